What follows belongs to an exercise in optimizing a design on an open flow for small area, a short achievable clock period and few clock cycles; a production flow would make more cautious choices. Only simulation tests tie the RTL to the original design; equivalence was not proved. Runs are listed by start time; runs that overlapped did not see each other's results, and the first one shown may already differ from the original design. Some runs may be left out. An edit can pass the tests and still lose a function that they never use.

==> design.v <==
module fa(input a, input b, input c, output s, output co);
  assign s = a ^ b ^ c;
  assign co = (a & b) | (a & c) | (b & c);
endmodule
module ha(input a, input b, output s, output co);
  assign s = a ^ b;
  assign co = a & b;
endmodule
module hn(input a, input b, output s, output co);
  xn2 ux(a, b, s);
  or2 uo(a, b, co);
endmodule
module xn2(input a, input b, output y);
  assign y = ~(a ^ b);
endmodule
module or2(input a, input b, output y);
  assign y = a | b;
endmodule
module mj(input a, input b, input c, output co);
  assign co = (a & b) | (a & c) | (b & c);
endmodule
module satadd(input [15:0] a, input [15:0] b, output [15:0] z);
  wire [16:0] s = {a[15], a} + {b[15], b};
  assign z = (s[16] ^ s[15]) ? {s[16], {15{~s[16]}}} : s[15:0];
endmodule
module bsel(input a1, input a0, input one, input two, input neg, output x);
  assign x = ((one & a1) | (two & a0)) ^ neg;
endmodule
module satmul(input [15:0] a, input [15:0] b, output [15:0] z);
  wire one1 = b[0];
  wire two2 = b[1] & ~b[0];
  wire q3 = ((one1 & a[0]) ^ b[1]);
  wire n4;
  bsel un4(a[1], a[0], one1, two2, b[1], n4);
  wire n5;
  bsel un5(a[2], a[1], one1, two2, b[1], n5);
  wire n6;
  bsel un6(a[3], a[2], one1, two2, b[1], n6);
  wire n7;
  bsel un7(a[4], a[3], one1, two2, b[1], n7);
  wire n8;
  bsel un8(a[5], a[4], one1, two2, b[1], n8);
  wire n9;
  bsel un9(a[6], a[5], one1, two2, b[1], n9);
  wire n10;
  bsel un10(a[7], a[6], one1, two2, b[1], n10);
  wire n11;
  bsel un11(a[8], a[7], one1, two2, b[1], n11);
  wire n12;
  bsel un12(a[9], a[8], one1, two2, b[1], n12);
  wire n13;
  bsel un13(a[10], a[9], one1, two2, b[1], n13);
  wire n14;
  bsel un14(a[11], a[10], one1, two2, b[1], n14);
  wire n15;
  bsel un15(a[12], a[11], one1, two2, b[1], n15);
  wire n16;
  bsel un16(a[13], a[12], one1, two2, b[1], n16);
  wire n17;
  bsel un17(a[14], a[13], one1, two2, b[1], n17);
  wire n18;
  bsel un18(a[15], a[14], one1, two2, b[1], n18);
  wire q19 = ~((a[15] & (one1 | two2)) ^ b[1]);
  wire one20 = b[2] ^ b[1];
  wire two21 = (b[3] & ~b[2] & ~b[1]) | (~b[3] & b[2] & b[1]);
  wire q22 = ((one20 & a[0]) ^ b[3]);
  wire n23;
  bsel un23(a[1], a[0], one20, two21, b[3], n23);
  wire n24;
  bsel un24(a[2], a[1], one20, two21, b[3], n24);
  wire n25;
  bsel un25(a[3], a[2], one20, two21, b[3], n25);
  wire n26;
  bsel un26(a[4], a[3], one20, two21, b[3], n26);
  wire n27;
  bsel un27(a[5], a[4], one20, two21, b[3], n27);
  wire n28;
  bsel un28(a[6], a[5], one20, two21, b[3], n28);
  wire n29;
  bsel un29(a[7], a[6], one20, two21, b[3], n29);
  wire n30;
  bsel un30(a[8], a[7], one20, two21, b[3], n30);
  wire n31;
  bsel un31(a[9], a[8], one20, two21, b[3], n31);
  wire n32;
  bsel un32(a[10], a[9], one20, two21, b[3], n32);
  wire n33;
  bsel un33(a[11], a[10], one20, two21, b[3], n33);
  wire n34;
  bsel un34(a[12], a[11], one20, two21, b[3], n34);
  wire n35;
  bsel un35(a[13], a[12], one20, two21, b[3], n35);
  wire n36;
  bsel un36(a[14], a[13], one20, two21, b[3], n36);
  wire n37;
  bsel un37(a[15], a[14], one20, two21, b[3], n37);
  wire q38 = ~((a[15] & (one20 | two21)) ^ b[3]);
  wire one39 = b[4] ^ b[3];
  wire two40 = (b[5] & ~b[4] & ~b[3]) | (~b[5] & b[4] & b[3]);
  wire q41 = ((one39 & a[0]) ^ b[5]);
  wire n42;
  bsel un42(a[1], a[0], one39, two40, b[5], n42);
  wire n43;
  bsel un43(a[2], a[1], one39, two40, b[5], n43);
  wire n44;
  bsel un44(a[3], a[2], one39, two40, b[5], n44);
  wire n45;
  bsel un45(a[4], a[3], one39, two40, b[5], n45);
  wire n46;
  bsel un46(a[5], a[4], one39, two40, b[5], n46);
  wire n47;
  bsel un47(a[6], a[5], one39, two40, b[5], n47);
  wire n48;
  bsel un48(a[7], a[6], one39, two40, b[5], n48);
  wire n49;
  bsel un49(a[8], a[7], one39, two40, b[5], n49);
  wire n50;
  bsel un50(a[9], a[8], one39, two40, b[5], n50);
  wire n51;
  bsel un51(a[10], a[9], one39, two40, b[5], n51);
  wire n52;
  bsel un52(a[11], a[10], one39, two40, b[5], n52);
  wire n53;
  bsel un53(a[12], a[11], one39, two40, b[5], n53);
  wire n54;
  bsel un54(a[13], a[12], one39, two40, b[5], n54);
  wire n55;
  bsel un55(a[14], a[13], one39, two40, b[5], n55);
  wire n56;
  bsel un56(a[15], a[14], one39, two40, b[5], n56);
  wire q57 = ~((a[15] & (one39 | two40)) ^ b[5]);
  wire one58 = b[6] ^ b[5];
  wire two59 = (b[7] & ~b[6] & ~b[5]) | (~b[7] & b[6] & b[5]);
  wire q60 = ((one58 & a[0]) ^ b[7]);
  wire n61;
  bsel un61(a[1], a[0], one58, two59, b[7], n61);
  wire n62;
  bsel un62(a[2], a[1], one58, two59, b[7], n62);
  wire n63;
  bsel un63(a[3], a[2], one58, two59, b[7], n63);
  wire n64;
  bsel un64(a[4], a[3], one58, two59, b[7], n64);
  wire n65;
  bsel un65(a[5], a[4], one58, two59, b[7], n65);
  wire n66;
  bsel un66(a[6], a[5], one58, two59, b[7], n66);
  wire n67;
  bsel un67(a[7], a[6], one58, two59, b[7], n67);
  wire n68;
  bsel un68(a[8], a[7], one58, two59, b[7], n68);
  wire n69;
  bsel un69(a[9], a[8], one58, two59, b[7], n69);
  wire n70;
  bsel un70(a[10], a[9], one58, two59, b[7], n70);
  wire n71;
  bsel un71(a[11], a[10], one58, two59, b[7], n71);
  wire n72;
  bsel un72(a[12], a[11], one58, two59, b[7], n72);
  wire n73;
  bsel un73(a[13], a[12], one58, two59, b[7], n73);
  wire n74;
  bsel un74(a[14], a[13], one58, two59, b[7], n74);
  wire n75;
  bsel un75(a[15], a[14], one58, two59, b[7], n75);
  wire q76 = ~((a[15] & (one58 | two59)) ^ b[7]);
  wire one77 = b[8] ^ b[7];
  wire two78 = (b[9] & ~b[8] & ~b[7]) | (~b[9] & b[8] & b[7]);
  wire q79 = ((one77 & a[0]) ^ b[9]);
  wire n80;
  bsel un80(a[1], a[0], one77, two78, b[9], n80);
  wire n81;
  bsel un81(a[2], a[1], one77, two78, b[9], n81);
  wire n82;
  bsel un82(a[3], a[2], one77, two78, b[9], n82);
  wire n83;
  bsel un83(a[4], a[3], one77, two78, b[9], n83);
  wire n84;
  bsel un84(a[5], a[4], one77, two78, b[9], n84);
  wire n85;
  bsel un85(a[6], a[5], one77, two78, b[9], n85);
  wire n86;
  bsel un86(a[7], a[6], one77, two78, b[9], n86);
  wire n87;
  bsel un87(a[8], a[7], one77, two78, b[9], n87);
  wire n88;
  bsel un88(a[9], a[8], one77, two78, b[9], n88);
  wire n89;
  bsel un89(a[10], a[9], one77, two78, b[9], n89);
  wire n90;
  bsel un90(a[11], a[10], one77, two78, b[9], n90);
  wire n91;
  bsel un91(a[12], a[11], one77, two78, b[9], n91);
  wire n92;
  bsel un92(a[13], a[12], one77, two78, b[9], n92);
  wire n93;
  bsel un93(a[14], a[13], one77, two78, b[9], n93);
  wire n94;
  bsel un94(a[15], a[14], one77, two78, b[9], n94);
  wire q95 = ~((a[15] & (one77 | two78)) ^ b[9]);
  wire one96 = b[10] ^ b[9];
  wire two97 = (b[11] & ~b[10] & ~b[9]) | (~b[11] & b[10] & b[9]);
  wire q98 = ((one96 & a[0]) ^ b[11]);
  wire n99;
  bsel un99(a[1], a[0], one96, two97, b[11], n99);
  wire n100;
  bsel un100(a[2], a[1], one96, two97, b[11], n100);
  wire n101;
  bsel un101(a[3], a[2], one96, two97, b[11], n101);
  wire n102;
  bsel un102(a[4], a[3], one96, two97, b[11], n102);
  wire n103;
  bsel un103(a[5], a[4], one96, two97, b[11], n103);
  wire n104;
  bsel un104(a[6], a[5], one96, two97, b[11], n104);
  wire n105;
  bsel un105(a[7], a[6], one96, two97, b[11], n105);
  wire n106;
  bsel un106(a[8], a[7], one96, two97, b[11], n106);
  wire n107;
  bsel un107(a[9], a[8], one96, two97, b[11], n107);
  wire n108;
  bsel un108(a[10], a[9], one96, two97, b[11], n108);
  wire n109;
  bsel un109(a[11], a[10], one96, two97, b[11], n109);
  wire n110;
  bsel un110(a[12], a[11], one96, two97, b[11], n110);
  wire n111;
  bsel un111(a[13], a[12], one96, two97, b[11], n111);
  wire n112;
  bsel un112(a[14], a[13], one96, two97, b[11], n112);
  wire n113;
  bsel un113(a[15], a[14], one96, two97, b[11], n113);
  wire q114 = ~((a[15] & (one96 | two97)) ^ b[11]);
  wire one115 = b[12] ^ b[11];
  wire two116 = (b[13] & ~b[12] & ~b[11]) | (~b[13] & b[12] & b[11]);
  wire q117 = ((one115 & a[0]) ^ b[13]);
  wire n118;
  bsel un118(a[1], a[0], one115, two116, b[13], n118);
  wire n119;
  bsel un119(a[2], a[1], one115, two116, b[13], n119);
  wire n120;
  bsel un120(a[3], a[2], one115, two116, b[13], n120);
  wire n121;
  bsel un121(a[4], a[3], one115, two116, b[13], n121);
  wire n122;
  bsel un122(a[5], a[4], one115, two116, b[13], n122);
  wire n123;
  bsel un123(a[6], a[5], one115, two116, b[13], n123);
  wire n124;
  bsel un124(a[7], a[6], one115, two116, b[13], n124);
  wire n125;
  bsel un125(a[8], a[7], one115, two116, b[13], n125);
  wire n126;
  bsel un126(a[9], a[8], one115, two116, b[13], n126);
  wire n127;
  bsel un127(a[10], a[9], one115, two116, b[13], n127);
  wire n128;
  bsel un128(a[11], a[10], one115, two116, b[13], n128);
  wire n129;
  bsel un129(a[12], a[11], one115, two116, b[13], n129);
  wire n130;
  bsel un130(a[13], a[12], one115, two116, b[13], n130);
  wire n131;
  bsel un131(a[14], a[13], one115, two116, b[13], n131);
  wire n132;
  bsel un132(a[15], a[14], one115, two116, b[13], n132);
  wire q133 = ~((a[15] & (one115 | two116)) ^ b[13]);
  wire one134 = b[14] ^ b[13];
  wire two135 = (b[15] & ~b[14] & ~b[13]) | (~b[15] & b[14] & b[13]);
  wire q136 = ((one134 & a[0]) ^ b[15]);
  wire n137;
  bsel un137(a[1], a[0], one134, two135, b[15], n137);
  wire n138;
  bsel un138(a[2], a[1], one134, two135, b[15], n138);
  wire n139;
  bsel un139(a[3], a[2], one134, two135, b[15], n139);
  wire n140;
  bsel un140(a[4], a[3], one134, two135, b[15], n140);
  wire n141;
  bsel un141(a[5], a[4], one134, two135, b[15], n141);
  wire n142;
  bsel un142(a[6], a[5], one134, two135, b[15], n142);
  wire n143;
  bsel un143(a[7], a[6], one134, two135, b[15], n143);
  wire n144;
  bsel un144(a[8], a[7], one134, two135, b[15], n144);
  wire n145;
  bsel un145(a[9], a[8], one134, two135, b[15], n145);
  wire n146;
  bsel un146(a[10], a[9], one134, two135, b[15], n146);
  wire n147;
  bsel un147(a[11], a[10], one134, two135, b[15], n147);
  wire n148;
  bsel un148(a[12], a[11], one134, two135, b[15], n148);
  wire n149;
  bsel un149(a[13], a[12], one134, two135, b[15], n149);
  wire n150;
  bsel un150(a[14], a[13], one134, two135, b[15], n150);
  wire n151;
  bsel un151(a[15], a[14], one134, two135, b[15], n151);
  wire q152 = ~((a[15] & (one134 | two135)) ^ b[15]);
  wire n153, n154;
  ha un153(n13, n30, n153, n154);
  wire n155, n156;
  ha un155(n14, n31, n155, n156);
  wire n157, n158;
  fa un157(n15, n32, n49, n157, n158);
  wire n159, n160;
  ha un159(n66, n83, n159, n160);
  wire n161, n162;
  fa un161(n16, n33, n50, n161, n162);
  wire n163, n164;
  ha un163(n67, n84, n163, n164);
  wire n165, n166;
  fa un165(n17, n34, n51, n165, n166);
  wire n167, n168;
  fa un167(n68, n85, n102, n167, n168);
  wire n169, n170;
  ha un169(n119, q136, n169, n170);
  wire n171, n172;
  fa un171(n18, n35, n52, n171, n172);
  wire n173, n174;
  fa un173(n69, n86, n103, n173, n174);
  wire n175, n176;
  ha un175(n120, n137, n175, n176);
  wire n177, n178;
  hn un177(q19, n36, n177, n178);
  wire n179, n180;
  fa un179(n53, n70, n87, n179, n180);
  wire n181, n182;
  fa un181(n104, n121, n138, n181, n182);
  wire n183, n184;
  hn un183(n37, n54, n183, n184);
  wire n185, n186;
  fa un185(n71, n88, n105, n185, n186);
  wire n187, n188;
  ha un187(n122, n139, n187, n188);
  wire n189, n190;
  fa un189(q38, n55, n72, n189, n190);
  wire n191, n192;
  fa un191(n89, n106, n123, n191, n192);
  wire n193, n194;
  hn un193(n56, n73, n193, n194);
  wire n195, n196;
  ha un195(n90, n107, n195, n196);
  wire n197, n198;
  fa un197(q57, n74, n91, n197, n198);
  wire n199, n200;
  hn un199(n75, n92, n199, n200);
  wire n201, n202;
  ha un201(n9, n26, n201, n202);
  wire n203, n204;
  ha un203(n10, n27, n203, n204);
  wire n205, n206;
  fa un205(n11, n28, n45, n205, n206);
  wire n207, n208;
  ha un207(n62, q79, n207, n208);
  wire n209, n210;
  fa un209(n12, n29, n46, n209, n210);
  wire n211, n212;
  ha un211(n63, n80, n211, n212);
  wire n213, n214;
  fa un213(n153, n47, n64, n213, n214);
  wire n215, n216;
  fa un215(n81, q98, b[11], n215, n216);
  wire n217, n218;
  fa un217(n154, n155, n48, n217, n218);
  wire n219, n220;
  fa un219(n65, n82, n99, n219, n220);
  wire n221, n222;
  fa un221(n156, n157, n159, n221, n222);
  wire n223, n224;
  fa un223(n100, q117, b[13], n223, n224);
  wire n225, n226;
  fa un225(n158, n160, n161, n225, n226);
  wire n227, n228;
  fa un227(n163, n101, n118, n227, n228);
  wire n229, n230;
  fa un229(n162, n164, n165, n229, n230);
  wire n231, n232;
  fa un231(n167, n169, b[15], n231, n232);
  wire n233, n234;
  fa un233(n166, n168, n170, n233, n234);
  wire n235, n236;
  fa un235(n171, n173, n175, n235, n236);
  wire n237, n238;
  fa un237(n172, n174, n176, n237, n238);
  wire n239, n240;
  fa un239(n177, n179, n181, n239, n240);
  wire n241, n242;
  fa un241(n178, n180, n182, n241, n242);
  wire n243, n244;
  fa un243(n183, n185, n187, n243, n244);
  wire n245, n246;
  fa un245(n184, n186, n188, n245, n246);
  wire n247, n248;
  fa un247(n189, n191, n140, n247, n248);
  wire n249, n250;
  fa un249(n190, n192, n193, n249, n250);
  wire n251, n252;
  fa un251(n195, n124, n141, n251, n252);
  wire n253, n254;
  fa un253(n194, n196, n197, n253, n254);
  wire n255, n256;
  fa un255(n108, n125, n142, n255, n256);
  wire n257, n258;
  fa un257(n198, n199, n109, n257, n258);
  wire n259, n260;
  ha un259(n126, n143, n259, n260);
  wire n261, n262;
  fa un261(n200, q76, n93, n261, n262);
  wire n263, n264;
  fa un263(n110, n127, n144, n263, n264);
  wire n265, n266;
  hn un265(n94, n111, n265, n266);
  wire n267, n268;
  ha un267(n128, n145, n267, n268);
  wire n269, n270;
  fa un269(q95, n112, n129, n269, n270);
  wire n271, n272;
  hn un271(n113, n130, n271, n272);
  wire n273, n274;
  ha un273(n7, n24, n273, n274);
  wire n275, n276;
  ha un275(n8, n25, n275, n276);
  wire n277, n278;
  fa un277(n201, n43, q60, n277, n278);
  wire n279, n280;
  fa un279(n202, n203, n44, n279, n280);
  wire n281, n282;
  fa un281(n204, n205, n207, n281, n282);
  wire n283, n284;
  fa un283(n206, n208, n209, n283, n284);
  wire n285, n286;
  fa un285(n210, n212, n213, n285, n286);
  wire n287, n288;
  fa un287(n214, n216, n217, n287, n288);
  wire n289, n290;
  fa un289(n218, n220, n221, n289, n290);
  wire n291, n292;
  fa un291(n222, n224, n225, n291, n292);
  wire n293, n294;
  fa un293(n226, n228, n229, n293, n294);
  wire n295, n296;
  fa un295(n230, n232, n233, n295, n296);
  wire n297, n298;
  fa un297(n234, n236, n237, n297, n298);
  wire n299, n300;
  fa un299(n238, n240, n241, n299, n300);
  wire n301, n302;
  fa un301(n242, n244, n245, n301, n302);
  wire n303, n304;
  fa un303(n246, n248, n249, n303, n304);
  wire n305, n306;
  fa un305(n250, n252, n253, n305, n306);
  wire n307, n308;
  fa un307(n254, n256, n257, n307, n308);
  wire n309, n310;
  fa un309(n258, n260, n261, n309, n310);
  wire n311, n312;
  fa un311(n262, n264, n265, n311, n312);
  wire n313, n314;
  fa un313(n266, n268, n269, n313, n314);
  wire n315, n316;
  ha un315(n270, n271, n315, n316);
  wire n317, n318;
  fa un317(n272, q114, n131, n317, n318);
  wire n319, n320;
  hn un319(n132, n149, n319, n320);
  wire n321, n322;
  ha un321(n5, q22, n321, n322);
  wire n323, n324;
  ha un323(n6, n23, n323, n324);
  wire n325, n326;
  fa un325(n273, q41, b[5], n325, n326);
  wire n327, n328;
  fa un327(n274, n275, n42, n327, n328);
  wire n329, n330;
  fa un329(n276, n277, b[7], n329, n330);
  wire n331, n332;
  fa un331(n278, n279, n61, n331, n332);
  wire n333, n334;
  fa un333(n280, n281, b[9], n333, n334);
  wire n335, n336;
  fa un335(n282, n283, n211, n335, n336);
  wire n337, n338;
  fa un337(n284, n285, n215, n337, n338);
  wire n339, n340;
  fa un339(n286, n287, n219, n339, n340);
  wire n341, n342;
  fa un341(n288, n289, n223, n341, n342);
  wire n343, n344;
  fa un343(n290, n291, n227, n343, n344);
  wire n345, n346;
  fa un345(n292, n293, n231, n345, n346);
  wire n347, n348;
  fa un347(n294, n295, n235, n347, n348);
  wire n349, n350;
  fa un349(n296, n297, n239, n349, n350);
  wire n351, n352;
  fa un351(n298, n299, n243, n351, n352);
  wire n353, n354;
  fa un353(n300, n301, n247, n353, n354);
  wire n355, n356;
  fa un355(n302, n303, n251, n355, n356);
  wire n357, n358;
  fa un357(n304, n305, n255, n357, n358);
  wire n359, n360;
  fa un359(n306, n307, n259, n359, n360);
  wire n361, n362;
  fa un361(n308, n309, n263, n361, n362);
  wire n363, n364;
  fa un363(n310, n311, n267, n363, n364);
  wire n365, n366;
  fa un365(n312, n313, n146, n365, n366);
  wire n367, n368;
  fa un367(n314, n315, n147, n367, n368);
  wire n369, n370;
  fa un369(n316, n317, n148, n369, n370);
  wire n371, n372;
  ha un371(n318, n319, n371, n372);
  wire n373, n374;
  fa un373(n320, q133, n150, n373, n374);
  wire w375 = ~n151;
  wire n376, n377;
  ha un376(q3, b[1], n376, n377);
  wire n378, n379;
  ha un378(n4, n377, n378, n379);
  wire n380;
  mj un380(n321, b[3], n379, n380);
  wire n381;
  mj un381(n322, n323, n380, n381);
  wire n382;
  mj un382(n324, n325, n381, n382);
  wire n383;
  mj un383(n326, n327, n382, n383);
  wire n384;
  mj un384(n328, n329, n383, n384);
  wire n385;
  mj un385(n330, n331, n384, n385);
  wire n386;
  mj un386(n332, n333, n385, n386);
  wire n387;
  mj un387(n334, n335, n386, n387);
  wire n388;
  mj un388(n336, n337, n387, n388);
  wire n389, n390;
  fa un389(n338, n339, n388, n389, n390);
  wire n391, n392;
  fa un391(n340, n341, n390, n391, n392);
  wire n393, n394;
  fa un393(n342, n343, n392, n393, n394);
  wire n395, n396;
  fa un395(n344, n345, n394, n395, n396);
  wire n397, n398;
  fa un397(n346, n347, n396, n397, n398);
  wire n399, n400;
  fa un399(n348, n349, n398, n399, n400);
  wire n401, n402;
  fa un401(n350, n351, n400, n401, n402);
  wire n403, n404;
  fa un403(n352, n353, n402, n403, n404);
  wire n405, n406;
  fa un405(n354, n355, n404, n405, n406);
  wire n407, n408;
  fa un407(n356, n357, n406, n407, n408);
  wire n409, n410;
  fa un409(n358, n359, n408, n409, n410);
  wire n411, n412;
  fa un411(n360, n361, n410, n411, n412);
  wire n413, n414;
  fa un413(n362, n363, n412, n413, n414);
  wire n415, n416;
  fa un415(n364, n365, n414, n415, n416);
  wire n417, n418;
  fa un417(n366, n367, n416, n417, n418);
  wire n419, n420;
  fa un419(n368, n369, n418, n419, n420);
  wire n421, n422;
  fa un421(n370, n371, n420, n421, n422);
  wire n423, n424;
  fa un423(n372, n373, n422, n423, n424);
  wire n425, n426;
  fa un425(n374, w375, n424, n425, n426);
  wire n427, n428;
  fa un427(n151, q152, n426, n427, n428);
  wire w429 = ~n428;
  wire [20:0] p = {w429, n427, n425, n423, n421, n419, n417, n415, n413, n411, n409, n407, n405, n403, n401, n399, n397, n395, n393, n391, n389};
  wire ovf = ~((&p[20:15]) | ~(|p[20:15]));
  assign z = ovf ? {p[20], {15{~p[20]}}} : p[15:0];
endmodule
module conv_window_unit(clk, reset, in_valid, in_ready, window, filter, filterSize,
		out_valid, value);
	input clk, reset;
	input in_valid;
	output in_ready;
	input [399:0] window;
	input [399:0] filter;
	input [15:0] filterSize;
	output out_valid;
	output signed [15:0] value;
	localparam K = 9;
	reg [399:0] win_r, fil_r;
	reg a_busy, a_last;
	reg [1:0] a_batch;
	reg [1:0] a_size;      
	reg b_valid, b_first, b_last;
	reg [1:0] b_pos;       
	reg [16*K-1:0] prod_r;
	reg [15:0] acc;
	reg out_v;
	wire accept = in_valid & in_ready & ~reset;
	assign in_ready = ~a_busy | a_last;
	assign out_valid = out_v;
	assign value = acc;
	always @(posedge clk) begin
		if (accept) begin
			win_r[16*(25-K)-1:0] <= window[16*(25-K)-1:0];
			fil_r[16*(25-K)-1:0] <= filter[16*(25-K)-1:0];
		end else begin
			win_r[16*(25-K)-1:0] <= win_r[16*25-1:16*K];
			fil_r[16*(25-K)-1:0] <= fil_r[16*25-1:16*K];
		end
		win_r[399:16*(25-K)] <= window[399:16*(25-K)];
		fil_r[399:16*(25-K)] <= filter[399:16*(25-K)];
	end
	wire [1:0] in_size = filterSize[2:0] - 3'd2;
	always @(posedge clk) begin
		if (reset) begin
			a_busy <= 1'b0;
		end else if (accept) begin
			a_busy <= 1'b1;
		end else if (a_last) begin
			a_busy <= 1'b0;
		end
		if (accept) begin
			a_size <= in_size;
			a_batch <= 2'd0;
			a_last <= ~in_size[1];
		end else begin
			a_batch <= a_batch + 2'd1;
			a_last <= (a_size == 2'd2) | (a_batch == 2'd1);
		end
	end
	wire [16*K-1:0] prod;
	genvar i;
	generate
		for (i = 0; i < K; i = i + 1) begin : mults
			satmul mp(win_r[16*i +: 16], fil_r[16*i +: 16], prod[16*i +: 16]);
		end
	endgenerate
	always @(posedge clk) begin
		if (reset)
			b_valid <= 1'b0;
		else
			b_valid <= a_busy;
		b_first <= (a_batch == 2'd0);
		b_last <= a_last;
		b_pos <= ~a_last ? 2'd2 : (a_size == 2'd0) ? 2'd0 : (a_size == 2'd1) ? 2'd2 : 2'd1;
		prod_r <= prod;
	end
	wire [15:0] acc_in = b_first ? 16'd0 : acc;
	wire [16*K-1:0] part;
	satadd ad0(acc_in, prod_r[15:0], part[15:0]);
	generate
		for (i = 1; i < K; i = i + 1) begin : chain
			satadd ad(prod_r[16*i +: 16], part[16*(i-1) +: 16], part[16*i +: 16]);
		end
	endgenerate
	always @(posedge clk) begin
		if (b_valid)
			acc <= (b_pos == 2'd0) ? part[16*3 +: 16] : (b_pos == 2'd1) ? part[16*(K-3) +: 16] : part[16*(K-1) +: 16];
		if (reset)
			out_v <= 1'b0;
		else
			out_v <= b_valid & b_last;
	end
endmodule
==> run.sh <==
#!/bin/bash
# synth_recipe.tcl (not shown) runs the flow's synth.tcl, then flattens the netlist and writes it again
# the make line also repeats each setting of config.mk as NAME=value (left out here)
make -C /OpenROAD-flow-scripts/flow DESIGN_CONFIG=/design/flow/config.mk WORK_HOME=/design/flow/orfs CLKGATE_MAP_FILE= SYNTH_SCRIPT=/design/flow/synth_recipe.tcl finish
==> config.mk <==
export PLATFORM = sky130hd
export DESIGN_NAME = conv_window_unit
export DESIGN_NICKNAME = conv_window_unit
export VERILOG_FILES = /design/flow/design.v
export SDC_FILE = /design/flow/constraint.sdc
export NUM_CORES = 4
export LEC_CHECK = 0
export CAP_MARGIN = 20
export CORE_MARGIN = 2
export CORE_UTILIZATION = 40
export SLEW_MARGIN = 20
export SYNTH_HIERARCHICAL = 1
export SYNTH_MINIMUM_KEEP_SIZE = 0
==> constraint.sdc <==
create_clock -name core_clock -period 120.0 [get_ports {clk}]
set_input_delay 24.0000 -clock core_clock [delete_from_list [all_inputs] [get_ports {clk}]]
set_output_delay 24.0000 -clock core_clock [all_outputs]
set_load 0.01 [all_outputs]
==> results of run 1 <==
-- modules after synthesis (local to each module, per instance), a selection --
module            cells  flops+latches
conv_window_unit   1632            972
satadd              157              0
satmul              109              0
bsel                  2              0
fa                    1              0
ha                    1              0
mj                    1              0
xn2                   1              0
or2                   1              0
-- cell usage after synthesis, types with 91 or more instances --
cell type	count	area share [%]
inv_1	104	0.43
mux2_2	174	2.1
mux2_4	356	5.8
buf_4	91	0.75
o21ai_0	161	0.88
a22oi_2	1080	15
a21oi_1	154	0.84
nor2_1	139	0.57
xnor2_1	1269	12
fa_1	945	21
maj3_2	171	2.1
nand2_1	233	0.95
dfxtp_1	954	21
ha_1	344	4.7
a21o_1	153	1.3
-- metrics by stage --
stage | util (%) | cell area [sq um] | setup slack, ps | hold slack (ps)
finish | 47.4 | 108000 | 91520 | 410
global route | 47.4 | 108000 | 91250 | 441
CTS | 47.4 | 108000 | 91580 | 415
detailed placement | 45.8 | 104000 | 90740 | 408
global placement | 45.8 | 104000 | 90770 | 413
floorplan | - | 91600 | 94950 | 367
-- final cells by class --
class / count / area [sq um] / share of cell area, %
multi-input cells: 6198 / 69800 / 64.8
flip-flops and latches: 972 / 19600 / 18.2
repair buffers: 1118 / 10500 / 9.71
well taps: 3009 / 3760 / 3.49
clock buffers: 152 / 3130 / 2.91
clock inverters: 46 / 509 / 0.472
inverters: 114 / 428 / 0.397
diodes: 4 / 10.0 / 0.00929
-- final timing paths --
path         cells past startpoint         to    start  slack (ps)
min                              2      out_v   b_last         410
max reg2reg                     84     acc[1]  b_first       97320
min reg2reg                      2      out_v   b_last         410
max                              7  fil_r[78]    reset       91520
-- metal layers --
metal	part of all wire (%)	GRT usage, %	vias up
met5	0	0	-
met4	2.9	6.70	0
met3	4.7	2.89	283
met2	49	35.2	1454
met1	43	26.5	31122
li1	-	-	29088
-- cells by family after synthesis --
| kind of cell | synth area share (%) |
|---|---|
| AO/OA/AOI/OAI | 21.3 |
| XOR/XNOR | 13.4 |
| adder cells (fa/ha/maj) | 27.7 |
| buffers and inverters | 2.62 |
| flip-flops | 21.4 |
| multiplexers | 8.98 |
| AND/OR/NAND/NOR | 4.48 |
-- worst min-delay path, cell delays in order (launching register included) --
cell and delay (ps):
dfxtp_1 290, nand2_1 50, nor2_1 30
-- sequential cells by signal, indices dropped and copies added (netlist names), 2 cells and up --
name     cells
a_batch      2
a_size       2
acc         16
b_pos        2
fil_r      400
prod_r     144
win_r      400
-- cells in the final DEF, fill, tap and decap left out, types with 23 or more instances in the layout --
cell type,synthesis,routed
xnor2_1,1269,1269
a22oi_2,1080,1080
dfxtp_1,954,952
fa_1,945,945
clkdlybuf4s50_1,0,822
mux2_4,356,356
ha_1,344,344
buf_4,91,294
nand2_1,233,233
mux2_2,174,174
maj3_2,171,171
a21oi_1,154,154
a21o_1,153,153
nor2_1,139,139
clkbuf_16,0,113
inv_1,104,104
o21ai_0,161,98
o21ai_1,18,81
nand3_1,81,81
mux2i_1,80,80
o211ai_1,72,72
or2_1,63,63
xor2_1,90,61
o21bai_1,54,54
nand2b_1,54,54
a21o_2,45,45
nand3b_1,45,45
nor2b_1,44,44
xor2_2,9,37
maj3_1,27,27
clkbuf_1,13,23
==> flow_metrics.env, run 1 <==
export IMPL_io_pins=837
export IMPL_placed_cells=11410
export IMPL_cts_clk_slew_worst_paths_ps=60
export IMPL_path_max_fanout=114
export IMPL_nNetsFinal=10619
export IMPL_drive_gt1_share_pct=28.9
export IMPL_cap_violations=0
export IMPL_max_slew_margin_pct=23.7
export IMPL_antenna_found_initial=6
export IMPL_fillers=20467
export IMPL_fin_setup_tns_ps=0
export IMPL_fp_dieW_microns=483
export IMPL_yosysWarnings=7
export IMPL_ctsHoldBuffers=0
export IMPL_grt_pass1_vias=66538
export IMPL_finalCritPeriodShare_pct=23.7
export IMPL_critical_path_top_delay_family="buffers and inverters"
export IMPL_ys_flop_type="dfxtp_1"
export IMPL_crit_arrival_ps=29100
export IMPL_synth_edf_count=18
export IMPL_worstPathCellList="clkdlybuf4s50_1, nand3b_4, buf_4, buf_12, buf_4, buf_4, mux2_2"
export IMPL_crit_type="input pin to flop"
export IMPL_status="complete, no violations"
export IMPL_yosysUniqueCellTypes=68
export IMPL_min_path_type="flop to flop"
export IMPL_fmax_ghz=0.0351
export IMPL_ys_seq_area_share_pct=21.4
export IMPL_cts_root_buf="clkbuf_16"
export IMPL_start_kind="input pin"
export IMPL_syn_area_per_cell_sq_um=12.2
export IMPL_routed_via_density=5.33
export IMPL_synth_cells=7527
export IMPL_ctsResizeCount=0
export IMPL_initial_utilization_pct=40.3
export IMPL_routabilityCongestion=0.842
export IMPL_fin_worst_skew_ps=39.2
export IMPL_ant_nets=0
export IMPL_grt_max_degree=115
export IMPL_rsz0062_at_grt="false"
export IMPL_wl_per_cell_microns=20.7
export IMPL_place_detailed_hpwl_mm=181
export IMPL_grt_overflow=0
export IMPL_syn_nets=9635
export IMPL_die_y_microns=483
export IMPL_htree_levels=3
export IMPL_tightestPinTransition_ps=1140
export IMPL_drv_slew=0
export IMPL_vias=61947
export IMPL_synth_area_sq_um=91600
export IMPL_crit_buf_inv=5
export IMPL_cts_sinks=972
export IMPL_clk_path_buf_depth=3
export IMPL_cts_tree="done"
export IMPL_hold_viol=0
export IMPL_grt_pass1_wl_mm=381
export IMPL_cpMaxStageDelayCell="buf_4"
export IMPL_drtPass1Iterations=5
export IMPL_setup_violations=0
export IMPL_port_buffers=822
export IMPL_endpoint_kind="flop"
export IMPL_clkLatencyLatePin_ps=780
export IMPL_wl_mm=241
export IMPL_async_flop_share_pct=0
export IMPL_cts_setup_buffers=0
export IMPL_cp_common_cell="buf_4"
export IMPL_period_minus_slack_ps=28480
export IMPL_core_sq_um=227000
export IMPL_stdcell_count=11613
export IMPL_fp_row_count=175
export IMPL_grt_usage_pct=20.5
export IMPL_drt_iter0_drc=3141
export IMPL_syn_to_final_growth_pct=17.6
export IMPL_drc=0
export IMPL_die_area_sq_um=233000
export IMPL_cp_required_ps=120620
export IMPL_cpPeakStageDelay_ps=870
export IMPL_ys_seq_elements=972
export IMPL_cts_buffers=107
Testbench counts, summed over its fixed seeds: cycles 4,973.
Power of run 1 is left out: the tool's default activity adds up to more than one toggle a clock period on the data nets, which glitch-free logic cannot reach.
==> run 2: changes to the inputs <==
--- a/design.v
+++ b/design.v
@@ -20,8 +20,61 @@
   assign co = (a & b) | (a & c) | (b & c);
 endmodule
 module satadd(input [15:0] a, input [15:0] b, output [15:0] z);
-  wire [16:0] s = {a[15], a} + {b[15], b};
-  assign z = (s[16] ^ s[15]) ? {s[16], {15{~s[16]}}} : s[15:0];
+  wire [15:0] g = a & b;
+  wire [15:0] p = a ^ b;
+  wire G1 = g[1] | (p[1] & g[0]);
+  wire G2 = g[3] | (p[3] & g[2]);
+  wire P2 = p[3] & p[2];
+  wire G3 = g[5] | (p[5] & g[4]);
+  wire P3 = p[5] & p[4];
+  wire G4 = g[7] | (p[7] & g[6]);
+  wire P4 = p[7] & p[6];
+  wire G5 = g[9] | (p[9] & g[8]);
+  wire P5 = p[9] & p[8];
+  wire G6 = g[11] | (p[11] & g[10]);
+  wire P6 = p[11] & p[10];
+  wire G7 = g[13] | (p[13] & g[12]);
+  wire P7 = p[13] & p[12];
+  wire G8 = g[15] | (p[15] & g[14]);
+  wire P8 = p[15] & p[14];
+  wire G9 = g[2] | (p[2] & G1);
+  wire G10 = G2 | (P2 & G1);
+  wire G11 = g[6] | (p[6] & G3);
+  wire P11 = p[6] & P3;
+  wire G12 = G4 | (P4 & G3);
+  wire P12 = P4 & P3;
+  wire G13 = g[10] | (p[10] & G5);
+  wire P13 = p[10] & P5;
+  wire G14 = G6 | (P6 & G5);
+  wire P14 = P6 & P5;
+  wire G15 = g[14] | (p[14] & G7);
+  wire P15 = p[14] & P7;
+  wire G16 = G8 | (P8 & G7);
+  wire P16 = P8 & P7;
+  wire G17 = g[4] | (p[4] & G10);
+  wire G18 = G3 | (P3 & G10);
+  wire G19 = G11 | (P11 & G10);
+  wire G20 = G12 | (P12 & G10);
+  wire G21 = g[12] | (p[12] & G14);
+  wire P21 = p[12] & P14;
+  wire G22 = G7 | (P7 & G14);
+  wire P22 = P7 & P14;
+  wire G23 = G15 | (P15 & G14);
+  wire P23 = P15 & P14;
+  wire G24 = G16 | (P16 & G14);
+  wire P24 = P16 & P14;
+  wire G25 = g[8] | (p[8] & G20);
+  wire G26 = G5 | (P5 & G20);
+  wire G27 = G13 | (P13 & G20);
+  wire G28 = G14 | (P14 & G20);
+  wire G29 = G21 | (P21 & G20);
+  wire G30 = G22 | (P22 & G20);
+  wire G31 = G23 | (P23 & G20);
+  wire G32 = G24 | (P24 & G20);
+  wire [16:0] c = {G32, G31, G30, G29, G28, G27, G26, G25, G20, G19, G18, G17, G10, G9, G1, g[0], 1'b0};
+  wire [15:0] s = p ^ c[15:0];
+  wire ovf = c[16] ^ c[15];
+  assign z = ovf ? {a[15], {15{~a[15]}}} : s;
 endmodule
 module bsel(input a1, input a0, input one, input two, input neg, output x);
   assign x = ((one & a1) | (two & a0)) ^ neg;
@@ -614,7 +667,7 @@
 	assign out_valid = out_v;
 	assign value = acc;
 	always @(posedge clk) begin
-		if (accept) begin
+		if (in_ready) begin
 			win_r[16*(25-K)-1:0] <= window[16*(25-K)-1:0];
 			fil_r[16*(25-K)-1:0] <= filter[16*(25-K)-1:0];
 		end else begin
@@ -633,7 +686,7 @@
 		end else if (a_last) begin
 			a_busy <= 1'b0;
 		end
-		if (accept) begin
+		if (in_ready) begin
 			a_size <= in_size;
 			a_batch <= 2'd0;
 			a_last <= ~in_size[1];
==> flow_metrics.env, run 2 <==
export IMPL_die_area_sq_um=222000
export IMPL_drv_slew=0
export IMPL_timing_rr_start="b_first"
export IMPL_start_kind="flop"
export IMPL_grt_max_degree=180
export IMPL_fillers=19913
export IMPL_ctsResizeCount=0
export IMPL_worst_r2r_setup_slack_ps=95760
export IMPL_fin_setup_tns_ps=0
export IMPL_fp_dieW_microns=471
export IMPL_clk_path_buf_depth=3
export IMPL_drc=0
export IMPL_layout_common_cells="nand2_1 (1680), xnor2_1 (1287), a22oi_2 (1080)"
export IMPL_port_buffers=822
export IMPL_cts_buffers=109
export IMPL_place_detailed_hpwl_mm=183
export IMPL_cp_required_ps=96000
export IMPL_tightestPinTransition_ps=1170
export IMPL_top_regs="fil_r x400, win_r x400, prod_r x144"
export IMPL_cts_clk_slew_worst_paths_ps=60
export IMPL_synth_edf_count=18
export IMPL_ctsHoldBuffers=0
export IMPL_clkLatencyLatePin_ps=770
export IMPL_path_max_fanout=62
export IMPL_drt_iter0_drc=3177
export IMPL_placed_cells=11781
export IMPL_multi_input_area_sq_um=65600
export IMPL_wl_per_cell_microns=20.5
export IMPL_fmax_ghz=0.0379
export IMPL_ys_seq_area_share_pct=22.5
export IMPL_io_pins=837
export IMPL_critical_path_top_delay_family="buffers and inverters"
export IMPL_synth_area_top_cells="fa_1 (22%), dfxtp_1 (22%), a22oi_2 (15%)"
export IMPL_crit_path_end="in_ready"
export IMPL_synth_area_sq_um=87400
export IMPL_synth_common_cells="nand2_1 (1680), xnor2_1 (1287), a22oi_2 (1080), fa_1 (972), dfxtp_1 (954)"
export IMPL_yosysWarnings=7
export IMPL_grt_pass1_wl_mm=391
export IMPL_period_minus_slack_ps=26410
export IMPL_fp_row_count=171
export IMPL_finalCritPeriodShare_pct=22.0
export IMPL_nNetsFinal=11164
export IMPL_setup_violations=0
export IMPL_die_y_microns=471
export IMPL_grt_overflow=0
export IMPL_crit_buf_inv=2
export IMPL_hold_viol=0
export IMPL_wl_mm=246
export IMPL_core_sq_um=217000
export IMPL_cap_violations=0
export IMPL_synth_most_common_cell="nand2_1"
export IMPL_crit_arrival_ps=2410
export IMPL_yosysUniqueCellTypes=51
export IMPL_routed_via_density=5.25
export IMPL_vias=62967
export IMPL_routabilityCongestion=0.860
export IMPL_cts_sinks=972
export IMPL_grt_pass1_vias=67804
export IMPL_cts_root_buf="clkbuf_16"
export IMPL_worstPathCellList="nor2b_4, inv_8, clkdlybuf4s50_1"
export IMPL_cpMaxStageDelayCell="clkdlybuf4s50_1"
export IMPL_setup_worst_path_start="a_last"
export IMPL_syn_area_per_cell_sq_um=10.8
export IMPL_htree_levels=3
export IMPL_grt_usage_pct=22.0
export IMPL_min_path_type="flop to flop"
export IMPL_endpoint_kind="primary output"
export IMPL_syn_nets=10211
export IMPL_cts_tree="done"
export IMPL_cts_setup_buffers=0
export IMPL_layout_commonest_cell="nand2_1"
export IMPL_drive_gt1_share_pct=19.8
export IMPL_crit_type="flop to primary output"
export IMPL_async_flop_share_pct=0
export IMPL_fin_worst_skew_ps=32.4
export IMPL_cpPeakStageDelay_ps=640
export IMPL_max_slew_margin_pct=22.0
export IMPL_status="complete, no violations"
export IMPL_path_depth=3
export IMPL_ant_nets=0
export IMPL_hold_ws_ps=389
export IMPL_synth_top_cell_by_area="fa_1"
export IMPL_ys_flop_type="dfxtp_1"
export IMPL_ys_seq_elements=972
export IMPL_synth_cells=8085
export IMPL_reg2reg_depth=75
export IMPL_rsz0062_at_grt="false"
export IMPL_initial_utilization_pct=40.2
export IMPL_drtPass1Iterations=7
export IMPL_antenna_found_initial=9
export IMPL_syn_to_final_growth_pct=18.5
export IMPL_yosysTopAreaCellShare_pct=22.3
export IMPL_regArea_sq_um=19600
export IMPL_r2r_end="acc[10]"
export IMPL_stdcell_count=11998
-- run 2: cell types whose count changed in the layout (fill, tap and decap cells not counted), moves of 71 or more --
cell,change
o211ai_1,-72
mux2_4,-356
o21ai_0,-71
nand2_1,+1447
maj3_2,-81
mux2i_1,+143
mux2_2,-165
-- run 2: cell type report --
cell class | instances | share of cell area [%]
Multi-Input combinational cell | 6754 | 63.3
Sequential cell | 972 | 19.0
Timing Repair Buffer | 1097 | 9.96
Tap cell | 2854 | 3.45
Clock buffer | 142 | 2.99
Clock inverter | 64 | 0.896
Inverter | 104 | 0.384
Antenna cell | 11 | 0.0266
-- run 2: modules after synthesis (local to each module, per instance), a selection --
module	flops+latches	area (sq um)	copies in the design	cells
ha	0	12.5	198	1
xn2	0	8.76	63	1
fa	0	20.0	936	1
mj	0	11.3	81	1
satadd	0	866	9	99
bsel	0	21.3	1080	2
or2	0	6.26	63	1
satmul	0	771	9	109
conv_window_unit	972	26600	1	2712
-- run 2: worst min-delay path, delay by kind of cell (launching register included) --
kind	cells	cell delay, ps
simple gates	2	80
flops	1	300
-- run 2: cells by family (layout without fill, tap and decap cells) --
logic type               Yosys count  after routing  synth area share (%)
other                              0             11                     0
adder cells (fa/ha/maj)         1397           1397                  28.2
multiplexers                     232            232                  2.67
AO/OA/AOI/OAI                   1621           1621                  20.0
buffers and inverters            359           1407                  2.60
flip-flops                       972            972                  22.5
AND/OR/NAND/NOR                 2127           2127                  10.2
XOR/XNOR                        1377           1377                  13.8
-- run 2: how the worst min path moves through the flow --
stage                from         end  depth (start not counted)
6_report       win_r[381]  win_r[237]                          2
5_1_grt        win_r[381]  win_r[237]                          2
4_1_cts        win_r[381]  win_r[237]                          2
3_5_place_dp   fil_r[319]  fil_r[175]                          2
3_3_place_gp   fil_r[296]  fil_r[152]                          2
2_1_floorplan      a_last      b_last                          0
-- run 2: per-layer routing --
metal	global-route usage, %	wire, microns
met3	2.66	9530
met1	28.3	106000
met5	0	13
met4	7.42	8110
met2	38.2	123000
-- run 2: stage by stage --
| step | util [%] | area (sq um) | setup slack, ps |
|---|---|---|---|
| floorplan | - | 87400 | 95190 |
| global placement | 45.8 | 99500 | 94290 |
| detailed placement | 45.8 | 99500 | 94270 |
| CTS | 47.7 | 104000 | 93420 |
| global route | 47.7 | 104000 | 93430 |
| finish | 47.7 | 104000 | 93590 |
Testbench counts for the RTL of run 2, summed over its fixed seeds: cycles 4,973.
Power of run 2 is left out for the same reason.
==> run 3: changes to the inputs <==
==> flow/run.sh (new file) <==
#!/bin/bash
# The standard layout (standard.sh, all steps), with one change: the
# buffers that global placement puts on the input and output ports are
# sky130_fd_sc_hd__buf_1 instead of the cell buffer_ports picks by default.
set -euo pipefail
export BUFFER_PORTS_ARGS="-buffer_cell sky130_fd_sc_hd__buf_1"
bash standard.sh finish > standard_finish.log 2>&1
==> standard.sh (new file) <==
#!/bin/bash
# synth_recipe.tcl (not shown) runs the flow's synth.tcl, then flattens the netlist and writes it again
# the make line also repeats each setting of config.mk as NAME=value (left out here)
make -C /OpenROAD-flow-scripts/flow DESIGN_CONFIG=/design/flow/config.mk WORK_HOME=/design/flow/orfs CLKGATE_MAP_FILE= SYNTH_SCRIPT=/design/flow/synth_recipe.tcl "${@:-finish}"
removed: run.sh
==> flow_metrics.env, run 3 <==
export IMPL_path_max_fanout=39
export IMPL_start_kind="flop"
export IMPL_routed_via_density=5.26
export IMPL_crit_arrival_ps=1950
export IMPL_finalCritPeriodShare_pct=21.6
export IMPL_port_buffers=822
export IMPL_rsz0062_at_grt="false"
export IMPL_endpoint_kind="primary output"
export IMPL_io_pins=837
export IMPL_synth_edf_count=18
export IMPL_die_area_sq_um=222000
export IMPL_grt_usage_pct=21.2
export IMPL_async_flop_share_pct=0
export IMPL_cap_violations=0
export IMPL_yosysWarnings=7
export IMPL_clkLatencyLatePin_ps=770
export IMPL_holdCritStartpoint="fil_r[385]"
export IMPL_setup_violations=0
export IMPL_ys_seq_area_share_pct=22.5
export IMPL_drc=0
export IMPL_grt_max_degree=160
export IMPL_min_path_cells=2
export IMPL_synth_top_cell_by_area="fa_1"
export IMPL_synth_most_common_cell="nand2_1"
export IMPL_synth_common_cells="nand2_1 (1680), xnor2_1 (1287), a22oi_2 (1080), fa_1 (972), dfxtp_1 (954)"
export IMPL_htree_levels=3
export IMPL_min_to="fil_r[241]"
export IMPL_cts_sinks=972
export IMPL_core_sq_um=217000
export IMPL_cts_clk_slew_worst_paths_ps=60
export IMPL_syn_nets=10211
export IMPL_status="complete, no violations"
export IMPL_die_y_microns=471
export IMPL_drt_iter0_drc=3360
export IMPL_vias=62951
export IMPL_grt_pass1_wl_mm=378
export IMPL_wl_mm=237
export IMPL_initial_utilization_pct=40.2
export IMPL_fmax_ghz=0.0385
export IMPL_dr_wl_met3_mm=10.0
export IMPL_synth_area_top_cells="fa_1 (22%), dfxtp_1 (22%), a22oi_2 (15%)"
export IMPL_max_slew_margin_pct=24.8
export IMPL_worst_r2r_setup_slack_ps=96180
export IMPL_fin_worst_skew_ps=36.0
export IMPL_grt_overflow=0
export IMPL_tightestPinTransition_ps=1130
export IMPL_antenna_found_initial=7
export IMPL_yosysUniqueCellTypes=51
export IMPL_top_layer="met4"
export IMPL_ctsResizeCount=0
export IMPL_fin_setup_tns_ps=0
export IMPL_nNetsFinal=11158
export IMPL_met2_length_mm=116
export IMPL_cts_tree="done"
export IMPL_drive_gt1_share_pct=19.5
export IMPL_drtPass1Iterations=6
export IMPL_ys_flop_type="dfxtp_1"
export IMPL_layout_commonest_cell="nand2_1"
export IMPL_cts_root_buf="clkbuf_16"
export IMPL_syn_to_final_growth_pct=12.2
export IMPL_synth_area_sq_um=87400
export IMPL_r2r_end="acc[14]"
export IMPL_yosysTopAreaCellShare_pct=22.3
export IMPL_ctsHoldBuffers=0
export IMPL_min_path_type="flop to flop"
export IMPL_fp_dieW_microns=471
export IMPL_clk_path_buf_depth=3
export IMPL_cts_setup_buffers=0
export IMPL_period_minus_slack_ps=25950
export IMPL_cp_required_ps=96000
export IMPL_layout_common_cells="nand2_1 (1680), xnor2_1 (1287), a22oi_2 (1080)"
export IMPL_grt_pass1_vias=67050
export IMPL_syn_area_per_cell_sq_um=10.8
export IMPL_ant_nets=0
export IMPL_routabilityCongestion=0.886
export IMPL_timing_rr_start="b_first"
export IMPL_fillers=20508
export IMPL_top_regs="fil_r x400, win_r x400, prod_r x144"
export IMPL_wl_per_cell_microns=19.8
export IMPL_crit_type="flop to primary output"
export IMPL_wl_met1_mm=101
export IMPL_ys_seq_elements=972
export IMPL_drv_slew=0
export IMPL_fp_row_count=171
export IMPL_place_detailed_hpwl_mm=177
export IMPL_synth_cells=8085
export IMPL_hold_viol=0
export IMPL_reg2reg_depth=76
export IMPL_cts_buffers=107
-- run 3: how the worst max path moves through the flow --
stage                start        to  slack (ps)  cells past startpoint
finish              a_last  in_ready       94050                      3
global route        a_last  in_ready       93940                      3
CTS                 a_last  in_ready       93880                      3
detailed placement  a_last  in_ready       94750                      3
global placement    a_last  in_ready       94750                      3
floorplan           a_busy  in_ready       95190                      4
-- run 3: cell type report --
class,count,area (sq um),area share [%]
Timing Repair Buffer,1093,5140,5.25
Inverter,104,398,0.406
Multi-Input combinational cell,6754,65500,66.8
Tap cell,2854,3570,3.64
Clock inverter,50,767,0.782
Antenna cell,7,17.5,0.0179
Sequential cell,972,19600,20.0
Clock buffer,144,2970,3.03
-- run 3: logic make-up after synthesis --
group / count (synthesis) / synth area share [%]
muxes: 232 / 2.67
DFF: 972 / 22.5
adders and majority gates: 1397 / 28.2
and+or+nand+nor: 2127 / 10.2
xor gates and xnor gates: 1377 / 13.8
AOI/OAI and AO/OA: 1621 / 20.0
buffers and inverters: 359 / 2.60
-- run 3: metal layers --
metal / global-route usage (%) / vias up
li1: - / 29550
met1: 27.2 / 31396
met2: 36.0 / 1610
met3: 2.45 / 395
met4: 8.98 / 0
met5: 0 / -
-- run 3: through the flow --
stage / cell area [sq um] / util, % / hold slack, ps / instances / setup slack [ps]
after floorplan: 87400 / - / 367 / 8085 / 95190
after global placement: 94300 / 43.4 / 398 / 11777 / 94750
after detailed placement: 94300 / 43.4 / 397 / 11777 / 94750
after CTS: 98000 / 45.1 / 395 / 11971 / 93880
after global routing: 98000 / 45.1 / 418 / 11975 / 93940
final: 98000 / 45.1 / 395 / 11978 / 94050
-- run 3: critical path, cell delays in order, from the launching register on --
cell and delay, ps:
dfxtp_1 530, nor2b_4 130, inv_8 260, buf_1 240
-- run 3: modules after synthesis (local to each module, per instance), a selection --
module / cells inside / flops+latches / area [sq um]
bsel: 2 / 0 / 21.3
or2: 1 / 0 / 6.26
ha: 1 / 0 / 12.5
mj: 1 / 0 / 11.3
satmul: 109 / 0 / 771
conv_window_unit: 2712 / 972 / 26600
xn2: 1 / 0 / 8.76
satadd: 99 / 0 / 866
fa: 1 / 0 / 20.0
Power of run 3 is left out for the same reason.
==> run 4: changes to the inputs <==
--- a/design.v
+++ b/design.v
@@ -662,12 +662,14 @@
 	reg [16*K-1:0] prod_r;
 	reg [15:0] acc;
 	reg out_v;
-	wire accept = in_valid & in_ready & ~reset;
-	assign in_ready = ~a_busy | a_last;
+	reg rdy_q, rdy_n;
+	wire ready = ~rdy_n;
+	wire accept = in_valid & ready & ~reset;
+	assign in_ready = rdy_q;
 	assign out_valid = out_v;
 	assign value = acc;
 	always @(posedge clk) begin
-		if (in_ready) begin
+		if (ready) begin
 			win_r[16*(25-K)-1:0] <= window[16*(25-K)-1:0];
 			fil_r[16*(25-K)-1:0] <= filter[16*(25-K)-1:0];
 		end else begin
@@ -678,21 +680,18 @@
 		fil_r[399:16*(25-K)] <= filter[399:16*(25-K)];
 	end
 	wire [1:0] in_size = filterSize[2:0] - 3'd2;
+	wire busy_d = ~reset & (accept | (a_busy & ~a_last));
+	wire last_d = ready ? ~in_size[1] : (a_size == 2'd2) | (a_batch == 2'd1);
 	always @(posedge clk) begin
-		if (reset) begin
-			a_busy <= 1'b0;
-		end else if (accept) begin
-			a_busy <= 1'b1;
-		end else if (a_last) begin
-			a_busy <= 1'b0;
-		end
-		if (in_ready) begin
+		a_busy <= busy_d;
+		a_last <= last_d;
+		rdy_q <= ~busy_d | last_d;
+		rdy_n <= busy_d & ~last_d;
+		if (ready) begin
 			a_size <= in_size;
 			a_batch <= 2'd0;
-			a_last <= ~in_size[1];
 		end else begin
 			a_batch <= a_batch + 2'd1;
-			a_last <= (a_size == 2'd2) | (a_batch == 2'd1);
 		end
 	end
 	wire [16*K-1:0] prod;
==> flow/run.sh (replaced) <==
#!/bin/bash
# The standard layout (standard.sh, all steps) with two changes:
# - after synthesis, flow/downsize.tcl gives the multiplier cells and the
#   window/filter load multiplexers their smallest drive strength;
# - the buffers that global placement puts on the ports are
#   sky130_fd_sc_hd__buf_1 instead of the cell buffer_ports picks by default.
set -euo pipefail
export POST_SYNTH_TCL="$PWD/flow/downsize.tcl"
export BUFFER_PORTS_ARGS="-buffer_cell sky130_fd_sc_hd__buf_1"
bash standard.sh finish > standard_finish.log 2>&1
==> flow/downsize.tcl (new file) <==
set db [ord::get_db]
set block [ord::get_db_block]
set lib_masters [dict create]
foreach lib [$db getLibs] {
  foreach m [$lib getMasters] {
    dict set lib_masters [$m getName] $m
  }
}
proc smallest { name } {
  upvar lib_masters lib_masters
  if { ![regexp {^(sky130_fd_sc_hd__[a-z0-9]+)_([0-9]+)$} $name -> base size] } {
    return ""
  }
  if { [regexp {df|dl|clk|conb|tap|fill|decap|diode} $base] } {
    return ""
  }
  set best ""
  set best_area 0
  foreach s {0 1 2 4} {
    set cand "${base}_$s"
    if { [dict exists $lib_masters $cand] } {
      set m [dict get $lib_masters $cand]
      set a [expr {[$m getWidth] * [$m getHeight]}]
      if { $best eq "" || $a < $best_area } {
        set best $m
        set best_area $a
      }
    }
  }
  return $best
}
proc drives_window_reg { inst } {
  foreach it [$inst getITerms] {
    if { ![$it isOutputSignal] } { continue }
    set net [$it getNet]
    if { $net eq "NULL" } { continue }
    foreach it2 [$net getITerms] {
      set n [[$it2 getInst] getName]
      if { [string match "win_r*" $n] || [string match "fil_r*" $n] } {
        return 1
      }
    }
  }
  return 0
}
proc is_seq { inst } {
  return [regexp {__(df|edf|sdf|dl)} [[$inst getMaster] getName]]
}
set cone [dict create]
set work {}
foreach inst [$block getInsts] {
  if { [string match "prod_r*" [$inst getName]] } {
    lappend work $inst
  }
}
while { [llength $work] > 0 } {
  set inst [lindex $work end]
  set work [lrange $work 0 end-1]
  foreach it [$inst getITerms] {
    if { ![$it isInputSignal] } { continue }
    set net [$it getNet]
    if { $net eq "NULL" } { continue }
    foreach it2 [$net getITerms] {
      if { ![$it2 isOutputSignal] } { continue }
      set drv [$it2 getInst]
      set dn [$drv getName]
      if { [is_seq $drv] || [dict exists $cone $dn] } { continue }
      dict set cone $dn 1
      lappend work $drv
    }
  }
}
puts "downsize: [dict size $cone] cells drive the product registers"
set swapped 0
set saved 0
foreach inst [$block getInsts] {
  set name [$inst getName]
  set m [$inst getMaster]
  set mname [$m getName]
  if { [dict exists $cone $name] || ([string match "*mux2*" $mname] && [drives_window_reg $inst]) } {
    set new [smallest $mname]
    if { $new ne "" && [$new getName] ne $mname } {
      set saved [expr {$saved + [$m getWidth] * [$m getHeight] - [$new getWidth] * [$new getHeight]}]
      $inst swapMaster $new
      incr swapped
    }
  }
}
puts "downsize: swapped $swapped cells, [expr {$saved / 1e6}] um2 less"
==> flow_metrics.env, run 4 <==
export IMPL_grt_usage_pct=20.6
export IMPL_yosysWarnings=7
export IMPL_io_pins=837
export IMPL_drc=0
export IMPL_period_minus_slack_ps=25600
export IMPL_vias=58228
export IMPL_rsz0062_at_grt="false"
export IMPL_layout_common_cells="xnor2_1 (1287), a22oi_1 (1080), fa_1 (972)"
export IMPL_cts_clk_slew_worst_paths_ps=60
export IMPL_top_regs="fil_r x400, win_r x400, prod_r x144"
export IMPL_nNetsFinal=10119
export IMPL_grt_pass1_wl_mm=341
export IMPL_endpoint_kind="primary output"
export IMPL_fp_dieW_microns=454
export IMPL_drtPass1Iterations=8
export IMPL_wl_mm=215
export IMPL_fin_worst_skew_ps=46.2
export IMPL_layout_commonest_cell="xnor2_1"
export IMPL_cpMaxStageDelayCell="buf_1"
export IMPL_antenna_cells=0
export IMPL_stdcell_count=10760
export IMPL_cts_root_buf="clkbuf_16"
export IMPL_worstPathCellList="buf_1"
export IMPL_die_area_sq_um=206000
export IMPL_hold_ws_ps=390
export IMPL_crit_type="flop to primary output"
export IMPL_max_slew_margin_pct=27.9
export IMPL_critical_path_top_delay_family="buffers and inverters"
export IMPL_cts_tree="done"
export IMPL_fp_row_count=165
export IMPL_cts_buffers=111
export IMPL_synth_area_sq_um=80800
export IMPL_drv_slew=0
export IMPL_grt_pass1_vias=60799
export IMPL_finalCritPeriodShare_pct=21.3
export IMPL_grt_max_degree=124
export IMPL_path_max_fanout=2
export IMPL_fmax_ghz=0.0391
export IMPL_ant_nets=0
export IMPL_cts_sinks=974
export IMPL_drt_iter0_drc=4169
export IMPL_wl_per_cell_microns=20.0
export IMPL_status="complete, no violations"
export IMPL_drive_gt1_share_pct=6.37
export IMPL_placed_cells=10552
export IMPL_die_y_microns=454
export IMPL_fin_setup_tns_ps=0
export IMPL_place_detailed_hpwl_mm=161
export IMPL_syn_to_final_growth_pct=13.8
export IMPL_core_sq_um=201000
export IMPL_grt_overflow=0
export IMPL_htree_levels=3
export IMPL_crit_arrival_ps=1600
export IMPL_cts_setup_buffers=0
export IMPL_setup_slack_ps=94400
export IMPL_min_path_type="flop to flop"
export IMPL_tightestPinTransition_ps=1080
export IMPL_post_place_ws_ps=95040
export IMPL_port_buffers=822
export IMPL_crit_buf_inv=1
export IMPL_cap_violations=0
export IMPL_syn_area_per_cell_sq_um=11.5
export IMPL_antenna_found_initial=6
export IMPL_ctsResizeCount=0
export IMPL_syn_nets=9135
export IMPL_routed_via_density=5.41
export IMPL_setup_violations=0
export IMPL_initial_utilization_pct=40.1
export IMPL_hold_viol=0
export IMPL_synth_cells=7009
export IMPL_clk_path_buf_depth=3
export IMPL_ctsHoldBuffers=0
export IMPL_routabilityCongestion=0.860
export IMPL_start_kind="flop"
export IMPL_cpPeakStageDelay_ps=430
export IMPL_cp_required_ps=96000
export IMPL_clkLatencyLatePin_ps=780
## run 4: through the flow
| step | util, % | cell area (sq um) |
|---|---|---|
| after CTS | 45.6 | 91900 |
| after global routing | 45.6 | 92000 |
| after detailed placement | 43.7 | 88100 |
| final | 45.6 | 92000 |
| after floorplan | - | 80800 |
| after global placement | 43.7 | 88100 |
## run 4: final cells by class
| cell class | count | area [sq um] |
|---|---|---|
| sequential | 974 | 19700 |
| timing repair buffer | 1069 | 4950 |
| clock inverter | 66 | 803 |
| inverter | 105 | 394 |
| multi-input combinational | 5732 | 59700 |
| tap | 2672 | 3340 |
| clock buffer | 142 | 3070 |
| fill | 18801 | 110000 |
## run 4: final timing paths
path / startpoint / endpoint / slack (ps) / cells after the start
max reg2reg: b_first / acc[7] / 96230 / 76
min: a_last / b_last / 390 / 0
min reg2reg: a_last / b_last / 390 / 0
max: acc[3] / value[3] / 94400 / 1
## run 4: metal layers
layer | vias up | track usage, % | part of all wire (%)
li1 | 26961 | - | -
met2 | 1842 | 35.8 | 50
met1 | 29112 | 26.7 | 42
met4 | 0 | 6.54 | 2.8
met5 | - | 0 | 0
met3 | 313 | 2.44 | 5.3
Testbench counts for the RTL of run 4, summed over its fixed seeds: cycles 4,973.
Power of run 4 is left out for the same reason.
==> run 5: changes to the inputs <==
--- a/config.mk
+++ b/config.mk
@@ -8,6 +8,7 @@
 export CAP_MARGIN = 20
 export CORE_MARGIN = 2
 export CORE_UTILIZATION = 40
+export CTS_BUF_LIST = sky130_fd_sc_hd__clkbuf_8
 export SLEW_MARGIN = 20
 export SYNTH_HIERARCHICAL = 1
 export SYNTH_MINIMUM_KEEP_SIZE = 0
==> flow_metrics.env, run 5 <==
export IMPL_status="complete, no violations"
export IMPL_fin_worst_skew_ps=63.8
export IMPL_cpPeakStageDelay_ps=440
export IMPL_drc=0
export IMPL_timing_rr_start="b_first"
export IMPL_hold_viol=0
export IMPL_worstPathCellList="buf_1"
export IMPL_htree_levels=4
export IMPL_setup_worst_path_start="acc[3]"
export IMPL_grt_pass1_vias=61395
export IMPL_die_area_sq_um=206000
export IMPL_crit_arrival_ps=1760
export IMPL_layout_commonest_cell="xnor2_1"
export IMPL_crit_type="flop to primary output"
export IMPL_start_kind="flop"
export IMPL_crit_buf_inv=1
export IMPL_fmax_ghz=0.0388
export IMPL_cpMaxStageDelayCell="buf_1"
export IMPL_path_depth=1
export IMPL_fp_row_count=165
export IMPL_cts_root_buf="clkbuf_8"
export IMPL_die_y_microns=454
export IMPL_clk_path_buf_depth=3
export IMPL_syn_nets=9135
export IMPL_rsz0062_at_grt="false"
export IMPL_setup_violations=0
export IMPL_min_path_type="flop to flop"
export IMPL_drt_iter0_drc=4121
export IMPL_port_buffers=822
export IMPL_ctsResizeCount=0
export IMPL_synth_cells=7009
export IMPL_critical_path_top_delay_family="buffers and inverters"
export IMPL_place_detailed_hpwl_mm=161
export IMPL_syn_to_final_growth_pct=13.6
export IMPL_syn_area_per_cell_sq_um=11.5
export IMPL_tightestPinTransition_ps=1080
export IMPL_grt_pass1_wl_mm=341
export IMPL_period_minus_slack_ps=25760
export IMPL_wl_per_cell_microns=19.8
export IMPL_synth_area_sq_um=80800
export IMPL_worst_r2r_setup_slack_ps=96120
export IMPL_clkLatencyLatePin_ps=970
export IMPL_path_max_fanout=2
export IMPL_initial_utilization_pct=40.1
export IMPL_max_slew_margin_pct=27.6
export IMPL_cts_setup_buffers=0
export IMPL_finalCritPeriodShare_pct=21.5
export IMPL_fp_dieW_microns=454
export IMPL_ctsHoldBuffers=0
export IMPL_drive_gt1_share_pct=6.95
export IMPL_cts_tree="done"
export IMPL_fin_setup_tns_ps=0
export IMPL_nNetsFinal=10179
export IMPL_io_pins=837
export IMPL_grt_max_degree=124
export IMPL_routabilityCongestion=0.860
export IMPL_grt_overflow=0
export IMPL_cts_buffers=171
export IMPL_wl_mm=215
export IMPL_routed_via_density=5.39
export IMPL_grt_usage_pct=20.7
export IMPL_cts_sinks=974
export IMPL_crit_path_end="value[3]"
export IMPL_endpoint_kind="primary output"
export IMPL_ant_nets=0
export IMPL_vias=58531
export IMPL_layout_common_cells="xnor2_1 (1287), a22oi_1 (1080), fa_1 (972)"
export IMPL_cap_violations=0
export IMPL_drtPass1Iterations=7
export IMPL_drv_slew=0
export IMPL_yosysWarnings=7
export IMPL_cp_required_ps=96000
export IMPL_top_regs="fil_r x400, win_r x400, prod_r x144"
export IMPL_core_sq_um=201000
export IMPL_antenna_found_initial=8
export IMPL_reg2reg_depth=76
export IMPL_r2r_end="acc[4]"
export IMPL_cts_clk_slew_worst_paths_ps=60
-- run 5: final cells by class --
cell class                      count  area [sq um]
Inverter                          105           394
Clock inverter                    101           965
Clock buffer                      201          2770
Antenna cell                        8          20.0
Sequential cell                   974         19700
Tap cell                         2672          3340
Fill cell                       18852        110000
Timing Repair Buffer             1069          4950
Multi-Input combinational cell   5732         59700
-- run 5: worst min-delay path by stage --
| stage | depth (start not counted) | slack [ps] | from | end |
|---|---|---|---|---|
| 4_1_cts | 0 | 390 | a_last | b_last |
| 3_5_place_dp | 0 | 380 | a_last | b_last |
| 2_1_floorplan | 0 | 350 | a_last | b_last |
| 3_3_place_gp | 0 | 370 | a_last | b_last |
| 6_report | 0 | 390 | a_last | b_last |
| 5_1_grt | 0 | 410 | a_last | b_last |
-- run 5: metal layers --
| layer | global-route usage (%) | vias up | share of wire, % | wire length [microns] |
|---|---|---|---|---|
| li1 | - | 27097 | - | - |
| met1 | 26.4 | 29254 | 42 | 89400 |
| met2 | 35.7 | 1826 | 50 | 108000 |
| met3 | 3.15 | 354 | 5.4 | 11600 |
| met4 | 6.71 | 0 | 3.0 | 6360 |
| met5 | 0 | - | 0 | 0 |
-- run 5: metrics by stage --
step	worst slack (ps)	cells	hold WS [ps]	cell area, sq um	utilization, %
after floorplan	95590	7009	350	80800	-
after global placement	95050	10552	372	88100	43.7
after detailed placement	95040	10552	383	88100	43.7
after CTS	94100	10854	391	91800	45.6
after global routing	94130	10860	406	91900	45.6
final	94240	10862	388	91900	45.6
Power of run 5 is left out for the same reason.
==> run 6: changes to the inputs <==
--- a/design.v
+++ b/design.v
@@ -720,8 +720,7 @@
 		end
 	endgenerate
 	always @(posedge clk) begin
-		if (b_valid)
-			acc <= (b_pos == 2'd0) ? part[16*3 +: 16] : (b_pos == 2'd1) ? part[16*(K-3) +: 16] : part[16*(K-1) +: 16];
+		acc <= (b_pos == 2'd0) ? part[16*3 +: 16] : (b_pos == 2'd1) ? part[16*(K-3) +: 16] : part[16*(K-1) +: 16];
 		if (reset)
 			out_v <= 1'b0;
 		else
==> flow/run.sh (replaced) <==
#!/bin/bash
# The standard layout (standard.sh, all steps) with these changes:
# - after synthesis, flow/downsize.tcl gives the multiplier cells and the
#   window/filter load multiplexers their smallest drive strength;
# - the port buffers that global placement adds are sky130_fd_sc_hd__buf_1
#   on the inputs and sky130_fd_sc_hd__buf_4 on the outputs (flow/outbuf.tcl)
#   instead of the cell buffer_ports picks by default.
set -euo pipefail
export POST_SYNTH_TCL="$PWD/flow/downsize.tcl"
export PRE_GLOBAL_PLACE_TCL="$PWD/flow/outbuf.tcl"
export BUFFER_PORTS_ARGS="-inputs -buffer_cell sky130_fd_sc_hd__buf_1"
bash standard.sh finish > standard_finish.log 2>&1
==> flow/outbuf.tcl (new file) <==
# Run by ORFS before global placement (PRE_GLOBAL_PLACE_TCL): buffers the
# output ports with sky130_fd_sc_hd__buf_4, which drives the port wire and
# load faster than buf_1; the input ports are buffered right after this by
# global_place.tcl's own buffer_ports call (BUFFER_PORTS_ARGS -inputs).
buffer_ports -outputs -buffer_cell sky130_fd_sc_hd__buf_4
--- a/config.mk
+++ b/config.mk
@@ -8,7 +8,6 @@
 export CAP_MARGIN = 20
 export CORE_MARGIN = 2
 export CORE_UTILIZATION = 40
-export CTS_BUF_LIST = sky130_fd_sc_hd__clkbuf_8
 export SLEW_MARGIN = 20
 export SYNTH_HIERARCHICAL = 1
 export SYNTH_MINIMUM_KEEP_SIZE = 0
==> flow_metrics.env, run 6 <==
export IMPL_status="complete, no violations"
export IMPL_drtPass1Iterations=8
export IMPL_met2_length_mm=104
export IMPL_syn_area_per_cell_sq_um=11.5
export IMPL_drc=0
export IMPL_wl_mm=215
export IMPL_syn_nets=9135
export IMPL_grt_pass1_wl_mm=341
export IMPL_cts_sinks=974
export IMPL_top_regs="fil_r x400, win_r x400, prod_r x144"
export IMPL_layout_common_cells="xnor2_1 (1287), a22oi_1 (1080), fa_1 (972)"
export IMPL_wl_met1_mm=91.6
export IMPL_clkLatencyLatePin_ps=770
export IMPL_grt_usage_pct=20.7
export IMPL_die_area_sq_um=205000
export IMPL_cts_buffers=109
export IMPL_rsz0062_at_grt="false"
export IMPL_fp_row_count=164
export IMPL_tightestPinTransition_ps=1120
export IMPL_cp_required_ps=96000
export IMPL_final_cell_area_sq_um=91600
export IMPL_vias=58139
export IMPL_path_max_fanout=2
export IMPL_grt_pass1_vias=60997
export IMPL_grt_max_degree=151
export IMPL_antenna_found_initial=4
export IMPL_initial_utilization_pct=40.3
export IMPL_fin_setup_tns_ps=0
export IMPL_setup_violations=0
export IMPL_worst_r2r_setup_slack_ps=96570
export IMPL_nNetsFinal=10109
export IMPL_yosysWarnings=7
export IMPL_cts_root_buf="clkbuf_16"
export IMPL_fp_dieW_microns=453
export IMPL_routabilityCongestion=0.882
export IMPL_drv_slew=0
export IMPL_layout_commonest_cell="xnor2_1"
export IMPL_place_detailed_hpwl_mm=161
export IMPL_top_layer="met5"
export IMPL_syn_to_final_growth_pct=13.6
export IMPL_ctsResizeCount=0
export IMPL_placed_cell_area_sq_um=87900
export IMPL_cts_tree="done"
export IMPL_drive_gt1_share_pct=6.28
export IMPL_post_route_util_pct=45.8
export IMPL_crit_type="flop to primary output"
export IMPL_min_path_type="flop to flop"
export IMPL_finalCritPeriodShare_pct=21.2
export IMPL_clk_path_buf_depth=3
export IMPL_hold_viol=0
export IMPL_synth_area_sq_um=80700
export IMPL_drt_iter0_drc=4218
export IMPL_start_kind="flop"
export IMPL_io_pins=837
export IMPL_fmax_ghz=0.0393
export IMPL_cts_setup_buffers=0
export IMPL_ant_nets=0
export IMPL_crit_arrival_ps=1440
export IMPL_synth_cells=7009
export IMPL_cts_clk_slew_worst_paths_ps=60
export IMPL_dr_wl_met3_mm=11.6
export IMPL_ctsHoldBuffers=0
export IMPL_cap_violations=0
export IMPL_grt_overflow=0
export IMPL_port_buffers=822
export IMPL_stdcell_count=10732
export IMPL_fillers=18656
export IMPL_endpoint_kind="primary output"
export IMPL_wl_per_cell_microns=20.0
export IMPL_core_sq_um=200000
export IMPL_period_minus_slack_ps=25440
export IMPL_routed_via_density=5.42
export IMPL_die_y_microns=453
export IMPL_placed_cells=10528
export IMPL_max_slew_margin_pct=25.2
export IMPL_htree_levels=3
export IMPL_fin_worst_skew_ps=22.2
run 6: stage by stage:
step                      hold slack, ps  setup slack, ps
after floorplan                      350            95590
after global placement               375            95290
after detailed placement             393            95300
after CTS                            399            94420
after global routing                 419            94480
final                                396            94560
run 6: cell type report:
class / count / area, sq um / share of cell area (%)
Inverter: 105 / 394 / 0.430
Tap cell: 2656 / 3320 / 3.63
Clock buffer: 142 / 2970 / 3.24
Clock inverter: 60 / 758 / 0.827
Timing Repair Buffer: 1061 / 4960 / 5.41
Antenna cell: 2 / 5.00 / 0.00546
Multi-Input combinational cell: 5732 / 59700 / 65.2
Sequential cell: 974 / 19500 / 21.3
run 6: worst paths after layout:
path,from,endpoint,depth (start not counted)
worst max-delay path,acc[9],value[9],0
worst min-delay path,a_last,b_last,0
worst max register to register,b_first,acc[12],77
worst min register to register,a_last,b_last,0
run 6: metal layers:
| metal | GRT usage [%] | vias up |
|---|---|---|
| met3 | 3.07 | 348 |
| met1 | 27.2 | 28979 |
| met5 | 0 | - |
| met4 | 7.49 | 6 |
| met2 | 34.4 | 1882 |
| li1 | - | 26924 |
Testbench counts for the RTL of run 6, summed over its fixed seeds: cycles 4,973.
Power of run 6 is left out for the same reason.
==> run 7: changes to the inputs <==
--- a/config.mk
+++ b/config.mk
@@ -8,6 +8,8 @@
 export CAP_MARGIN = 20
 export CORE_MARGIN = 2
 export CORE_UTILIZATION = 40
+export CTS_CLUSTER_DIAMETER = 100
+export CTS_CLUSTER_SIZE = 30
 export SLEW_MARGIN = 20
 export SYNTH_HIERARCHICAL = 1
 export SYNTH_MINIMUM_KEEP_SIZE = 0
==> flow_metrics.env, run 7 <==
export IMPL_status="complete, no violations"
export IMPL_htree_levels=2
export IMPL_setup_worst_path_start="acc[9]"
export IMPL_fin_setup_tns_ps=0
export IMPL_grt_overflow=0
export IMPL_final_cell_area_sq_um=90000
export IMPL_nNetsFinal=10056
export IMPL_path_max_fanout=2
export IMPL_synth_cells=7009
export IMPL_drtPass1Iterations=7
export IMPL_routed_via_density=5.42
export IMPL_cts_tree="done"
export IMPL_cp_required_ps=96000
export IMPL_post_place_ws_ps=95300
export IMPL_layout_commonest_cell="xnor2_1"
export IMPL_grt_usage_pct=20.4
export IMPL_antenna_found_initial=4
export IMPL_fmax_ghz=0.0393
export IMPL_layout_common_cells="xnor2_1 (1287), a22oi_1 (1080), fa_1 (972)"
export IMPL_drt_iter0_drc=4149
export IMPL_core_sq_um=200000
export IMPL_cts_sinks=974
export IMPL_syn_to_final_growth_pct=11.5
export IMPL_r2r_end="acc[12]"
export IMPL_reg2reg_depth=77
export IMPL_cap_violations=0
export IMPL_drv_slew=0
export IMPL_yosysWarnings=7
export IMPL_tightestPinTransition_ps=1110
export IMPL_crit_type="flop to primary output"
export IMPL_synth_area_sq_um=80700
export IMPL_fin_worst_skew_ps=49.4
export IMPL_crit_arrival_ps=1420
export IMPL_post_route_util_pct=45.0
export IMPL_finalCritPeriodShare_pct=21.2
export IMPL_cts_buffers=56
export IMPL_routabilityCongestion=0.882
export IMPL_grt_pass1_wl_mm=339
export IMPL_holdCritStartpoint="a_last"
export IMPL_max_slew_margin_pct=25.8
export IMPL_syn_area_per_cell_sq_um=11.5
export IMPL_io_pins=837
export IMPL_hold_viol=0
export IMPL_initial_utilization_pct=40.3
export IMPL_clk_path_buf_depth=3
export IMPL_rsz0062_at_grt="false"
export IMPL_wl_mm=213
export IMPL_wl_per_cell_microns=20.1
export IMPL_grt_max_degree=151
export IMPL_start_kind="flop"
export IMPL_setup_violations=0
export IMPL_cts_setup_buffers=0
export IMPL_fp_row_count=164
export IMPL_ctsResizeCount=0
export IMPL_period_minus_slack_ps=25420
export IMPL_syn_nets=9135
export IMPL_worst_r2r_setup_slack_ps=96550
export IMPL_cts_clk_slew_worst_paths_ps=110
export IMPL_endpoint_kind="primary output"
export IMPL_timing_rr_start="b_first"
export IMPL_min_path_type="flop to flop"
export IMPL_grt_pass1_vias=60263
export IMPL_die_y_microns=453
export IMPL_min_to="b_last"
export IMPL_drive_gt1_share_pct=5.26
export IMPL_vias=57626
export IMPL_ctsHoldBuffers=0
export IMPL_drc=0
export IMPL_clkLatencyLatePin_ps=740
export IMPL_die_area_sq_um=205000
export IMPL_setup_slack_ps=94580
export IMPL_ant_nets=0
export IMPL_place_detailed_hpwl_mm=161
export IMPL_placed_cell_area_sq_um=87900
export IMPL_cts_root_buf="clkbuf_16"
export IMPL_top_regs="fil_r x400, win_r x400, prod_r x144"
export IMPL_port_buffers=822
export IMPL_fp_dieW_microns=453
export IMPL_min_path_cells=0
export IMPL_fillers=18798
## run 7: changes by cell type in the layout (fill, tap and decap cells not counted), moves of 8 or more
cell / delta
clkinvlp_4: -11
clkbuf_16: -54
bufinv_16: -8
inv_12: +8
clkinv_2: -14
clkbuf_1: -21
clkbuf_8: -10
## run 7: area by class of cell
cell class | count | area (sq um) | share of cell area (%)
multi-input cells | 5732 | 59700 | 66.3
flip-flops and latches | 974 | 19500 | 21.7
repair buffers | 1061 | 4960 | 5.51
well taps | 2656 | 3320 | 3.69
clock buffers | 57 | 1410 | 1.56
clock inverters | 36 | 687 | 0.763
inverters | 105 | 394 | 0.438
diodes | 2 | 5.00 | 0.00556
## run 7: layer usage
metal / GRT usage [%] / part of all wire [%] / vias to the layer above
met5: 0 / 0.017 / -
met1: 27.2 / 43 / 28737
met2: 34.2 / 48 / 1844
met4: 6.92 / 3.4 / 6
met3: 2.45 / 5.2 / 289
li1: - / - / 26750
## run 7: how the worst max path moves through the flow
stage	end	cells after the start	slack, ps
after floorplan	rdy_n	3	95590
after global placement	value[8]	0	95290
after detailed placement	value[8]	0	95300
after CTS	value[8]	0	94450
after global routing	value[9]	0	94510
final	value[9]	0	94580
## run 7: through the flow
step                      hold slack [ps]  std cells
after global routing                  432      10622
final                                 403      10623
after detailed placement              393      10528
after floorplan                       350       7009
after CTS                             408      10621
after global placement                375      10528
Power of run 7 is left out for the same reason.
==> run 8: changes to the inputs <==
==> flow/run.sh (replaced) <==
#!/bin/bash
# The standard layout (standard.sh, all steps) with these changes:
# - after synthesis, flow/downsize.tcl gives the multiplier cells and the
#   window/filter load multiplexers their smallest drive strength;
# - the port buffers that global placement adds are sky130_fd_sc_hd__buf_1
#   instead of the cell buffer_ports picks by default, and before placement
#   repair flow/outbuf.tcl makes those on the output ports buf_4.
set -euo pipefail
export POST_SYNTH_TCL="$PWD/flow/downsize.tcl"
export PRE_RESIZE_TCL="$PWD/flow/outbuf.tcl"
export BUFFER_PORTS_ARGS="-buffer_cell sky130_fd_sc_hd__buf_1"
bash standard.sh finish > standard_finish.log 2>&1
==> flow/outbuf.tcl (replaced) <==
# Run by ORFS before placement repair (PRE_RESIZE_TCL): the buffers that
# buffer_ports put on the output ports (buf_1, see run.sh) become buf_4,
# which drive the port wire and load faster. Detailed placement, which comes
# later, legalizes them.
set db [ord::get_db]
set block [ord::get_db_block]
set buf4 [$db findMaster sky130_fd_sc_hd__buf_4]
set n 0
foreach bt [$block getBTerms] {
  if { [$bt getIoType] ne "OUTPUT" } { continue }
  set net [$bt getNet]
  if { $net eq "NULL" } { continue }
  foreach it [$net getITerms] {
    if { ![$it isOutputSignal] } { continue }
    set inst [$it getInst]
    if { [[$inst getMaster] getName] eq "sky130_fd_sc_hd__buf_1" } {
      $inst swapMaster $buf4
      incr n
    }
  }
}
puts "outbuf: $n output port buffers are now buf_4"
==> flow_metrics.env, run 8 <==
export IMPL_crit_type="flop to primary output"
export IMPL_endpoint_kind="primary output"
export IMPL_antenna_found_initial=0
export IMPL_start_kind="flop"
export IMPL_fin_setup_tns_ps=0
export IMPL_syn_area_per_cell_sq_um=11.5
export IMPL_io_pins=837
export IMPL_die_area_sq_um=205000
export IMPL_routed_via_density=5.42
export IMPL_die_y_microns=453
export IMPL_fmax_ghz=0.0393
export IMPL_grt_pass1_vias=60457
export IMPL_wl_mm=213
export IMPL_clk_path_buf_depth=3
export IMPL_cpMaxStageDelayCell="dfxtp_1"
export IMPL_grt_pass1_wl_mm=340
export IMPL_htree_levels=2
export IMPL_layout_commonest_cell="xnor2_1"
export IMPL_finalCritPeriodShare_pct=21.2
export IMPL_timing_rr_start="b_first"
export IMPL_crit_buf_inv=1
export IMPL_fin_worst_skew_ps=51.8
export IMPL_crit_path_end="value[6]"
export IMPL_crit_arrival_ps=1460
export IMPL_grt_usage_pct=20.5
export IMPL_path_depth=1
export IMPL_status="complete, no violations"
export IMPL_critical_path_top_delay_family="flip-flops"
export IMPL_cts_buffers=54
export IMPL_vias=57689
export IMPL_worst_r2r_setup_slack_ps=97310
export IMPL_r2r_end="acc[1]"
export IMPL_port_buffers=822
export IMPL_rsz0062_at_grt="false"
export IMPL_antenna_cells=0
export IMPL_yosysWarnings=7
export IMPL_layout_common_cells="xnor2_1 (1287), a22oi_1 (1080), fa_1 (972)"
export IMPL_fp_dieW_microns=453
export IMPL_place_detailed_hpwl_mm=161
export IMPL_setup_worst_path_start="acc[6]"
export IMPL_syn_nets=9135
export IMPL_period_minus_slack_ps=25460
export IMPL_cp_required_ps=96000
export IMPL_drv_slew=0
export IMPL_tightestPinTransition_ps=1050
export IMPL_cts_clk_slew_worst_paths_ps=110
export IMPL_ctsResizeCount=0
export IMPL_cts_setup_buffers=0
export IMPL_grt_max_degree=74
export IMPL_cpPeakStageDelay_ps=560
export IMPL_drive_gt1_share_pct=5.46
export IMPL_synth_area_sq_um=80700
export IMPL_worstPathCellList="buf_4"
export IMPL_drc=0
export IMPL_nNetsFinal=10077
export IMPL_post_route_util_pct=45.0
export IMPL_initial_utilization_pct=40.3
export IMPL_cap_violations=0
export IMPL_grt_overflow=0
export IMPL_drt_iter0_drc=3745
export IMPL_drtPass1Iterations=6
export IMPL_cts_root_buf="clkbuf_16"
export IMPL_wl_per_cell_microns=20.0
export IMPL_max_slew_margin_pct=29.8
export IMPL_syn_to_final_growth_pct=11.6
export IMPL_fillers=18728
export IMPL_routabilityCongestion=0.861
export IMPL_cts_tree="done"
export IMPL_core_sq_um=200000
export IMPL_ctsHoldBuffers=0
export IMPL_setup_violations=0
export IMPL_top_regs="fil_r x400, win_r x400, prod_r x144"
export IMPL_synth_cells=7009
export IMPL_reg2reg_depth=77
export IMPL_fp_row_count=164
export IMPL_ant_nets=0
export IMPL_clkLatencyLatePin_ps=750
export IMPL_cts_sinks=974
export IMPL_hold_viol=0
export IMPL_min_path_type="flop to flop"
export IMPL_path_max_fanout=2
[run 8: area by class of cell]
| type | instances | area, sq um | area share (%) |
|---|---|---|---|
| multi-input combinational | 5732 | 59700 | 66.3 |
| sequential | 974 | 19500 | 21.7 |
| timing repair buffer | 1084 | 5120 | 5.68 |
| tap | 2656 | 3320 | 3.69 |
| clock buffer | 58 | 1400 | 1.55 |
| clock inverter | 30 | 604 | 0.671 |
| inverter | 105 | 394 | 0.438 |
[run 8: how the worst min path moves through the flow]
stage               startpoint  endpoint  slack [ps]  cells past startpoint
CTS                     a_last    b_last         400                      0
global route            a_last    b_last         410                      0
finish                  a_last    b_last         390                      0
floorplan               a_last    b_last         350                      0
global placement        a_last    b_last         380                      0
detailed placement      a_last    b_last         380                      0
[run 8: stage by stage]
step | setup WS (ps) | cell area, sq um | hold WS, ps | cells
2_1_floorplan | 95590 | 80700 | 350 | 7009
3_3_place_gp | 95120 | 88000 | 377 | 10549
3_5_place_dp | 95270 | 88000 | 377 | 10549
4_1_cts | 94430 | 90000 | 399 | 10637
5_1_grt | 94460 | 90100 | 414 | 10639
6_report | 94540 | 90100 | 390 | 10639
[run 8: layer usage]
layer	global-route usage (%)	wire length (microns)	share of wire [%]
met5	0	0	0
met3	2.30	11000	5.2
met1	27.6	92000	43
met4	6.24	6600	3.1
met2	34.4	103000	48
Power of run 8 is left out for the same reason.
==> run 9: changes to the inputs <==
--- a/config.mk
+++ b/config.mk
@@ -8,8 +8,8 @@
 export CAP_MARGIN = 20
 export CORE_MARGIN = 2
 export CORE_UTILIZATION = 40
-export CTS_CLUSTER_DIAMETER = 100
-export CTS_CLUSTER_SIZE = 30
+export CTS_CLUSTER_DIAMETER = 80
+export CTS_CLUSTER_SIZE = 24
 export SLEW_MARGIN = 20
 export SYNTH_HIERARCHICAL = 1
 export SYNTH_MINIMUM_KEEP_SIZE = 0
==> flow_metrics.env, run 9 <==
export IMPL_drt_iter0_drc=3880
export IMPL_antenna_found_initial=0
export IMPL_start_kind="flop"
export IMPL_tightestPinTransition_ps=1040
export IMPL_drv_slew=0
export IMPL_regArea_sq_um=19500
export IMPL_finalCritPeriodShare_pct=21.2
export IMPL_clkLatencyLatePin_ps=740
export IMPL_cpPeakStageDelay_ps=550
export IMPL_htree_levels=3
export IMPL_drive_gt1_share_pct=5.93
export IMPL_drc=0
export IMPL_multi_input_area_sq_um=59700
export IMPL_synth_cells=7009
export IMPL_fmax_ghz=0.0393
export IMPL_initial_utilization_pct=40.3
export IMPL_hold_viol=0
export IMPL_cts_buffers=76
export IMPL_io_pins=837
export IMPL_fillers=18669
export IMPL_cts_root_buf="clkbuf_16"
export IMPL_cts_sinks=974
export IMPL_path_max_fanout=2
export IMPL_crit_arrival_ps=1460
export IMPL_crit_buf_inv=1
export IMPL_vias=57852
export IMPL_setup_violations=0
export IMPL_placed_cell_area_sq_um=88000
export IMPL_cts_setup_buffers=0
export IMPL_wl_per_cell_microns=20.0
export IMPL_yosysWarnings=7
export IMPL_core_sq_um=200000
export IMPL_die_y_microns=453
export IMPL_syn_area_per_cell_sq_um=11.5
export IMPL_max_slew_margin_pct=30.5
export IMPL_die_area_sq_um=205000
export IMPL_min_path_type="flop to flop"
export IMPL_layout_commonest_cell="xnor2_1"
export IMPL_ctsHoldBuffers=0
export IMPL_syn_to_final_growth_pct=12.7
export IMPL_final_cell_area_sq_um=90900
export IMPL_hold_ws_ps=385
export IMPL_ctsResizeCount=0
export IMPL_nNetsFinal=10099
export IMPL_cp_required_ps=96000
export IMPL_synth_area_sq_um=80700
export IMPL_cts_clk_slew_worst_paths_ps=90
export IMPL_fp_dieW_microns=453
export IMPL_rsz0062_at_grt="false"
export IMPL_syn_nets=9135
export IMPL_cpMaxStageDelayCell="dfxtp_1"
export IMPL_routed_via_density=5.42
export IMPL_grt_pass1_vias=60757
export IMPL_place_detailed_hpwl_mm=161
export IMPL_status="complete, no violations"
export IMPL_ant_nets=0
export IMPL_clk_path_buf_depth=3
export IMPL_fp_row_count=164
export IMPL_top_regs="fil_r x400, win_r x400, prod_r x144"
export IMPL_wl_mm=213
export IMPL_worstPathCellList="buf_4"
export IMPL_antenna_cells=0
export IMPL_routabilityCongestion=0.861
export IMPL_port_buffers=822
export IMPL_grt_pass1_wl_mm=341
export IMPL_crit_type="flop to primary output"
export IMPL_critical_path_top_delay_family="flip-flops"
export IMPL_drtPass1Iterations=6
export IMPL_grt_usage_pct=20.6
export IMPL_fin_worst_skew_ps=40.2
export IMPL_cts_tree="done"
export IMPL_period_minus_slack_ps=25460
export IMPL_layout_common_cells="xnor2_1 (1287), a22oi_1 (1080), fa_1 (972)"
export IMPL_grt_max_degree=74
export IMPL_cap_violations=0
export IMPL_fin_setup_tns_ps=0
export IMPL_endpoint_kind="primary output"
export IMPL_grt_overflow=0
## run 9: final cells by class
class,instances,share of cell area (%)
sequential,974,21.5
tap,2656,3.65
clock buffer,83,2.20
clock inverter,46,0.947
timing repair buffer,1084,5.63
inverter,105,0.433
multi-input combinational,5732,65.7
## run 9: per-stage QoR
stage | util, % | worst slack, ps | std cells
2_1_floorplan | - | 95590 | 7009
3_3_place_gp | 44.0 | 95120 | 10549
3_5_place_dp | 44.0 | 95270 | 10549
4_1_cts | 45.4 | 94440 | 10678
5_1_grt | 45.4 | 94450 | 10680
6_report | 45.4 | 94540 | 10680
## run 9: path summary, 6_finish.rpt
| check | end | depth (start not counted) | start | slack, ps |
|---|---|---|---|---|
| worst max-delay path | value[6] | 1 | acc[6] | 94540 |
| worst min register to register | b_last | 0 | a_last | 380 |
| worst min-delay path | b_last | 0 | a_last | 380 |
| worst max register to register | acc[7] | 77 | b_first | 97300 |
## run 9: routing by layer
layer | GRT usage, % | vias to the layer above | share of wire, %
met5 | 0 | - | 0
met4 | 6.46 | 0 | 3.2
met3 | 2.80 | 275 | 5.0
met2 | 34.4 | 1646 | 48
met1 | 27.5 | 29060 | 43
li1 | - | 26871 | -
Power of run 9 is left out for the same reason.
==> run 10: changes to the inputs <==
==> config.mk (replaced) <==
export PLATFORM = sky130hd
export DESIGN_NAME = conv_window_unit
export DESIGN_NICKNAME = conv_window_unit
export VERILOG_FILES = /design/flow/design.v
export SDC_FILE = /design/flow/constraint.sdc
export NUM_CORES = 4
export LEC_CHECK = 0
export CAP_MARGIN = 10
export CORE_MARGIN = 2
export CORE_UTILIZATION = 40
export CTS_CLUSTER_DIAMETER = 100
export CTS_CLUSTER_SIZE = 30
export SLEW_MARGIN = 10
export SYNTH_HIERARCHICAL = 1
export SYNTH_MINIMUM_KEEP_SIZE = 0
==> flow_metrics.env, run 10 <==
export IMPL_die_area_sq_um=205000
export IMPL_clk_path_buf_depth=3
export IMPL_crit_type="flop to primary output"
export IMPL_fin_worst_skew_ps=49.2
export IMPL_routabilityCongestion=0.861
export IMPL_grt_pass1_vias=60536
export IMPL_cts_buffers=54
export IMPL_routed_via_density=5.43
export IMPL_cts_tree="done"
export IMPL_reg2reg_depth=77
export IMPL_placed_cells=10549
export IMPL_drive_gt1_share_pct=5.41
export IMPL_drtPass1Iterations=6
export IMPL_layout_common_cells="xnor2_1 (1287), a22oi_1 (1080), fa_1 (972)"
export IMPL_nNetsFinal=10075
export IMPL_antenna_cells=0
export IMPL_period_minus_slack_ps=25490
export IMPL_post_place_ws_ps=95270
export IMPL_min_to="b_last"
export IMPL_die_y_microns=453
export IMPL_drc=0
export IMPL_top_regs="fil_r x400, win_r x400, prod_r x144"
export IMPL_fin_setup_tns_ps=0
export IMPL_fp_dieW_microns=453
export IMPL_finalCritPeriodShare_pct=21.2
export IMPL_drt_iter0_drc=4260
export IMPL_ctsResizeCount=0
export IMPL_path_max_fanout=2
export IMPL_critical_path_top_delay_family="flip-flops"
export IMPL_status="complete, no violations"
export IMPL_grt_pass1_wl_mm=339
export IMPL_place_detailed_hpwl_mm=161
export IMPL_grt_usage_pct=20.4
export IMPL_grt_max_degree=74
export IMPL_drv_slew=0
export IMPL_synth_area_sq_um=80700
export IMPL_cts_clk_slew_worst_paths_ps=110
export IMPL_min_path_cells=0
export IMPL_layout_commonest_cell="xnor2_1"
export IMPL_tightestPinTransition_ps=1170
export IMPL_wl_per_cell_microns=20.0
export IMPL_worst_r2r_setup_slack_ps=97300
export IMPL_cts_setup_buffers=0
export IMPL_htree_levels=2
export IMPL_cts_sinks=974
export IMPL_hold_viol=0
export IMPL_crit_buf_inv=1
export IMPL_final_cell_area_sq_um=90100
export IMPL_ctsHoldBuffers=0
export IMPL_io_pins=837
export IMPL_vias=57772
export IMPL_setup_slack_ps=94510
export IMPL_synth_cells=7009
export IMPL_cpPeakStageDelay_ps=570
export IMPL_syn_to_final_growth_pct=11.6
export IMPL_syn_area_per_cell_sq_um=11.5
export IMPL_fp_row_count=164
export IMPL_grt_overflow=0
export IMPL_port_buffers=822
export IMPL_cp_required_ps=96000
export IMPL_cap_violations=0
export IMPL_setup_violations=0
export IMPL_rsz0062_at_grt="false"
export IMPL_min_path_type="flop to flop"
export IMPL_syn_nets=9135
export IMPL_r2r_end="acc[2]"
export IMPL_wl_mm=212
export IMPL_initial_utilization_pct=40.3
export IMPL_stdcell_count=10637
export IMPL_cts_root_buf="clkbuf_16"
export IMPL_crit_arrival_ps=1490
export IMPL_endpoint_kind="primary output"
export IMPL_max_slew_margin_pct=21.7
export IMPL_start_kind="flop"
export IMPL_holdCritStartpoint="a_last"
export IMPL_placed_cell_area_sq_um=88000
export IMPL_antenna_found_initial=1
export IMPL_yosysWarnings=7
export IMPL_fmax_ghz=0.0392
export IMPL_core_sq_um=200000
export IMPL_clkLatencyLatePin_ps=750
export IMPL_timing_rr_start="b_first"
export IMPL_worstPathCellList="buf_4"
export IMPL_ant_nets=0
export IMPL_cpMaxStageDelayCell="dfxtp_1"
==> run 10: metal layers <==
metal / wire [microns] / GRT usage, % / up-vias
li1: - / - / 26802
met1: 92000 / 27.4 / 28933
met2: 103000 / 34.4 / 1735
met3: 10100 / 2.18 / 300
met4: 6780 / 6.45 / 2
met5: 13 / 0 / -
==> run 10: worst register-to-register path: cells and delay by family, from the launching register on <==
kind | cells | cell delay (ps)
AND/OR/NAND/NOR | 11 | 1940
adder cells (fa/ha/maj) | 18 | 5870
flip-flops | 1 | 640
buffers and inverters | 2 | 520
AO/OA/AOI/OAI | 37 | 11350
multiplexers | 9 | 2320
==> run 10: area by class of cell <==
cell class / instances / area [sq um]
well taps: 2656 / 3320
multi-input cells: 5732 / 59700
inverters: 105 / 394
flip-flops and latches: 974 / 19500
clock buffers: 57 / 1390
clock inverters: 31 / 628
repair buffers: 1082 / 5100
fillers: 18809 / 110000
==> run 10: stage by stage <==
step / hold slack, ps / utilization (%)
global route: 408 / 45.0
finish: 388 / 45.0
global placement: 377 / 44.0
CTS: 394 / 45.0
floorplan: 350 / -
detailed placement: 377 / 44.0
==> run 10: how the worst max path moves through the flow <==
stage	startpoint	to	slack [ps]	cells after the start
floorplan	in_valid	rdy_n	95590	3
global placement	acc[9]	value[9]	95120	1
detailed placement	acc[6]	value[6]	95270	1
CTS	acc[6]	value[6]	94430	1
global route	acc[6]	value[6]	94460	1
finish	acc[6]	value[6]	94510	1
Power of run 10 is left out for the same reason.
==> run 11: changes to the inputs <==
--- a/config.mk
+++ b/config.mk
@@ -5,11 +5,12 @@
 export SDC_FILE = /design/flow/constraint.sdc
 export NUM_CORES = 4
 export LEC_CHECK = 0
-export CAP_MARGIN = 10
+export CAP_MARGIN = 20
 export CORE_MARGIN = 2
-export CORE_UTILIZATION = 40
+export CORE_UTILIZATION = 60
 export CTS_CLUSTER_DIAMETER = 100
 export CTS_CLUSTER_SIZE = 30
-export SLEW_MARGIN = 10
+export PLACE_DENSITY = 0.72
+export SLEW_MARGIN = 20
 export SYNTH_HIERARCHICAL = 1
 export SYNTH_MINIMUM_KEEP_SIZE = 0
==> flow_metrics.env, run 11 <==
export IMPL_rsz0062_at_grt="false"
export IMPL_fp_row_count=134
export IMPL_clkLatencyLatePin_ps=670
export IMPL_post_place_ws_ps=95300
export IMPL_cts_root_buf="clkbuf_16"
export IMPL_nNetsFinal=10044
export IMPL_routed_via_density=6.01
export IMPL_drive_gt1_share_pct=5.02
export IMPL_ctsResizeCount=0
export IMPL_synth_area_sq_um=80700
export IMPL_initial_utilization_pct=60.5
export IMPL_top_regs="fil_r x400, win_r x400, prod_r x144"
export IMPL_wl_per_cell_microns=20.7
export IMPL_max_slew_margin_pct=26.6
export IMPL_status="complete, no violations"
export IMPL_cts_sinks=974
export IMPL_worstPathCellList="buf_4"
export IMPL_multi_input_area_sq_um=59700
export IMPL_grt_pass1_vias=60357
export IMPL_die_y_microns=371
export IMPL_cts_buffers=46
export IMPL_drc=0
export IMPL_drtPass1Iterations=8
export IMPL_finalCritPeriodShare_pct=21.1
export IMPL_drt_iter0_drc=4836
export IMPL_cpMaxStageDelayCell="dfxtp_1"
export IMPL_fmax_ghz=0.0394
export IMPL_layout_common_cells="xnor2_1 (1287), a22oi_1 (1080), fa_1 (972)"
export IMPL_min_path_type="flop to flop"
export IMPL_ant_nets=0
export IMPL_crit_arrival_ps=1370
export IMPL_cts_setup_buffers=0
export IMPL_crit_type="flop to primary output"
export IMPL_critical_path_top_delay_family="flip-flops"
export IMPL_fin_worst_skew_ps=35.2
export IMPL_grt_pass1_wl_mm=324
export IMPL_cpPeakStageDelay_ps=490
export IMPL_die_area_sq_um=137000
export IMPL_path_max_fanout=2
export IMPL_syn_nets=9135
export IMPL_ctsHoldBuffers=0
export IMPL_cts_clk_slew_worst_paths_ps=110
export IMPL_setup_violations=0
export IMPL_hold_ws_ps=392
export IMPL_routabilityCongestion=0.915
export IMPL_syn_area_per_cell_sq_um=11.5
export IMPL_syn_to_final_growth_pct=9.47
export IMPL_fp_dieW_microns=371
export IMPL_grt_max_degree=156
export IMPL_crit_buf_inv=1
export IMPL_core_sq_um=133000
export IMPL_regArea_sq_um=19500
export IMPL_io_pins=837
export IMPL_cts_tree="done"
export IMPL_port_buffers=822
export IMPL_wl_mm=201
export IMPL_cap_violations=0
export IMPL_place_detailed_hpwl_mm=152
export IMPL_drv_slew=0
export IMPL_yosysWarnings=7
export IMPL_clk_path_buf_depth=3
export IMPL_setup_slack_ps=94630
export IMPL_layout_commonest_cell="xnor2_1"
export IMPL_htree_levels=2
export IMPL_fillers=10587
export IMPL_antenna_found_initial=4
export IMPL_grt_overflow=0
export IMPL_vias=58359
export IMPL_cp_required_ps=96000
export IMPL_fin_setup_tns_ps=0
export IMPL_tightestPinTransition_ps=1100
export IMPL_endpoint_kind="primary output"
export IMPL_period_minus_slack_ps=25370
export IMPL_synth_cells=7009
export IMPL_start_kind="flop"
export IMPL_grt_usage_pct=29.1
export IMPL_hold_viol=0
[run 11: final cells by class]
class,count,area share (%)
multi-input combinational,5732,67.6
sequential,974,22.1
timing repair buffer,1059,5.60
tap,1768,2.50
clock buffer,49,1.33
inverter,105,0.446
clock inverter,22,0.409
antenna,1,0.00283
[run 11: worst paths after layout]
check | start | to | slack [ps] | cells past startpoint
setup reg to reg | b_first | acc[13] | 96050 | 75
hold / removal | a_last | b_last | 390 | 0
setup / recovery | acc[3] | value[3] | 94630 | 1
hold reg to reg | a_last | b_last | 390 | 0
[run 11: layer usage]
layer,track usage (%),up-vias,share of wire [%]
met5,0,-,0
met4,8.85,0,3.2
met3,4.24,337,7.1
met2,49.5,2203,49
met1,38.4,29110,41
li1,-,26709,-
[run 11: through the flow]
stage	cells	utilization (%)	cell area, sq um
after floorplan	7009	-	80700
final	9710	66.2	88300
after CTS	9709	66.2	88300
after global routing	9709	66.2	88300
after global placement	9637	64.9	86700
after detailed placement	9638	65.0	86800
Power of run 11 is left out for the same reason.
==> run 12: changes to the inputs <==
--- a/design.v
+++ b/design.v
@@ -667,7 +667,8 @@
 	wire accept = in_valid & ready & ~reset;
 	assign in_ready = rdy_q;
 	assign out_valid = out_v;
-	assign value = acc;
+	reg [15:0] val_r;
+	assign value = val_r;
 	always @(posedge clk) begin
 		if (ready) begin
 			win_r[16*(25-K)-1:0] <= window[16*(25-K)-1:0];
@@ -719,8 +720,10 @@
 			satadd ad(prod_r[16*i +: 16], part[16*(i-1) +: 16], part[16*i +: 16]);
 		end
 	endgenerate
+	wire [15:0] res = (b_pos == 2'd0) ? part[16*3 +: 16] : (b_pos == 2'd1) ? part[16*(K-3) +: 16] : part[16*(K-1) +: 16];
 	always @(posedge clk) begin
-		acc <= (b_pos == 2'd0) ? part[16*3 +: 16] : (b_pos == 2'd1) ? part[16*(K-3) +: 16] : part[16*(K-1) +: 16];
+		acc <= part[16*(K-1) +: 16];
+		val_r <= res;
 		if (reset)
 			out_v <= 1'b0;
 		else
--- a/config.mk
+++ b/config.mk
@@ -7,10 +7,9 @@
 export LEC_CHECK = 0
 export CAP_MARGIN = 20
 export CORE_MARGIN = 2
-export CORE_UTILIZATION = 60
+export CORE_UTILIZATION = 40
 export CTS_CLUSTER_DIAMETER = 100
 export CTS_CLUSTER_SIZE = 30
-export PLACE_DENSITY = 0.72
 export SLEW_MARGIN = 20
 export SYNTH_HIERARCHICAL = 1
 export SYNTH_MINIMUM_KEEP_SIZE = 0
==> flow_metrics.env, run 12 <==
export IMPL_die_y_microns=454
export IMPL_wl_met1_mm=90.3
export IMPL_grt_overflow=0
export IMPL_endpoint_kind="primary output"
export IMPL_top_regs="fil_r x400, win_r x400, prod_r x144"
export IMPL_cpPeakStageDelay_ps=570
export IMPL_nNetsFinal=10085
export IMPL_status="complete, no violations"
export IMPL_dr_wl_met3_mm=9.41
export IMPL_worstPathCellList="buf_4"
export IMPL_fin_worst_skew_ps=37.9
export IMPL_place_detailed_hpwl_mm=163
export IMPL_antenna_found_initial=7
export IMPL_drive_gt1_share_pct=5.49
export IMPL_drc=0
export IMPL_met2_length_mm=107
export IMPL_cap_violations=0
export IMPL_layout_commonest_cell="xnor2_1"
export IMPL_syn_to_final_growth_pct=11.9
export IMPL_grt_pass1_vias=60324
export IMPL_cts_buffers=57
export IMPL_routabilityCongestion=0.885
export IMPL_setup_violations=0
export IMPL_syn_area_per_cell_sq_um=11.5
export IMPL_grt_max_degree=81
export IMPL_htree_levels=2
export IMPL_cts_sinks=990
export IMPL_vias=57587
export IMPL_min_path_type="flop to flop"
export IMPL_wl_per_cell_microns=20.0
export IMPL_ctsHoldBuffers=0
export IMPL_core_sq_um=202000
export IMPL_fillers=18902
export IMPL_die_area_sq_um=206000
export IMPL_critical_path_top_delay_family="flip-flops"
export IMPL_yosysWarnings=7
export IMPL_ctsResizeCount=0
export IMPL_ant_nets=0
export IMPL_tightestPinTransition_ps=1090
export IMPL_path_max_fanout=1
export IMPL_final_cell_area_sq_um=90600
export IMPL_cts_clk_slew_worst_paths_ps=110
export IMPL_cp_required_ps=96000
export IMPL_synth_cells=7025
export IMPL_io_pins=837
export IMPL_cpMaxStageDelayCell="dfxtp_1"
export IMPL_finalCritPeriodShare_pct=21.2
export IMPL_placed_cell_area_sq_um=88300
export IMPL_cts_setup_buffers=0
export IMPL_crit_type="flop to primary output"
export IMPL_grt_pass1_wl_mm=338
export IMPL_cts_tree="done"
export IMPL_drv_slew=0
export IMPL_clkLatencyLatePin_ps=740
export IMPL_clk_path_buf_depth=3
export IMPL_start_kind="flop"
export IMPL_initial_utilization_pct=40.2
export IMPL_fp_row_count=165
export IMPL_port_buffers=822
export IMPL_syn_nets=9151
export IMPL_routed_via_density=5.39
export IMPL_crit_buf_inv=1
export IMPL_grt_usage_pct=20.4
export IMPL_drt_iter0_drc=3868
export IMPL_fp_dieW_microns=454
export IMPL_max_slew_margin_pct=27.5
export IMPL_fin_setup_tns_ps=0
export IMPL_wl_mm=213
export IMPL_top_layer="met5"
export IMPL_synth_area_sq_um=81000
export IMPL_period_minus_slack_ps=25500
export IMPL_layout_common_cells="xnor2_1 (1287), a22oi_1 (1080), dfxtp_1 (987)"
export IMPL_crit_arrival_ps=1500
export IMPL_rsz0062_at_grt="false"
export IMPL_fmax_ghz=0.0392
export IMPL_hold_viol=0
export IMPL_drtPass1Iterations=6
export IMPL_cts_root_buf="clkbuf_16"
-- run 12: final timing paths --
path | startpoint | end | slack, ps | cells past startpoint
worst max-delay path | val_r[14] | value[14] | 94500 | 1
worst min-delay path | a_last | b_last | 380 | 0
worst max register to register | b_first | val_r[10] | 95630 | 75
worst min register to register | a_last | b_last | 380 | 0
-- run 12: layout make-up --
class,count,area [sq um],area share (%)
Inverter,105,394,0.435
Clock buffer,61,1470,1.63
Sequential cell,990,19800,21.9
Clock inverter,38,785,0.866
Antenna cell,7,17.5,0.0193
Multi-Input combinational cell,5732,59700,65.9
Tap cell,2672,3340,3.69
Timing Repair Buffer,1073,5040,5.56
-- run 12: per-layer routing --
metal / global-route usage (%) / vias up
met4: 5.73 / 2
met5: 0 / -
met3: 1.97 / 234
li1: - / 26817
met2: 35.8 / 1610
met1: 26.6 / 28924
-- run 12: metrics by stage --
stage / utilization (%) / cells / worst slack, ps / hold WS, ps
2_1_floorplan: - / 7025 / 95590 / 350
3_3_place_gp: 43.7 / 10572 / 95290 / 373
3_5_place_dp: 43.8 / 10572 / 95290 / 377
4_1_cts: 44.9 / 10671 / 94440 / 392
5_1_grt: 44.9 / 10673 / 94060 / 420
6_report: 44.9 / 10678 / 94500 / 382
Testbench counts for the RTL of run 12, summed over its fixed seeds: cycles 4,973.
Power of run 12 is left out for the same reason.
==> run 13: changes to the inputs <==
--- a/config.mk
+++ b/config.mk
@@ -7,9 +7,10 @@
 export LEC_CHECK = 0
 export CAP_MARGIN = 20
 export CORE_MARGIN = 2
-export CORE_UTILIZATION = 40
+export CORE_UTILIZATION = 70
 export CTS_CLUSTER_DIAMETER = 100
 export CTS_CLUSTER_SIZE = 30
+export PLACE_DENSITY = 0.8
 export SLEW_MARGIN = 20
 export SYNTH_HIERARCHICAL = 1
 export SYNTH_MINIMUM_KEEP_SIZE = 0
==> flow_metrics.env, run 13 <==
export IMPL_regArea_sq_um=19800
export IMPL_fmax_ghz=0.0394
export IMPL_drive_gt1_share_pct=4.94
export IMPL_tightestPinTransition_ps=1090
export IMPL_cts_tree="done"
export IMPL_max_slew_margin_pct=27.0
export IMPL_period_minus_slack_ps=25400
export IMPL_cts_sinks=990
export IMPL_clk_path_buf_depth=3
export IMPL_synth_cells=7025
export IMPL_finalCritPeriodShare_pct=21.2
export IMPL_path_depth=1
export IMPL_grt_pass1_vias=60484
export IMPL_wl_mm=196
export IMPL_layout_common_cells="xnor2_1 (1287), a22oi_1 (1080), dfxtp_1 (987)"
export IMPL_drv_slew=0
export IMPL_cap_violations=0
export IMPL_timing_rr_start="b_first"
export IMPL_crit_buf_inv=1
export IMPL_fin_worst_skew_ps=44.6
export IMPL_setup_worst_path_start="val_r[3]"
export IMPL_rsz0062_at_grt="false"
export IMPL_grt_max_degree=81
export IMPL_htree_levels=2
export IMPL_start_kind="flop"
export IMPL_reg2reg_depth=75
export IMPL_drt_iter0_drc=5389
export IMPL_grt_overflow=0
export IMPL_synth_area_sq_um=81000
export IMPL_top_regs="fil_r x400, win_r x400, prod_r x144"
export IMPL_endpoint_kind="primary output"
export IMPL_cts_root_buf="clkbuf_16"
export IMPL_cts_buffers=45
export IMPL_cts_setup_buffers=0
export IMPL_place_detailed_hpwl_mm=147
export IMPL_io_pins=837
export IMPL_wl_per_cell_microns=20.7
export IMPL_multi_input_area_sq_um=59700
export IMPL_syn_area_per_cell_sq_um=11.5
export IMPL_min_path_type="flop to flop"
export IMPL_r2r_end="val_r[14]"
export IMPL_nNetsFinal=10061
export IMPL_path_max_fanout=1
export IMPL_core_sq_um=115000
export IMPL_worst_r2r_setup_slack_ps=95710
export IMPL_grt_pass1_wl_mm=317
export IMPL_crit_arrival_ps=1400
export IMPL_setup_violations=0
export IMPL_port_buffers=822
export IMPL_crit_path_end="value[3]"
export IMPL_worstPathCellList="buf_4"
export IMPL_status="complete, no violations"
export IMPL_routed_via_density=6.24
export IMPL_fp_dieW_microns=344
export IMPL_cts_clk_slew_worst_paths_ps=110
export IMPL_die_y_microns=344
export IMPL_ctsHoldBuffers=0
export IMPL_grt_usage_pct=32.9
export IMPL_layout_commonest_cell="xnor2_1"
export IMPL_ctsResizeCount=0
export IMPL_hold_viol=0
export IMPL_die_area_sq_um=118000
export IMPL_clkLatencyLatePin_ps=690
export IMPL_cpMaxStageDelayCell="dfxtp_1"
export IMPL_antenna_cells=0
export IMPL_initial_utilization_pct=70.7
export IMPL_critical_path_top_delay_family="flip-flops"
export IMPL_antenna_found_initial=2
export IMPL_vias=59037
export IMPL_fp_row_count=124
export IMPL_cp_required_ps=96000
export IMPL_drc=0
export IMPL_yosysWarnings=7
export IMPL_cpPeakStageDelay_ps=540
export IMPL_routabilityCongestion=0.942
export IMPL_syn_nets=9151
export IMPL_crit_type="flop to primary output"
export IMPL_drtPass1Iterations=6
export IMPL_ant_nets=0
export IMPL_syn_to_final_growth_pct=8.90
export IMPL_fillers=7764
export IMPL_fin_setup_tns_ps=0
-- run 13: cell types whose count changed in the layout (fill, tap and decap cells not counted), sizes merged, moves of 2 or more --
cell    change
clkbuf     -14
clkinv     -17
buf        -12
diode       -7
bufinv      -2
-- run 13: layout make-up --
class | count | share of cell area [%]
Sequential cell | 990 | 22.5
Multi-Input combinational cell | 5732 | 67.7
Timing Repair Buffer | 1061 | 5.61
Tap cell | 1512 | 2.14
Inverter | 105 | 0.447
Clock inverter | 19 | 0.325
Clock buffer | 47 | 1.29
-- run 13: stage by stage --
| step | area, sq um | hold WS (ps) | setup WS [ps] | std cells | utilization [%] |
|---|---|---|---|---|---|
| after detailed placement | 86800 | 365 | 95320 | 9400 | 75.8 |
| after global routing | 88200 | 391 | 94320 | 9466 | 77.0 |
| final | 88200 | 379 | 94600 | 9466 | 77.0 |
| after CTS | 88200 | 382 | 94630 | 9466 | 77.0 |
| after floorplan | 81000 | 350 | 95590 | 7025 | - |
| after global placement | 86700 | 366 | 95320 | 9398 | 75.7 |
-- run 13: worst min path at each step --
| stage | to | cells after the start | slack (ps) | from |
|---|---|---|---|---|
| after floorplan | b_last | 0 | 350 | a_last |
| after global placement | b_last | 0 | 370 | a_last |
| after detailed placement | b_last | 0 | 370 | a_last |
| after CTS | b_last | 0 | 380 | a_last |
| after global routing | b_last | 0 | 390 | a_last |
| final | b_last | 0 | 380 | a_last |
-- run 13: worst reg2reg max path: cells and delay by family, from the launching register on --
kind | cells | cell delay (ps)
adder cells (fa/ha/maj) | 18 | 6030
multiplexers | 9 | 2290
AND/OR/NAND/NOR | 11 | 1740
flip-flops | 1 | 690
AO/OA/AOI/OAI | 37 | 13370
-- run 13: per-layer routing --
metal	up-vias	global-route usage, %	routed length, microns
met5	-	0	21
met4	4	8.71	5300
met3	385	4.79	14600
met2	2434	56.1	96800
met1	29449	44.2	79200
li1	26765	-	-
Power of run 13 is left out for the same reason.
==> run 14: changes to the inputs <==
--- a/design.v
+++ b/design.v
@@ -667,8 +667,7 @@
 	wire accept = in_valid & ready & ~reset;
 	assign in_ready = rdy_q;
 	assign out_valid = out_v;
-	reg [15:0] val_r;
-	assign value = val_r;
+	assign value = acc;
 	always @(posedge clk) begin
 		if (ready) begin
 			win_r[16*(25-K)-1:0] <= window[16*(25-K)-1:0];
@@ -720,10 +719,8 @@
 			satadd ad(prod_r[16*i +: 16], part[16*(i-1) +: 16], part[16*i +: 16]);
 		end
 	endgenerate
-	wire [15:0] res = (b_pos == 2'd0) ? part[16*3 +: 16] : (b_pos == 2'd1) ? part[16*(K-3) +: 16] : part[16*(K-1) +: 16];
 	always @(posedge clk) begin
-		acc <= part[16*(K-1) +: 16];
-		val_r <= res;
+		acc <= (b_pos == 2'd0) ? part[16*3 +: 16] : (b_pos == 2'd1) ? part[16*(K-3) +: 16] : part[16*(K-1) +: 16];
 		if (reset)
 			out_v <= 1'b0;
 		else
==> flow/outbuf.tcl (replaced) <==
# Run by ORFS before placement repair (PRE_RESIZE_TCL): the buffers that
# buffer_ports put on the output ports (buf_1, see run.sh) become buf_4,
# which drive the port wire and load faster, and the flip-flops that drive
# those buffers get the drive strength 4 (same cell type) for the wire from
# the flip-flop to the buffer. Detailed placement, which comes later,
# legalizes them.
set db [ord::get_db]
set block [ord::get_db_block]
set buf4 [$db findMaster sky130_fd_sc_hd__buf_4]
set n 0
set nff 0
foreach bt [$block getBTerms] {
  if { [$bt getIoType] ne "OUTPUT" } { continue }
  set net [$bt getNet]
  if { $net eq "NULL" } { continue }
  foreach it [$net getITerms] {
    if { ![$it isOutputSignal] } { continue }
    set inst [$it getInst]
    if { [[$inst getMaster] getName] ne "sky130_fd_sc_hd__buf_1" } { continue }
    $inst swapMaster $buf4
    incr n
    # the flip-flop that drives the buffer
    foreach bit [$inst getITerms] {
      if { ![$bit isInputSignal] } { continue }
      set inet [$bit getNet]
      if { $inet eq "NULL" } { continue }
      foreach dit [$inet getITerms] {
        if { ![$dit isOutputSignal] } { continue }
        set ff [$dit getInst]
        set fm [[$ff getMaster] getName]
        if { [regexp {^(sky130_fd_sc_hd__dfxtp)_[12]$} $fm -> base] } {
          $ff swapMaster [$db findMaster ${base}_4]
          incr nff
        }
      }
    }
  }
}
puts "outbuf: $n output port buffers are now buf_4, $nff flip-flops driving them are now dfxtp_4"
==> flow_metrics.env, run 14 <==
export IMPL_cpPeakStageDelay_ps=390
export IMPL_finalCritPeriodShare_pct=21.0
export IMPL_wl_per_cell_microns=21.0
export IMPL_min_to="b_last"
export IMPL_hold_viol=0
export IMPL_syn_nets=9135
export IMPL_drv_slew=0
export IMPL_start_kind="flop"
export IMPL_grt_busiest_layer="met2"
export IMPL_yosysWarnings=7
export IMPL_layout_commonest_cell="xnor2_1"
export IMPL_max_slew_margin_pct=27.1
export IMPL_r2r_end="acc[12]"
export IMPL_synth_cells=7009
export IMPL_initial_utilization_pct=70.6
export IMPL_syn_area_per_cell_sq_um=11.5
export IMPL_drtPass1Iterations=8
export IMPL_routabilityCongestion=0.922
export IMPL_top_regs="fil_r x400, win_r x400, prod_r x144"
export IMPL_post_route_util_pct=76.9
export IMPL_setup_slack_ps=94770
export IMPL_tightestPinTransition_ps=1090
export IMPL_status="complete, no violations"
export IMPL_cp_required_ps=96000
export IMPL_antenna_cells=0
export IMPL_fp_dieW_microns=344
export IMPL_routed_via_density=6.26
export IMPL_reg2reg_depth=75
export IMPL_clkLatencyLatePin_ps=680
export IMPL_place_detailed_hpwl_mm=149
export IMPL_cts_clk_slew_worst_paths_ps=120
export IMPL_clk_path_buf_depth=3
export IMPL_cts_setup_buffers=0
export IMPL_critical_path_top_delay_family="flip-flops"
export IMPL_core_sq_um=114000
export IMPL_min_path_type="flop to flop"
export IMPL_die_y_microns=344
export IMPL_die_area_sq_um=118000
export IMPL_worstPathCellList="buf_4"
export IMPL_cts_root_buf="clkbuf_16"
export IMPL_endpoint_kind="primary output"
export IMPL_grt_overflow=0
export IMPL_grt_pass1_vias=61471
export IMPL_nNetsFinal=10042
export IMPL_vias=59156
export IMPL_ant_nets=0
export IMPL_fmax_ghz=0.0396
export IMPL_post_place_ws_ps=95190
export IMPL_grt_pass1_wl_mm=321
export IMPL_grt_use_met3_pct=5.70
export IMPL_syn_to_final_growth_pct=9.01
export IMPL_worst_r2r_setup_slack_ps=95900
export IMPL_antenna_found_initial=0
export IMPL_cap_violations=0
export IMPL_holdCritStartpoint="a_last"
export IMPL_min_path_cells=0
export IMPL_drt_iter0_drc=5426
export IMPL_fp_row_count=124
export IMPL_grt_usage_pct=33.4
export IMPL_cts_tree="done"
export IMPL_setup_violations=0
export IMPL_path_max_fanout=2
export IMPL_port_buffers=822
export IMPL_crit_arrival_ps=1230
export IMPL_synth_area_sq_um=80700
export IMPL_drc=0
export IMPL_grt_util_met2_pct=57.5
export IMPL_fin_worst_skew_ps=28.9
export IMPL_cpMaxStageDelayCell="dfxtp_4"
export IMPL_placed_cell_area_sq_um=86500
export IMPL_period_minus_slack_ps=25230
export IMPL_fin_setup_tns_ps=0
export IMPL_ctsResizeCount=0
export IMPL_io_pins=837
export IMPL_cts_sinks=974
export IMPL_grt_max_degree=168
export IMPL_crit_type="flop to primary output"
export IMPL_htree_levels=2
export IMPL_ctsHoldBuffers=0
export IMPL_rsz0062_at_grt="false"
export IMPL_cts_buffers=44
export IMPL_crit_buf_inv=1
export IMPL_drive_gt1_share_pct=5.18
export IMPL_final_cell_area_sq_um=88000
export IMPL_layout_common_cells="xnor2_1 (1287), a22oi_1 (1080), fa_1 (972)"
export IMPL_timing_rr_start="b_first"
export IMPL_wl_mm=198
export IMPL_use_met1_pct=42.7
==> run 14: stage by stage <==
stage	hold WS [ps]	std cells
after floorplan	350	7009
after global placement	382	9381
after detailed placement	376	9381
after CTS	390	9449
after global routing	402	9450
final	387	9450
==> run 14: routing by layer <==
| metal | vias to the layer above | wire length [microns] |
|---|---|---|
| met4 | 0 | 7430 |
| met3 | 524 | 15500 |
| met2 | 2628 | 98100 |
| met1 | 29299 | 77200 |
| li1 | 26705 | - |
| met5 | - | 0 |
==> run 14: worst max path at each step <==
stage	startpoint	endpoint	slack, ps	cells after the start
after floorplan	in_valid	rdy_n	95590	3
after global placement	filterSize[1]	rdy_q	95210	4
after detailed placement	in_valid	rdy_q	95190	4
after CTS	acc[6]	value[6]	94730	1
after global routing	b_first	acc[12]	94480	75
final	acc[6]	value[6]	94770	1
==> run 14: final cells by class <==
type / count / area, sq um
Timing Repair Buffer: 1059 / 4960
Tap cell: 1512 / 1890
Clock buffer: 50 / 1140
Clock inverter: 18 / 260
Multi-Input combinational cell: 5732 / 59700
Sequential cell: 974 / 19600
Inverter: 105 / 394
Fill cell: 7724 / 26400
Testbench counts for the RTL of run 14, summed over its fixed seeds: cycles 4,973.
Power of run 14 is left out for the same reason.
==> run 15: changes to the inputs <==
--- a/config.mk
+++ b/config.mk
@@ -7,10 +7,10 @@
 export LEC_CHECK = 0
 export CAP_MARGIN = 20
 export CORE_MARGIN = 2
-export CORE_UTILIZATION = 70
+export CORE_UTILIZATION = 60
 export CTS_CLUSTER_DIAMETER = 100
 export CTS_CLUSTER_SIZE = 30
-export PLACE_DENSITY = 0.8
+export PLACE_DENSITY = 0.72
 export SLEW_MARGIN = 20
 export SYNTH_HIERARCHICAL = 1
 export SYNTH_MINIMUM_KEEP_SIZE = 0
==> flow_metrics.env, run 15 <==
export IMPL_drt_iter0_drc=4597
export IMPL_path_max_fanout=2
export IMPL_wl_per_cell_microns=20.7
export IMPL_rsz0062_at_grt="false"
export IMPL_clk_path_buf_depth=3
export IMPL_cts_tree="done"
export IMPL_synth_area_sq_um=80700
export IMPL_drtPass1Iterations=6
export IMPL_setup_worst_path_start="acc[3]"
export IMPL_wl_mm=201
export IMPL_fp_row_count=134
export IMPL_die_area_sq_um=137000
export IMPL_ctsResizeCount=0
export IMPL_cts_clk_slew_worst_paths_ps=110
export IMPL_yosysWarnings=7
export IMPL_layout_commonest_cell="xnor2_1"
export IMPL_cts_buffers=46
export IMPL_cp_required_ps=96000
export IMPL_setup_violations=0
export IMPL_fin_setup_tns_ps=0
export IMPL_port_buffers=822
export IMPL_layout_common_cells="xnor2_1 (1287), a22oi_1 (1080), fa_1 (972)"
export IMPL_fp_dieW_microns=371
export IMPL_post_route_util_pct=66.2
export IMPL_worstPathCellList="buf_4"
export IMPL_core_sq_um=133000
export IMPL_critical_path_top_delay_family="flip-flops"
export IMPL_fin_worst_skew_ps=30.4
export IMPL_grt_overflow=0
export IMPL_die_y_microns=371
export IMPL_endpoint_kind="primary output"
export IMPL_holdCritStartpoint="a_last"
export IMPL_period_minus_slack_ps=25230
export IMPL_antenna_found_initial=5
export IMPL_clkLatencyLatePin_ps=670
export IMPL_cts_root_buf="clkbuf_16"
export IMPL_place_detailed_hpwl_mm=152
export IMPL_post_place_ws_ps=95310
export IMPL_drc=0
export IMPL_setup_slack_ps=94770
export IMPL_syn_area_per_cell_sq_um=11.5
export IMPL_ctsHoldBuffers=0
export IMPL_initial_utilization_pct=60.5
export IMPL_routed_via_density=5.99
export IMPL_start_kind="flop"
export IMPL_routabilityCongestion=0.915
export IMPL_hold_viol=0
export IMPL_ant_nets=0
export IMPL_synth_cells=7009
export IMPL_timing_rr_start="b_first"
export IMPL_io_pins=837
export IMPL_crit_type="flop to primary output"
export IMPL_grt_usage_pct=29.1
export IMPL_vias=58184
export IMPL_grt_pass1_wl_mm=324
export IMPL_status="complete, no violations"
export IMPL_nNetsFinal=10044
export IMPL_grt_max_degree=156
export IMPL_antenna_cells=0
export IMPL_syn_to_final_growth_pct=9.55
export IMPL_cpMaxStageDelayCell="dfxtp_4"
export IMPL_cts_sinks=974
export IMPL_finalCritPeriodShare_pct=21.0
export IMPL_cts_setup_buffers=0
export IMPL_syn_nets=9135
export IMPL_top_regs="fil_r x400, win_r x400, prod_r x144"
export IMPL_drv_slew=0
export IMPL_tightestPinTransition_ps=1070
export IMPL_max_slew_margin_pct=28.6
export IMPL_fmax_ghz=0.0396
export IMPL_crit_arrival_ps=1230
export IMPL_cap_violations=0
export IMPL_grt_pass1_vias=60461
export IMPL_min_path_type="flop to flop"
export IMPL_cpPeakStageDelay_ps=400
export IMPL_crit_buf_inv=1
export IMPL_drive_gt1_share_pct=5.25
export IMPL_htree_levels=2
==> run 15: final timing paths <==
path         endpoint  slack (ps)  cells after the start
max          value[3]       94770                      1
max reg2reg   acc[12]       96020                     75
min reg2reg    b_last         390                      0
min            b_last         390                      0
==> run 15: routing by layer <==
metal / global-route usage, % / wire length, microns
met1: 38.4 / 81700
met2: 49.3 / 98000
met3: 4.21 / 14200
met4: 9.12 / 6760
met5: 0 / 41
==> run 15: layout make-up <==
type                    count  area (sq um)
fillers                 10555         45100
clock buffers              51          1210
repair buffers           1059          4940
flip-flops and latches    974         19600
multi-input cells        5732         59700
clock inverters            20           322
inverters                 105           394
well taps                1768          2210
==> run 15: metrics by stage <==
| step | hold slack (ps) | instances | area (sq um) |
|---|---|---|---|
| after CTS | 397 | 9709 | 88400 |
| after detailed placement | 378 | 9638 | 86800 |
| after global placement | 379 | 9637 | 86700 |
| after global routing | 402 | 9709 | 88400 |
| after floorplan | 350 | 7009 | 80700 |
| final | 392 | 9709 | 88400 |
Power of run 15 is left out for the same reason.
==> run 16: changes to the inputs <==
--- a/config.mk
+++ b/config.mk
@@ -7,10 +7,10 @@
 export LEC_CHECK = 0
 export CAP_MARGIN = 20
 export CORE_MARGIN = 2
-export CORE_UTILIZATION = 60
+export CORE_UTILIZATION = 75
 export CTS_CLUSTER_DIAMETER = 100
 export CTS_CLUSTER_SIZE = 30
-export PLACE_DENSITY = 0.72
+export PLACE_DENSITY = 0.85
 export SLEW_MARGIN = 20
 export SYNTH_HIERARCHICAL = 1
 export SYNTH_MINIMUM_KEEP_SIZE = 0
==> flow_metrics.env, run 16 <==
export IMPL_status="complete, no violations"
export IMPL_cp_required_ps=96000
export IMPL_setup_violations=0
export IMPL_routed_via_density=6.43
export IMPL_ant_nets=0
export IMPL_final_cell_area_sq_um=87900
export IMPL_syn_nets=9135
export IMPL_ctsResizeCount=0
export IMPL_cts_tree="done"
export IMPL_placed_cell_area_sq_um=86400
export IMPL_io_pins=837
export IMPL_die_y_microns=332
export IMPL_crit_buf_inv=1
export IMPL_cts_buffers=46
export IMPL_fin_worst_skew_ps=28.4
export IMPL_htree_levels=2
export IMPL_finalCritPeriodShare_pct=21.0
export IMPL_cts_sinks=974
export IMPL_drtPass1Iterations=10
export IMPL_path_max_fanout=2
export IMPL_min_to="b_last"
export IMPL_grt_overflow=0
export IMPL_routabilityCongestion=0.923
export IMPL_cts_setup_buffers=0
export IMPL_wl_per_cell_microns=21.5
export IMPL_drt_iter0_drc=5596
export IMPL_start_kind="flop"
export IMPL_nNetsFinal=10043
export IMPL_grt_max_degree=165
export IMPL_tightestPinTransition_ps=1130
export IMPL_wl_mm=201
export IMPL_placed_cells=9272
export IMPL_stdcell_count=9339
export IMPL_grt_pass1_wl_mm=326
export IMPL_reg2reg_depth=75
export IMPL_worstPathCellList="buf_4"
export IMPL_synth_cells=7009
export IMPL_min_path_cells=0
export IMPL_antenna_cells=0
export IMPL_initial_utilization_pct=75.5
export IMPL_cpMaxStageDelayCell="dfxtp_4"
export IMPL_synth_area_sq_um=80700
export IMPL_timing_rr_start="b_first"
export IMPL_endpoint_kind="primary output"
export IMPL_vias=60058
export IMPL_die_area_sq_um=110000
export IMPL_yosysWarnings=7
export IMPL_drive_gt1_share_pct=5.18
export IMPL_crit_type="flop to primary output"
export IMPL_top_regs="fil_r x400, win_r x400, prod_r x144"
export IMPL_r2r_end="acc[13]"
export IMPL_fp_dieW_microns=332
export IMPL_grt_usage_pct=36.2
export IMPL_rsz0062_at_grt="false"
export IMPL_holdCritStartpoint="a_last"
export IMPL_period_minus_slack_ps=25240
export IMPL_hold_viol=0
export IMPL_cap_violations=0
export IMPL_fp_row_count=120
export IMPL_worst_r2r_setup_slack_ps=96020
export IMPL_syn_to_final_growth_pct=8.93
export IMPL_clkLatencyLatePin_ps=680
export IMPL_port_buffers=822
export IMPL_cts_root_buf="clkbuf_16"
export IMPL_setup_worst_path_start="acc[15]"
export IMPL_min_path_type="flop to flop"
export IMPL_cpPeakStageDelay_ps=380
export IMPL_syn_area_per_cell_sq_um=11.5
export IMPL_cts_clk_slew_worst_paths_ps=110
export IMPL_place_detailed_hpwl_mm=150
export IMPL_core_sq_um=107000
export IMPL_fmax_ghz=0.0396
export IMPL_drc=0
export IMPL_critical_path_top_delay_family="flip-flops"
export IMPL_layout_common_cells="xnor2_1 (1287), a22oi_1 (1080), fa_1 (972)"
export IMPL_fin_setup_tns_ps=0
export IMPL_ctsHoldBuffers=0
export IMPL_layout_commonest_cell="xnor2_1"
export IMPL_clk_path_buf_depth=3
export IMPL_crit_arrival_ps=1240
export IMPL_antenna_found_initial=1
export IMPL_max_slew_margin_pct=24.4
export IMPL_grt_pass1_vias=62847
export IMPL_drv_slew=0
-- run 16: cell type report --
| type | instances | area [sq um] |
|---|---|---|
| fillers | 6419 | 19000 |
| well taps | 1403 | 1760 |
| clock inverters | 19 | 323 |
| inverters | 105 | 394 |
| flip-flops and latches | 974 | 19600 |
| repair buffers | 1058 | 4940 |
| clock buffers | 48 | 1180 |
| multi-input cells | 5732 | 59700 |
-- run 16: worst max-delay path by stage --
stage,endpoint,depth (start not counted),slack [ps]
CTS,value[15],1,94740
detailed placement,win_r[144],2,95350
floorplan,rdy_n,3,95590
global placement,value[2],1,95290
global route,value[15],1,94730
finish,value[15],1,94760
-- run 16: per-stage QoR --
| step | hold slack, ps | setup WS (ps) | utilization, % |
|---|---|---|---|
| 2_1_floorplan | 350 | 95590 | - |
| 3_3_place_gp | 369 | 95290 | 80.7 |
| 3_5_place_dp | 368 | 95350 | 80.8 |
| 4_1_cts | 384 | 94740 | 82.2 |
| 5_1_grt | 393 | 94730 | 82.2 |
| 6_report | 383 | 94760 | 82.2 |
-- run 16: routing by layer --
metal  GRT usage [%]  vias up  part of all wire [%]
met5               0        -                0.0065
met4            13.5        2                   4.2
met3            6.24      683                   8.6
met2            62.5     3099                    50
met1            45.6    29583                    37
li1                -    26691                     -
Power of run 16 is left out for the same reason.

[port drivers added, routing unchanged]
No port has a modelled driver above. Below, the same layouts with a new extraction and two added sets of constraints. Step 1 sets driving cells, clkbuf_16 on the clock port and buf_2 on the other inputs (assumed; they add their load-dependent delay and slew). Step 2 moves the port delays by t, midway between the first and last clock arrival at a register: inputs arrive t later, outputs are due t later. That takes back most of the time a late clock gives input paths. Slacks: ideal / step 1 / step 2; pairs: ideal / step 1.
| run | t (ns) | slack for setup (ns) | hold WS [ns] | worst slew at a driven data input, ns |
|---|---|---|---|---|
| run 1 | 0.857 | 91.520 / 91.566 / 90.709 | 0.410 / 0.410 / 0.410 | 0.14 |
| run 2 | 0.851 | 93.591 / 93.494 / 94.346 | 0.389 / 0.389 / 0.389 | 0.18 |
| run 3 | 0.854 | 94.053 / 93.956 / 94.810 | 0.395 / 0.395 / 0.395 | 0.20 |
| run 4 | 0.842 | 94.399 / 94.314 / 95.155 | 0.390 / 0.390 / 0.390 | 0.10 |
| run 5 | 1.026 | 94.237 / 94.148 / 95.154 | 0.388 / 0.388 / 0.388 | 0.10 |
| run 6 | 0.845 | 94.556 / 94.473 / 95.318 | 0.396 / 0.396 / 0.396 | 0.11 |
| run 7 | 0.803 | 94.576 / 94.489 / 95.292 | 0.403 / 0.403 / 0.403 | 0.12 |
| run 8 | 0.803 | 94.539 / 94.451 / 95.254 | 0.390 / 0.390 / 0.390 | 0.11 |
| run 9 | 0.809 | 94.541 / 94.453 / 95.262 | 0.385 / 0.385 / 0.385 | 0.11 |
| run 10 | 0.805 | 94.514 / 94.425 / 95.230 | 0.388 / 0.388 / 0.388 | 0.11 |
| run 11 | 0.746 | 94.632 / 94.547 / 95.250 | 0.392 / 0.392 / 0.392 | 0.10 |
| run 12 | 0.821 | 94.500 / 94.408 / 95.229 | 0.382 / 0.382 / 0.382 | 0.11 |
| run 13 | 0.748 | 94.602 / 94.521 / 95.269 | 0.379 / 0.379 / 0.379 | 0.09 |
| run 14 | 0.745 | 94.769 / 94.688 / 95.207 | 0.387 / 0.387 / 0.387 | 0.08 |
| run 15 | 0.752 | 94.770 / 94.685 / 95.240 | 0.392 / 0.392 / 0.392 | 0.09 |
| run 16 | 0.746 | 94.760 / 94.680 / 95.353 | 0.383 / 0.383 / 0.383 | 0.10 |
After both steps setup and hold are still met in every run listed. The setup slack of run 1, which loses most, moves by +0.046 ns with the drivers and by -0.811 ns with both steps.
